From an optimization exercise on the open Yosys and OpenROAD flow, aimed at small area; shortcuts taken in it are not production practice. At most, simulation tests tie the RTL to the original design; equivalence was not proved. Runs are listed by start time; runs that overlapped did not see each other's results, and the first one shown may already differ from the original design. Some runs may be left out. An edit can pass the tests and still lose a function that they never use. No functional check of the RTL was part of runs 1 to 5.

## flow/run.sh

```bash
#!/bin/bash
# synth_recipe.tcl (not shown) runs the flow's synth.tcl, then flattens the netlist and writes it again
# the make line also repeats each setting of config.mk as NAME=value (left out here)
make -C /OpenROAD-flow-scripts/flow DESIGN_CONFIG=/design/flow/config.mk WORK_HOME=/design/flow/orfs CLKGATE_MAP_FILE= SYNTH_SCRIPT=/design/flow/synth_recipe.tcl finish
```

## flow/config.mk

```make
export PLATFORM = sky130hd
export DESIGN_NAME = mini16sc_cpu
export DESIGN_NICKNAME = mini16sc_cpu
export VERILOG_FILES = /design/flow/design.v
export SDC_FILE = /design/flow/constraint.sdc
export NUM_CORES = 4
export LEC_CHECK = 0
export CAP_MARGIN = 20
export CORE_MARGIN = 2
export CORE_UTILIZATION = 40
export SLEW_MARGIN = 20
```

## flow/constraint.sdc

```tcl
create_clock -name core_clock -period 7.0 [get_ports {clk}]
set_input_delay 1.4000 -clock core_clock [delete_from_list [all_inputs] [get_ports {clk}]]
set_output_delay 1.4000 -clock core_clock [all_outputs]
set_load 0.01 [all_outputs]
```

## flow/design.v

```verilog
module mini16sc_cpu
  #(
    parameter WIDTH_I = 16,
    parameter WIDTH_D = 16,
    parameter DEPTH_I = 10,
    parameter DEPTH_D = 10,
    parameter DEPTH_REG = 5
    )
  (
   input                    clk,
   input                    reset,
   input                    soft_reset,
   output reg [DEPTH_I-1:0] mem_i_r_addr,
   input [WIDTH_I-1:0]      mem_i_r_data,
   output reg [DEPTH_D-1:0] mem_d_r_addr,
   input [WIDTH_D-1:0]      mem_d_r_data,
   output reg [DEPTH_D-1:0] mem_d_w_addr,
   output reg [WIDTH_D-1:0] mem_d_w_data,
   output reg               mem_d_we
   );
  localparam TRUE = 1'b1;
  localparam FALSE = 1'b0;
  localparam ONE = 1'd1;
  localparam ZERO = 1'd0;
  localparam FFFF = {WIDTH_D{1'b1}};
  localparam SHIFT_BITS = $clog2(WIDTH_D);
  localparam DEPTH_OPERAND = 5;
  localparam MUL_DELAY = 3;
  localparam BL_OFFSET = 1'd1;
  localparam I_NOP  = 5'h00;
  localparam I_ST   = 5'h01;
  localparam I_MVC  = 5'h02;
  localparam I_BA   = 5'h03;
  localparam I_BC   = 5'h04;
  localparam I_MUL  = 5'h05;
  localparam I_SR   = 5'h06;
  localparam I_SL   = 5'h07;
  localparam I_SRA  = 5'h08;
  localparam I_ADD  = 5'h10;
  localparam I_SUB  = 5'h11;
  localparam I_AND  = 5'h12;
  localparam I_OR   = 5'h13;
  localparam I_XOR  = 5'h14;
  localparam I_MV   = 5'h15;
  localparam I_MVIL = 5'h16;
  localparam I_MVS  = 5'h17;
  localparam I_BL   = 5'h18;
  localparam I_LD   = 5'h19;
  localparam I_CNZ  = 5'h1a;
  localparam I_CNM  = 5'h1b;
  localparam SP_REG_MVC = 0;
  localparam SP_REG_MVIL = 1;
  reg [WIDTH_I-1:0]        inst;
  wire [DEPTH_OPERAND-1:0] ol_d;
  wire [DEPTH_OPERAND-1:0] ol_a;
  wire [10:0]              im_l;
  wire                     is_im;
  wire [4:0]               op;
  reg                      do_jump;
  reg [DEPTH_I-1:0]        jump_addr;
  reg [WIDTH_D-1:0]        reg_data_w;
  reg [WIDTH_D-1:0]        reg_data_r_d;
  reg [WIDTH_D-1:0]        reg_data_r_a;
  wire [WIDTH_D-1:0]       reg_addr_a;
  reg [DEPTH_REG-1:0]      reg_addr_w;
  reg                      reg_we;
  reg [WIDTH_D-1:0]        alu_din_d,  alu_din_a;
  reg [WIDTH_D-1:0]        result_sl,  sl_pd,  sl_pa,  sl_b;
  reg [WIDTH_D-1:0]        result_sr,  sr_pd,  sr_pa,  sr_b;
  reg [WIDTH_D-1:0]        result_sra, sra_pd, sra_pa, sra_b;
  reg [WIDTH_D-1:0]        result_mul, mul_pd, mul_pa;
  reg [WIDTH_D-1:0]        mul_b [0:MUL_DELAY];
  reg [WIDTH_D-1:0]        regfile [0:(1<<DEPTH_REG)-1];
  reg [WIDTH_D-1:0]        reg_sp [0:3];
  reg                      reg_a_nz;
  reg                      reg_a_nm;
  integer                  i;
  assign ol_d = inst[15:11];
  assign ol_a = inst[10:6];
  assign is_im = inst[5];
  assign op = inst[4:0];
  assign im_l = inst[15:5];
  always @*
  begin
    reg_data_r_d = regfile[ol_d];
    reg_data_r_a = regfile[ol_a];
    reg_a_nz = (reg_data_r_a != ZERO);
    reg_a_nm = (reg_data_r_a[WIDTH_D-1] == 1'b0);
    case (op)
      I_MVC:   reg_addr_w = SP_REG_MVC;
      I_MVIL:  reg_addr_w = SP_REG_MVIL;
      default: reg_addr_w = ol_d;
    endcase
    if ((op[4] == TRUE) || ((op == I_MVC) && (reg_a_nz == TRUE)))
      reg_we = TRUE;
    else
      reg_we = FALSE;
    if ((op == I_BA) || ((op == I_BC) && (reg_data_r_d != ZERO)) || (op == I_BL))
    begin
      do_jump = TRUE;
      jump_addr = reg_data_r_a;
    end
    else
    begin
      do_jump = FALSE;
      jump_addr = ZERO;
    end
    alu_din_d = reg_data_r_d;
    if (is_im == TRUE)
      alu_din_a = $signed(ol_a);
    else
      alu_din_a = reg_data_r_a;
    case (op)
      I_ADD: reg_data_w = alu_din_d + alu_din_a;
      I_SUB: reg_data_w = alu_din_d - alu_din_a;
      I_AND: reg_data_w = alu_din_d & alu_din_a;
      I_OR:  reg_data_w = alu_din_d | alu_din_a;
      I_XOR: reg_data_w = alu_din_d ^ alu_din_a;
      I_MV:  reg_data_w = alu_din_a;
      I_MVC: reg_data_w = alu_din_d;
      I_MVS: reg_data_w = reg_sp[alu_din_a[1:0]];
      I_BL:  reg_data_w = mem_i_r_addr + BL_OFFSET;
      I_LD:  reg_data_w = mem_d_r_data;
      I_MVIL: reg_data_w = im_l;
      I_CNZ:
        begin
          if (reg_a_nz == TRUE)
            reg_data_w = {WIDTH_D{TRUE}};
          else
            reg_data_w = {WIDTH_D{FALSE}};
        end
      I_CNM:
        begin
          if (reg_a_nm == TRUE)
            reg_data_w = {WIDTH_D{TRUE}};
          else
            reg_data_w = {WIDTH_D{FALSE}};
        end
      default: reg_data_w = ZERO;
    endcase
  end
  always @(posedge clk)
  begin
    if (reg_we == 1'b1)
    begin
      regfile[reg_addr_w] <= reg_data_w;
    end
    if (reset == TRUE)
    begin
      mem_i_r_addr <= ZERO;
    end
    else
    begin
      if (soft_reset == TRUE)
      begin
        mem_i_r_addr <= ZERO;
      end
      else
      begin
        if (do_jump == TRUE)
        begin
          mem_i_r_addr <= jump_addr;
        end
        else
        begin
          mem_i_r_addr <= mem_i_r_addr + ONE;
        end
      end
    end
    if (reset == TRUE)
      inst <= ZERO;
    else
      inst <= mem_i_r_data;
    if (op == I_LD)
      mem_d_r_addr <= reg_data_r_a;
    if (op == I_ST)
      mem_d_w_addr <= reg_data_r_d;
    if (op == I_ST)
      mem_d_w_data <= alu_din_a;
    if (op == I_ST)
      mem_d_we <= TRUE;
    else
      mem_d_we <= FALSE;
    if (op == I_MUL)
    begin
      mul_pd <= alu_din_d;
      mul_pa <= alu_din_a;
    end
    mul_b[0] <= mul_pd * mul_pa;
    for (i = 0; i < MUL_DELAY; i = i + 1)
    begin: gen_mul_b
      mul_b[i + 1] <= mul_b[i];
    end
    reg_sp[3] <= mul_b[MUL_DELAY];
    if (op == I_SL)
    begin
      sl_pd <= alu_din_d;
      sl_pa <= alu_din_a;
    end
    sl_b <= sl_pd << sl_pa;
    reg_sp[0] <= sl_b;
    if (op == I_SR)
    begin
      sr_pd <= alu_din_d;
      sr_pa <= alu_din_a;
    end
    sr_b <= sr_pd >> sr_pa;
    reg_sp[1] <= sr_b;
    if (op == I_SRA)
    begin
      sra_pd <= alu_din_d;
      sra_pa <= alu_din_a;
    end
    sra_b <= $signed(sra_pd) >>> sra_pa;
    reg_sp[2] <= sra_b;
  end
endmodule
```

==> results of run 1 <==
-- worst min-delay path by stage --
stage	startpoint	end	slack (ns)	cells after the start
finish	sra_b[4]	reg_sp[2][4]	0.32	0
floorplan	mul_b[0][0]	mul_b[1][0]	0.31	0
detailed placement	sl_b[10]	reg_sp[0][10]	0.31	0
CTS	sra_b[4]	reg_sp[2][4]	0.32	0
global placement	sr_b[13]	reg_sp[1][13]	0.31	0
global route	sr_b[11]	reg_sp[1][11]	0.33	0
-- per-stage QoR --
stage          cell area (um^2)  utilization [%]  hold WS [ns]  worst slack [ns]  instances
2_1_floorplan             42700                -         0.310              1.60       2909
3_3_place_gp              45700             43.3         0.311             0.748       4340
3_5_place_dp              45700             43.3         0.312             0.649       4340
4_1_cts                   48700             46.2         0.325             0.586       4510
5_1_grt                   48700             46.2         0.328             0.232       4510
6_report                  48700             46.2         0.321             0.729       4510
-- Yosys cell counts (6+ instances only) --
library cell / instances / area [um^2]
o21bai_1: 6 / 45.0
nor3_1: 26 / 130
o2111ai_1: 7 / 61.3
o211ai_1: 28 / 210
a211oi_1: 9 / 67.6
a22oi_1: 57 / 428
o21ai_0: 58 / 290
inv_1: 158 / 593
a31oi_1: 16 / 100
nor2b_1: 42 / 263
mux4_2: 264 / 5950
nor3b_1: 9 / 67.6
nand2b_1: 16 / 100
dfxtp_1: 203 / 4060
buf_2: 30 / 150
a21o_1: 9 / 67.6
nand2_1: 197 / 739
xnor2_1: 57 / 499
buf_1: 19 / 71.3
buf_6: 8 / 90.1
xor2_1: 17 / 149
nand3_1: 34 / 170
edfxtp_1: 676 / 20300
ha_1: 102 / 1280
and2_1: 78 / 488
a222oi_1: 22 / 220
clkbuf_1: 100 / 375
nor2_1: 162 / 608
nor4_1: 14 / 87.6
nand4_1: 11 / 68.8
a221oi_1: 23 / 201
fa_1: 81 / 1620
and3_1: 8 / 50.1
a2111oi_0: 6 / 52.6
buf_4: 9 / 67.6
mux2_2: 26 / 293
mux2i_1: 151 / 1510
a21oi_1: 79 / 395
-- layer usage --
| metal | GRT usage (%) | up-vias | part of all wire, % |
|---|---|---|---|
| li1 | - | 11398 | - |
| met1 | 34.5 | 14096 | 41 |
| met2 | 39.1 | 1453 | 46 |
| met3 | 4.86 | 292 | 8.5 |
| met4 | 10.0 | 0 | 4.0 |
| met5 | 0 | - | 0 |
-- logic make-up after synthesis --
family / after synthesis / synth area share (%)
compound gates: 373 / 6.09
xor+xnor: 74 / 1.52
fa+ha+maj: 183 / 6.78
buf+inv: 331 / 3.29
flops: 879 / 57.0
mux: 441 / 18.1
simple gates: 628 / 7.13
-- worst reg2reg max path: cells and delay by family (launching register included) --
kind | cells | cell delay (ns)
compound gates | 4 | 1.30
buf+inv | 3 | 1.17
simple gates | 3 | 0.53
mux | 4 | 1.54
fa+ha+maj | 1 | 0.47
flops | 1 | 0.96
-- sequential cells by signal (all words and copies together), names as in the netlist --
signal        cells
regfile         512
mul_b            64
reg_sp           64
inst             16
mem_d_w_data     16
mul_pa           16
mul_pd           16
sl_b             16
sl_pa            16
sl_pd            16
sr_b             16
sr_pa            16
sr_pd            16
sra_b            16
sra_pa           16
sra_pd           16
mem_d_r_addr     10
mem_d_w_addr     10
mem_i_r_addr     10
mem_d_we          1
-- cell type report --
type | instances | area (um^2) | area share (%)
repair buffers | 208 | 1830 | 3.75
well taps | 1391 | 1740 | 3.57
flip-flops and latches | 879 | 24400 | 50.0
clock buffers | 117 | 2540 | 5.21
clock inverters | 53 | 522 | 1.07
inverters | 163 | 612 | 1.26
multi-input cells | 1699 | 17100 | 35.1
==> impl_metrics.tcl, run 1 <==
set metrics [dict create \
    routed_wl_um 137000 \
    start_util_pct 40.5 \
    crit_arrival_ns 6.65 \
    crit_family "multiplexers" \
    tritoncts "done" \
    critical_path_class "reg2reg" \
    yosysWarningCount 3 \
    io_pins 82 \
    max_stage_delay_ns 0.96 \
    synth-seq-cells 879 \
    crit_buf_inv 3 \
    area_growth_pct 14.1 \
    post-route-min-period_ns 6.27 \
    layout-drive-gt1-share_pct 20.4 \
    fin_skew_ns 0.0602 \
    seq_area_frac_synth_pct 57.0 \
    fin_tns_setup_ns 0 \
    cts_setup_buffers 0 \
    root_buffer "clkbuf_16" \
    hold_viol 0 \
    clk_pin_slew_ns 0.06 \
    maxSlewHeadroom_pct 24.4 \
    crit_required_ns 7.38 \
    grt_pass1_wl_um 195000 \
    cts_hold_buf 0 \
    synth_edf_count 676 \
    worstSetupStartpoint "inst[11]" \
    r2r_start "inst[11]" \
    cp-end-kind "flip-flop" \
    ant_nets 0 \
    grt_max_degree 64 \
    clock_path_buffers 3 \
    critPathMaxFanout 63 \
    setup_viol 0 \
    period_share_pct 89.6 \
    outcome "no timing/DRC/antenna violations" \
    grt_antenna_before_repair 1 \
    num_rows 119 \
    via_per_inst 6.04 \
    rr_worst_depth 15 \
    crit_cells 15 \
    port_buffers 81 \
    cpMaxStageDelayCell "dfxtp_4" \
    final_cell_mix "676 x edfxtp_1, 264 x mux4_2, 197 x nand2_1" \
    layout_commonest_cell "edfxtp_1" \
    cts_buffers 91 \
    drtIter0Drc 3576 \
    synthCells 2909 \
    cp-endpoint "regfile[4][15]" \
    ys.flop_type "edfxtp_1" \
    die_height_um 331 \
    fmax_mhz 159 \
    ys_async_sr_fraction_pct 0 \
    grt_usage_pct 25.0 \
    synthDistinctLibCells 80 \
    cts_sinks 879 \
    clkLatencyLatePin_ns 0.70 \
    grt_pass1_vias 27230 \
    hp-class "reg2reg" \
    num-fill-cells 9043 \
    tightest_slew_ns 1.13 \
    grt_setup_unrepaired "no" \
    wl_per_cell_um 30.3 \
    grt-ovfl-total 0 \
    drv_cap 0 \
    finalMaxSlewViolations 0 \
    core_area_um2 106000 \
    avgSynthCellArea_um2 14.7 \
    nets 3260 \
    regToRegEndpoint "regfile[4][15]" \
    antenna_cells 0 \
    drc 0 \
    start_kind "flip-flop" \
    hpwl_um 94900 \
    dr_total_vias 27239 \
    die-area_um2 109000 \
    synth_area_um2 42700 \
    cts_resized 0 \
    gp_congestion 0.947 \
    htree_levels 3 \
    dr.pass1.iters 7 \
    crit_chain "buf_12 -> mux4_2 -> mux4_2 -> mux2i_1 -> inv_1 -> ha_1 -> a21oi_1 -> a21oi_1 -> o31ai_1 -> o21ai_0 -> nand4_1 -> mux2i_1 -> nor4b_2 -> nand2_1 -> buf_4" \
    chipWidth_um 331 \
    ff2ff_setup_slack_ns 0.73 \
]
Power of run 1 is not shown: the default activity estimate is doubtful for this run.
==> run 2, diff against run 1 <==
==> flow/design.v (replaced) <==
module mini16sc_cpu
  #(
    parameter WIDTH_I = 16,
    parameter WIDTH_D = 16,
    parameter DEPTH_I = 10,
    parameter DEPTH_D = 10,
    parameter DEPTH_REG = 5
    )
  (
   input                    clk,
   input                    reset,
   input                    soft_reset,
   output reg [DEPTH_I-1:0] mem_i_r_addr,
   input [WIDTH_I-1:0]      mem_i_r_data,
   output reg [DEPTH_D-1:0] mem_d_r_addr,
   input [WIDTH_D-1:0]      mem_d_r_data,
   output reg [DEPTH_D-1:0] mem_d_w_addr,
   output reg [WIDTH_D-1:0] mem_d_w_data,
   output reg               mem_d_we
   );
  localparam I_ST   = 5'h01;
  localparam I_MVC  = 5'h02;
  localparam I_BA   = 5'h03;
  localparam I_BC   = 5'h04;
  localparam I_MUL  = 5'h05;
  localparam I_SR   = 5'h06;
  localparam I_SL   = 5'h07;
  localparam I_SRA  = 5'h08;
  localparam I_ADD  = 5'h10;
  localparam I_SUB  = 5'h11;
  localparam I_AND  = 5'h12;
  localparam I_OR   = 5'h13;
  localparam I_XOR  = 5'h14;
  localparam I_MV   = 5'h15;
  localparam I_MVIL = 5'h16;
  localparam I_MVS  = 5'h17;
  localparam I_BL   = 5'h18;
  localparam I_LD   = 5'h19;
  localparam I_CNZ  = 5'h1a;
  localparam I_CNM  = 5'h1b;
  reg [15:0]  inst;
  wire [4:0]  ol_d = inst[15:11];
  wire [4:0]  ol_a = inst[10:6];
  wire        is_im = inst[5];
  wire [4:0]  op = inst[4:0];
  reg [15:0]  regfile [0:31];
  wire [15:0] rd = regfile[ol_d];
  wire [15:0] ra = regfile[ol_a];
  wire [15:0] b = is_im ? {{11{ol_a[4]}}, ol_a} : ra;
  wire        ra_nz = |ra;
  wire        u_go = (op == I_MUL) | (op == I_SR) | (op == I_SL) | (op == I_SRA);
  wire [1:0]  u_sel = {(op == I_SRA) | (op == I_MUL), (op == I_SR) | (op == I_MUL)};
  reg         s1_v, s2_v;
  reg [1:0]   s1_k, s2_k;
  reg [15:0]  s1_d, s1_b, s2_d;
  reg [15:0]  m3, m4, m5;
  reg [15:0]  sp0, sp1, sp2, sp3;
  wire        sh_big = |s1_b[15:4];
  wire        sh_left = (s1_k == 2'd0);
  wire        sh_fill = (s1_k == 2'd2) & s1_d[15];
  wire [15:0] sh_in;
  wire [15:0] sh_out;
  wire [15:0] sh_res;
  genvar g;
  generate
    for (g = 0; g < 16; g = g + 1) begin : g_rev
      assign sh_in[g] = sh_left ? s1_d[15-g] : s1_d[g];
      assign sh_res[g] = sh_left ? sh_out[15-g] : sh_out[g];
    end
  endgenerate
  wire [31:0] sh_ext = {{16{sh_fill}}, sh_in} >> s1_b[3:0];
  assign sh_out = sh_big ? {16{sh_fill}} : sh_ext[15:0];
  wire [15:0] mul_res = s1_d * s1_b;
  always @(posedge clk) begin
    s1_v <= u_go;
    s1_k <= u_sel;
    s1_d <= rd;
    s1_b <= b;
    s2_v <= s1_v;
    s2_k <= s1_k;
    s2_d <= (s1_k == 2'd3) ? mul_res : sh_res;
    if (s2_v && s2_k == 2'd0) sp0 <= s2_d;
    if (s2_v && s2_k == 2'd1) sp1 <= s2_d;
    if (s2_v && s2_k == 2'd2) sp2 <= s2_d;
    if (s2_v && s2_k == 2'd3) m3 <= s2_d;
    m4 <= m3;
    m5 <= m4;
    sp3 <= m5;
  end
  reg [15:0] sp_r;
  always @* begin
    case (b[1:0])
      2'd0: sp_r = sp0;
      2'd1: sp_r = sp1;
      2'd2: sp_r = sp2;
      default: sp_r = sp3;
    endcase
  end
  wire [10:0] pc_inc = {1'b0, mem_i_r_addr} + 11'd1;
  reg [15:0] wdata;
  always @* begin
    case (op)
      I_ADD:  wdata = rd + b;
      I_SUB:  wdata = rd - b;
      I_AND:  wdata = rd & b;
      I_OR:   wdata = rd | b;
      I_XOR:  wdata = rd ^ b;
      I_MV:   wdata = b;
      I_MVC:  wdata = rd;
      I_MVS:  wdata = sp_r;
      I_BL:   wdata = {5'd0, pc_inc};
      I_LD:   wdata = mem_d_r_data;
      I_MVIL: wdata = {5'd0, inst[15:5]};
      I_CNZ:  wdata = {16{ra_nz}};
      I_CNM:  wdata = {16{~ra[15]}};
      default: wdata = 16'd0;
    endcase
  end
  wire       we = op[4] | ((op == I_MVC) & ra_nz);
  wire [4:0] waddr = (op == I_MVC) ? 5'd0 : (op == I_MVIL) ? 5'd1 : ol_d;
  wire do_jump = (op == I_BA) | (op == I_BL) | ((op == I_BC) & (|rd));
  always @(posedge clk) begin
    if (we)
      regfile[waddr] <= wdata;
    if (reset | soft_reset)
      mem_i_r_addr <= 10'd0;
    else if (do_jump)
      mem_i_r_addr <= ra[9:0];
    else
      mem_i_r_addr <= pc_inc[9:0];
    if (reset)
      inst <= 16'd0;
    else
      inst <= mem_i_r_data;
    if (op == I_LD)
      mem_d_r_addr <= ra[9:0];
    mem_d_w_addr <= rd[9:0];
    mem_d_w_data <= b;
    mem_d_we <= (op == I_ST);
  end
endmodule
==> run 2 against run 1 <==
  * Still clean
  * Wire length shrank 9.9%
  * Area after synthesis is 11% lower
  * Die area down 11%
  * Utilization down 0.33 points
  * Via count fell by 7.9%
  * Cell count down 8.7%
  * Cell area is 11% lower
==> impl_metrics.tcl, run 2 <==
set metrics [dict create \
    gp_congestion 0.975 \
    crit_arrival_ns 6.92 \
    routed_wl_um 123000 \
    area_growth_pct 13.8 \
    hold_viol 0 \
    synth_top_family_by_area "multiplexers" \
    final_cell_mix "586 x edfxtp_1, 239 x mux4_2, 203 x mux2i_1" \
    synth_mux_area_share_pct 20.3 \
    cts_sinks 715 \
    io_pins 82 \
    maxSlewHeadroom_pct 15.5 \
    chipWidth_um 313 \
    hpwl_um 83700 \
    grt_max_degree 80 \
    synth_top_area_share_pct 46.1 \
    start_util_pct 40.3 \
    fmax_mhz 152 \
    nets 3005 \
    setup_viol 0 \
    htree_levels 3 \
    die-area_um2 97900 \
    root_buffer "clkbuf_16" \
    synth-seq-cells 715 \
    drtIter0Drc 3058 \
    num_rows 113 \
    cts_resized 0 \
    synth_compound_area_share_pct 6.82 \
    worst_slack_ns 0.421 \
    synth_edf_count 586 \
    ant_nets 0 \
    cts_buffers 74 \
    synth_xor_xnor_area_share_pct 1.65 \
    grt_antenna_before_repair 2 \
    post-route-min-period_ns 6.58 \
    drc 0 \
    crit_required_ns 7.34 \
    largest_register_ff_count 512 \
    finalMaxSlewViolations 0 \
    seq_area_frac_synth_pct 52.9 \
    port_buffers 81 \
    drv_cap 0 \
    tightest_slew_ns 1.26 \
    synth_top_cell_by_area "edfxtp_1" \
    ys.flop_type "edfxtp_1" \
    critical_path_class "reg2reg" \
    synth_most_common_cell "edfxtp_1" \
    synth_area_um2 38200 \
    yosys.area_share.simple_pct 6.83 \
    grt_pass1_wl_um 178000 \
    grt_usage_pct 25.0 \
    clk_pin_slew_ns 0.06 \
    period_share_pct 94.0 \
    tritoncts "done" \
    critPathMaxFanout 79 \
    yosysWarningCount 1 \
    ys_async_sr_fraction_pct 0 \
    start_kind "flip-flop" \
    clkLatencyLatePin_ns 0.64 \
    avgSynthCellArea_um2 14.1 \
    core_area_um2 94700 \
    fin_tns_setup_ns 0 \
    die_height_um 313 \
    layout-drive-gt1-share_pct 19.3 \
    top_register "regfile" \
    synthAdderAreaFrac_pct 7.56 \
    place_ws_ns 0.590 \
    synth_commonest_cells "586 x edfxtp_1, 239 x mux4_2, 203 x mux2i_1" \
    fin_skew_ns 0.0266 \
    clock_path_buffers 3 \
    via_per_inst 6.10 \
    cts_hold_buf 0 \
    synthDistinctLibCells 74 \
    layout_commonest_cell "edfxtp_1" \
    hp-class "reg2reg" \
    ys_top_cells_by_area "edfxtp_1 46%, mux4_2 14%, dfxtp_1 6.8%" \
    grt-ovfl-total 0 \
    cp-end-kind "flip-flop" \
    grt_setup_unrepaired "no" \
    synthCells 2710 \
    dr_total_vias 25100 \
    outcome "no timing/DRC/antenna violations" \
    dr.pass1.iters 6 \
    grt_pass1_vias 25263 \
    cts_setup_buffers 0 \
    wl_per_cell_um 29.9 \
]
run 2: cell count changes after synthesis, sizes merged, moves of 14 or more:
cell	before	now
nor2	162	139
dfxtp	203	129
nand2	197	144
inv	161	175
a21oi	80	103
a211oi	9	26
mux4	264	239
edfxtp	676	586
o211ai	29	7
mux2i	151	203
run 2: metal layers:
metal	global-route usage (%)	routed length, um
met2	39.5	57500
met3	4.14	10100
met5	0	0
met4	11.1	5860
met1	34.0	49700
run 2: layout make-up:
cell class / count / area, um^2
Antenna cell: 3 / 7.51
Clock buffer: 97 / 2010
Clock inverter: 41 / 552
Fill cell: 8317 / 51300
Inverter: 176 / 661
Multi-Input combinational cell: 1635 / 16800
Sequential cell: 715 / 20200
Tap cell: 1265 / 1580
Timing Repair Buffer: 186 / 1640
run 2: final timing paths:
check / startpoint / endpoint / slack (ns) / cells past startpoint
max: inst[6] / regfile[21][15] / 0.42 / 23
min: m4[15] / m5[15] / 0.33 / 0
max reg2reg: inst[6] / regfile[21][15] / 0.42 / 23
min reg2reg: m4[15] / m5[15] / 0.33 / 0
run 2: critical path, stage by stage, from the launching register on:
cell	delay (ns)
dfxtp_4	0.65
buf_12	0.31
buf_12	0.44
mux4_2	0.61
nand2_1	0.09
a21o_1	0.11
nand4_1	0.53
a21o_1	0.39
nand2_1	0.07
nand2_1	0.09
nor2_1	0.23
a21oi_1	0.12
xnor2_1	0.17
ha_1	0.35
or2_2	0.30
a21oi_1	0.17
inv_1	0.09
a31oi_1	0.23
o21ai_0	0.16
xnor2_1	0.20
a21oi_1	0.06
a41oi_1	0.21
nand3_1	0.20
buf_4	0.35
run 2: stage by stage:
step	cell area (um^2)	instances	hold WS (ns)	util, %
2_1_floorplan	38200	2710	0.310	-
3_3_place_gp	40800	3977	0.310	43.1
3_5_place_dp	40800	3977	0.313	43.1
4_1_cts	43400	4115	0.328	45.8
5_1_grt	43400	4116	0.331	45.8
6_report	43400	4118	0.328	45.8
run 2: kinds of logic after synthesis:
group,count (synthesis)
adders and majority gates,182
DFF,715
muxes,470
AOI/OAI and AO/OA,377
xor gates and xnor gates,72
and+or+nand+nor,534
buffers and inverters,360
Power of run 2 is not shown: the default activity estimate is doubtful for this run.
==> run 3, diff against run 2 <==
--- a/flow/design.v
+++ b/flow/design.v
@@ -46,4 +46,12 @@
   reg [15:0]  regfile [0:31];
-  wire [15:0] rd = regfile[ol_d];
-  wire [15:0] ra = regfile[ol_a];
+  wire [511:0] rf_all;
+  genvar      gr;
+  generate
+    for (gr = 0; gr < 32; gr = gr + 1) begin : g_rf
+      assign rf_all[16*gr+15:16*gr] = regfile[gr];
+    end
+  endgenerate
+  wire [15:0] rd, ra;
+  mini16sc_rf_read u_rd (.sel(ol_d), .rf(rf_all), .q(rd));
+  mini16sc_rf_read u_ra (.sel(ol_a), .rf(rf_all), .q(ra));
   wire [15:0] b = is_im ? {{11{ol_a[4]}}, ol_a} : ra;
@@ -141 +149,26 @@
 endmodule
+module mini16sc_aoi222(input [2:0] a, input [2:0] s, output y);
+  assign y = ~|(a & s);
+endmodule
+module mini16sc_rf_read(input [4:0] sel, input [511:0] rf, output [15:0] q);
+  wire [32:0] dec;
+  genvar i, j;
+  generate
+    for (i = 0; i < 32; i = i + 1) begin : g_dec
+      assign dec[i] = (sel == i);
+    end
+    assign dec[32] = 1'b0;
+    for (j = 0; j < 16; j = j + 1) begin : g_bit
+      wire [32:0] col;
+      wire [10:0] y;
+      for (i = 0; i < 32; i = i + 1) begin : g_col
+        assign col[i] = rf[16*i+j];
+      end
+      assign col[32] = 1'b0;
+      for (i = 0; i < 11; i = i + 1) begin : g_aoi
+        mini16sc_aoi222 u (.a(col[3*i+2:3*i]), .s(dec[3*i+2:3*i]), .y(y[i]));
+      end
+      assign q[j] = ~&y;
+    end
+  endgenerate
+endmodule
--- a/flow/config.mk
+++ b/flow/config.mk
@@ -11 +11,2 @@
 export SLEW_MARGIN = 20
+export SYNTH_HIERARCHICAL = 1
==> run 3 against run 2 <==
  * Sequential cell count is the same
  * Non-clock buffer count up 32
  * Cell area decreased by 8.1%
  * Sequential share of layout area rose by 4.1 points
  * Global-route usage is 2.2 points higher
  * Via count grew 3.4%
  * Clock skew grew 0.011 ns
  * Clock-buffer cell count fell by 7
  * Highest routed layer is now met5
  * Synthesized cell count fell by 5.9%
==> impl_metrics.tcl, run 3 <==
set metrics [dict create \
    clock_path_buffers 3 \
    setup_viol 0 \
    num_rows 107 \
    num-fill-cells 7572 \
    routed_wl_um 121000 \
    cts_setup_buffers 0 \
    clk_pin_slew_ns 0.07 \
    grt-ovfl-total 0 \
    area_growth_pct 16.8 \
    hp-class "reg2reg" \
    fin_skew_ns 0.0375 \
    crit_arrival_ns 6.96 \
    fin_tns_setup_ns 0 \
    top_register "regfile" \
    hold_viol 0 \
    outcome "no timing/DRC/antenna violations" \
    final_cell_mix "586 x edfxtp_1, 375 x a222oi_1, 162 x nor2_1" \
    chipWidth_um 296 \
    cpMaxStageDelayCell "a222oi_1" \
    synthCells 2550 \
    dr_total_vias 25958 \
    tightest_slew_ns 1.14 \
    yosysWarningCount 7 \
    wl_per_cell_um 30.0 \
    crit_chain "nand2b_1 -> nor2_1 -> a222oi_1 -> nand4_1 -> or3_1 -> mux2_2 -> inv_1 -> ha_1 -> o21ai_0 -> ha_1 -> nor2b_1 -> o31a_1 -> o21a_1 -> a21oi_1 -> o21ai_1 -> o21ai_0 -> xnor2_1 -> a211o_1 -> buf_4" \
    cp-end-kind "flip-flop" \
    cts_sinks 715 \
    critPathMaxFanout 32 \
    gp_congestion 0.980 \
    synth_commonest_cells "586 x edfxtp_1, 375 x a222oi_1, 173 x nor2_1" \
    finalMaxSlewViolations 0 \
    cp-endpoint "regfile[23][11]" \
    post-route-min-period_ns 6.65 \
    io_pins 82 \
    cts_resized 0 \
    max_stage_delay_ns 0.59 \
    ant_nets 0 \
    grt_usage_pct 27.2 \
    r2r_start "inst[6]" \
    hpwl_um 86000 \
    worstSetupStartpoint "inst[6]" \
    drv_cap 0 \
    clkLatencyLatePin_ns 0.65 \
    synthDistinctLibCells 75 \
    grt_pass1_vias 24842 \
    avgSynthCellArea_um2 13.4 \
    period_share_pct 95.0 \
    ys_top_cells_by_area "edfxtp_1 52%, a222oi_1 11%, dfxtp_1 7.6%" \
    start_util_pct 40.2 \
    via_per_inst 6.45 \
    nets 3035 \
    port_buffers 81 \
    fmax_mhz 150 \
    layout_commonest_cell "edfxtp_1" \
    regToRegEndpoint "regfile[23][11]" \
    die-area_um2 87700 \
    root_buffer "clkbuf_16" \
    cts_buffers 75 \
    synth_most_common_cell "edfxtp_1" \
    layout-drive-gt1-share_pct 11.6 \
    rr_worst_depth 19 \
    drc 0 \
    synth_edf_count 586 \
    cts_hold_buf 0 \
    grt_pass1_wl_um 172000 \
    drtIter0Drc 4973 \
    synth_top_area_share_pct 51.5 \
    ys_async_sr_fraction_pct 0 \
    start_kind "flip-flop" \
    synth-seq-cells 715 \
    crit_required_ns 7.31 \
    grt_max_degree 38 \
    grt_antenna_before_repair 3 \
    largest_register_ff_count 512 \
    core_area_um2 84900 \
    critical_path_class "reg2reg" \
    tritoncts "done" \
    die_height_um 296 \
    htree_levels 3 \
    seq_area_frac_synth_pct 59.1 \
    synth_top_cell_by_area "edfxtp_1" \
    synth_area_um2 34100 \
    dr.pass1.iters 15 \
    maxSlewHeadroom_pct 23.8 \
    ys.flop_type "edfxtp_1" \
    grt_setup_unrepaired "no" \
    ff2ff_setup_slack_ns 0.35 \
]
## run 3: cell types whose count changed after synthesis, moves of 37 or more
cell | previous run | this run
a222oi_1 | 16 | 375
mux4_2 | 239 | 18
mux2i_1 | 203 | 17
nand4_1 | 9 | 70
a21oi_1 | 103 | 52
a22oi_1 | 52 | 15
## run 3: through the flow
stage	setup slack, ns	instance area [um^2]	util, %	cells	hold slack (ns)
floorplan	0.592	34400	-	2612	0.310
CTS	0.545	39900	47.0	4021	0.326
global placement	0.587	37300	44.0	3882	0.311
finish	0.351	39900	47.0	4025	0.326
global route	0.00433	39900	47.0	4023	0.332
detailed placement	0.600	37300	44.0	3883	0.312
## run 3: area by class of cell
type                       instances  area [um^2]  area share (%)
sequential                       715        20200            50.6
multi-input combinational       1652        13300            33.4
clock buffer                      90         2030            5.08
timing repair buffer             218         1840            4.60
tap                             1144         1430            3.59
inverter                         155          582            1.46
clock inverter                    48          492            1.23
antenna                            3         7.51          0.0188
## run 3: kinds of logic after synthesis
kind of cell / count (synthesis) / share of synthesized area [%]
multiplexers: 39 / 1.86
buffers and inverters: 245 / 2.87
AO/OA/AOI/OAI: 622 / 15.8
other: 2 / 0.0220
AND/OR/NAND/NOR: 671 / 9.94
adder cells (fa/ha/maj): 183 / 8.49
XOR/XNOR: 73 / 1.91
flip-flops: 715 / 59.1
## run 3: worst min path at each step
stage,start,to,slack [ns],cells after the start
floorplan,m4[0],m5[0],0.31,0
global placement,m4[8],m5[8],0.31,0
detailed placement,m4[10],m5[10],0.31,0
CTS,m4[10],m5[10],0.33,0
global route,m5[7],sp3[7],0.33,0
finish,m4[10],m5[10],0.33,0
## run 3: worst max-delay path, delay by kind of cell, from the launching register on
kind            cells  cell delay [ns]
mux                 1             0.37
compound gates      8             2.46
flops               1             0.48
fa+ha+maj           2             0.56
simple gates        5             1.85
buf+inv             2             0.44
xor+xnor            1             0.12
## run 3: modules after synthesis, one instance, submodules excluded
module	times used	flip-flops and latches
mini16sc_cpu	1	715
mini16sc_rf_read	2	0
mini16sc_aoi222	352	0
## run 3: metal layers
metal	wire length [um]	GRT usage (%)
met5	7	0
met2	55100	42.4
met1	47400	36.6
met4	5440	11.5
met3	13000	6.01
Power of run 3 is not shown: the default activity estimate is doubtful for this run.
==> run 4, diff against run 3 <==
--- a/flow/design.v
+++ b/flow/design.v
@@ -107,2 +107,5 @@
   wire [10:0] pc_inc = {1'b0, mem_i_r_addr} + 11'd1;
+  wire        is_sub = op[0];
+  wire [16:0] addsub_x = {rd, 1'b1} + {b ^ {16{is_sub}}, is_sub};
+  wire [15:0] addsub = addsub_x[16:1];
   reg [15:0] wdata;
@@ -110,4 +113,4 @@
     case (op)
-      I_ADD:  wdata = rd + b;
-      I_SUB:  wdata = rd - b;
+      I_ADD,
+      I_SUB:  wdata = addsub;
       I_AND:  wdata = rd & b;
@@ -138,6 +141,7 @@
       mem_i_r_addr <= pc_inc[9:0];
+    inst[15:5] <= mem_i_r_data[15:5];
     if (reset)
-      inst <= 16'd0;
+      inst[4:0] <= 5'd0;
     else
-      inst <= mem_i_r_data;
+      inst[4:0] <= mem_i_r_data[4:0];
     if (op == I_LD)
--- a/flow/config.mk
+++ b/flow/config.mk
@@ -7,6 +7,8 @@
 export LEC_CHECK = 0
-export CAP_MARGIN = 20
+export CAP_MARGIN = 0
 export CORE_MARGIN = 2
 export CORE_UTILIZATION = 40
-export SLEW_MARGIN = 20
+export CTS_BUF_LIST = sky130_fd_sc_hd__clkbuf_4 sky130_fd_sc_hd__clkbuf_8
+export CTS_CLUSTER_SIZE = 25
+export SLEW_MARGIN = 0
 export SYNTH_HIERARCHICAL = 1
==> run 4 against run 3 <==
  * Critical endpoint is now regfile[29][14]
  * First-iteration DRC count grew 4.3%
  * Non-clock buffer count shrank 6
  * Register-to-register slack lost 0.02 ns
  * Sequential cell count is the same
  * Fmax shrank 0.28%
  * Clock skew grew 0.023 ns
  * Wire length grew 0.18%
  * Worst setup slack lost 0.019 ns
  * Synthesized cell count shrank 2.9%
  * Utilization grew 0.12 points
  * Sequential share of layout area grew 0.51 points
  * Highest routed layer unchanged
==> impl_metrics.tcl, run 4 <==
set metrics [dict create \
    via_per_inst 6.48 \
    outcome "no timing/DRC/antenna violations" \
    critical_path_class "reg2reg" \
    top_register "regfile" \
    synth-seq-cells 715 \
    largest_register_ff_count 512 \
    die-area_um2 87100 \
    grt_antenna_before_repair 14 \
    synth_most_common_cell "edfxtp_1" \
    critPathMaxFanout 18 \
    fin_skew_ns 0.0610 \
    hp-class "reg2reg" \
    cts_resized 0 \
    cts_sinks 715 \
    hold_viol 0 \
    finalMaxSlewViolations 0 \
    crit_arrival_ns 7.23 \
    routed_wl_um 121000 \
    avgSynthCellArea_um2 13.7 \
    ys.flop_type "edfxtp_1" \
    cp-end-kind "flip-flop" \
    wl_per_cell_um 30.2 \
    clkLatencyLatePin_ns 0.78 \
    post-route-min-period_ns 6.67 \
    synth_top_area_share_pct 51.9 \
    grt_setup_unrepaired "no" \
    crit_required_ns 7.56 \
    htree_levels 3 \
    synth_edf_count 586 \
    drv_cap 0 \
    setup_viol 0 \
    gp_congestion 1.00 \
    final_cell_mix "586 x edfxtp_1, 356 x a222oi_1, 158 x inv_1" \
    clock_path_buffers 3 \
    synth_commonest_cells "586 x edfxtp_1, 356 x a222oi_1, 158 x inv_1" \
    dr.pass1.iters 15 \
    root_buffer "clkbuf_8" \
    io_pins 82 \
    ff2ff_setup_slack_ns 0.33 \
    grt-ovfl-total 0 \
    start_util_pct 40.4 \
    grt_pass1_vias 25189 \
    tightest_slew_ns 1.36 \
    dr_total_vias 26003 \
    nets 2993 \
    port_buffers 81 \
    clk_pin_slew_ns 0.07 \
    fin_tns_setup_ns 0 \
    ys_async_sr_fraction_pct 0 \
    grt_usage_pct 27.5 \
    hpwl_um 86500 \
    layout_commonest_cell "edfxtp_1" \
    period_share_pct 95.3 \
    start_kind "flip-flop" \
    drc 0 \
    yosysWarningCount 7 \
    ant_nets 0 \
    die_height_um 295 \
    area_growth_pct 16.5 \
    chipWidth_um 295 \
    num_rows 106 \
    core_area_um2 83800 \
    maxSlewHeadroom_pct 8.86 \
    grt_max_degree 33 \
    synthDistinctLibCells 68 \
    cts_setup_buffers 0 \
    ys_top_cells_by_area "edfxtp_1 52%, a222oi_1 11%, dfxtp_1 7.6%" \
    synthCells 2475 \
    layout-drive-gt1-share_pct 14.3 \
    synth_top_cell_by_area "edfxtp_1" \
    cts_hold_buf 0 \
    grt_pass1_wl_um 174000 \
    num-fill-cells 7362 \
    drtIter0Drc 5186 \
    tritoncts "done" \
    fmax_mhz 150 \
    seq_area_frac_synth_pct 59.5 \
    cts_buffers 113 \
    synth_area_um2 33900 \
]
-- run 4: logic make-up after synthesis --
family / synth area share (%)
flip-flops: 59.5
XOR/XNOR: 1.86
buffers and inverters: 2.81
other: 0.0222
AO/OA/AOI/OAI: 14.8
adder cells (fa/ha/maj): 8.30
multiplexers: 3.23
AND/OR/NAND/NOR: 9.42
-- run 4: path summary, 6_finish.rpt --
path	start	endpoint	depth (start not counted)
worst min register to register	m5[2]	sp3[2]	0
worst max register to register	inst[7]	regfile[29][14]	17
worst max-delay path	inst[7]	regfile[29][14]	17
worst min-delay path	m5[2]	sp3[2]	0
-- run 4: worst max-delay path: stages (launching register included) --
cell       delay (ns)
dfxtp_1          0.49
nand2b_1         0.49
nor2_1           0.36
a222oi_1         0.66
nand4_1          0.47
or3_1            0.64
a21oi_1          0.35
xnor2_1          0.11
ha_1             0.33
a41oi_1          0.15
o21ai_0          0.14
a21oi_1          0.24
o21bai_1         0.12
a21oi_1          0.32
o21ai_0          0.16
mux2i_1          0.16
o2111ai_2        0.89
buf_4            0.37
-- run 4: per-module statistics from Yosys (local to each module, per instance) --
module / cells inside / flip-flops and latches / times used
mini16sc_cpu: 1899 / 715 / 1
mini16sc_rf_read: 112 / 0 / 2
mini16sc_aoi222: 1 / 0 / 352
-- run 4: per-stage QoR --
step	cell area [um^2]	util [%]	std cells	setup WS, ns	hold slack [ns]
finish	39500	47.1	4015	0.332	0.321
global route	39500	47.1	4011	0.247	0.333
CTS	39500	47.1	4008	0.588	0.326
detailed placement	37100	44.3	3800	0.651	0.312
global placement	37100	44.3	3800	0.745	0.311
floorplan	34100	-	2537	0.500	0.310
-- run 4: area by class of cell --
cell class	count	area [um^2]	area share, %
clock inverter	55	450	1.14
sequential	715	20200	51.1
multi-input combinational	1581	13100	33.3
tap	1134	1420	3.59
antenna	7	17.5	0.0444
clock buffer	153	1890	4.78
inverter	158	593	1.50
timing repair buffer	212	1790	4.54
-- run 4: per-layer routing --
metal  up-vias  global-route usage [%]  part of all wire, %
met3       314                    5.95                   11
met1     13092                    36.2                   38
met2      1772                    43.2                   46
met5         -                       0                0.090
met4        16                    13.4                  5.4
li1      10809                       -                    -
Power of run 4 is not shown: the default activity estimate is doubtful for this run.
==> run 5, diff against run 4 <==
--- a/flow/config.mk
+++ b/flow/config.mk
@@ -9,5 +9,6 @@
 export CORE_MARGIN = 2
-export CORE_UTILIZATION = 40
+export CORE_UTILIZATION = 55
 export CTS_BUF_LIST = sky130_fd_sc_hd__clkbuf_4 sky130_fd_sc_hd__clkbuf_8
 export CTS_CLUSTER_SIZE = 25
+export GPL_TIMING_DRIVEN = 0
 export SLEW_MARGIN = 0
==> run 5 against run 4 <==
  * The layout now fails its checks (capacitance limit, slew limit)
  * Via count grew 0.12%
  * Cell count shrank 8.7%
  * Global-route usage rose by 9.6 points
  * Worst setup slack worse by 0.12 ns
==> impl_metrics.tcl, run 5 <==
set metrics [dict create \
    outcome "finished with violations" \
    so_faults "capacitance limit, slew limit" \
    worst_slack_ns 0.215 \
    cts_buffers 112 \
    die_height_um 252 \
    grt_setup_unrepaired "no" \
    root_buffer "clkbuf_8" \
    final_cell_mix "586 x edfxtp_1, 356 x a222oi_1, 158 x inv_1" \
    clk_pin_slew_ns 0.07 \
    hpwl_um 85200 \
    layout_commonest_cell "edfxtp_1" \
    critPathMaxFanout 16 \
    grt_pass1_wl_um 170000 \
    grt_antenna_before_repair 4 \
    grt_usage_pct 37.1 \
    die-area_um2 63600 \
    clkLatencyLatePin_ns 0.77 \
    synth_top_cell_by_area "edfxtp_1" \
    layout-drive-gt1-share_pct 13.8 \
    maxSlewHeadroom_pct -2.70 \
    drv_cap 4 \
    synth_most_common_cell "edfxtp_1" \
    top_register "regfile" \
    ant_nets 0 \
    yosysWarningCount 7 \
    fin_tns_setup_ns 0 \
    fin_skew_ns 0.0658 \
    avgSynthCellArea_um2 13.7 \
    finalMaxSlewViolations 35 \
    io_pins 82 \
    dpl.cell_count 3462 \
    place_ws_ns -0.683 \
    ys.flop_type "edfxtp_1" \
    ys_top_cells_by_area "edfxtp_1 52%, a222oi_1 11%, dfxtp_1 7.6%" \
    core_area_um2 61400 \
    synthCells 2475 \
    cp-end-kind "flip-flop" \
    nets 2999 \
    synthDistinctLibCells 68 \
    rr_worst_depth 18 \
    num_rows 91 \
    setup_viol 0 \
    dr_total_vias 26034 \
    chipWidth_um 252 \
    synth_area_um2 33900 \
    synth_top_area_share_pct 51.9 \
    ys_async_sr_fraction_pct 0 \
    drc 0 \
    routed_wl_um 119000 \
    htree_levels 3 \
    clock_path_buffers 3 \
    synth_commonest_cells "586 x edfxtp_1, 356 x a222oi_1, 158 x inv_1" \
    period_share_pct 96.9 \
    tritoncts "done" \
    area_growth_pct 15.8 \
    seq_area_frac_synth_pct 59.5 \
    crit_required_ns 7.61 \
    via_per_inst 7.10 \
    start_kind "flip-flop" \
    whs_path_depth 0 \
    wl_per_cell_um 32.6 \
    grt_pass1_vias 25119 \
    num-fill-cells 4632 \
    fmax_mhz 147 \
    crit_arrival_ns 7.39 \
    grt_max_degree 33 \
    largest_register_ff_count 512 \
    cts_hold_buf 0 \
    hold_viol 0 \
    final-instance-count-excl-fill 3666 \
    post-route-min-period_ns 6.78 \
    critical_path_class "reg2reg" \
    synth_edf_count 586 \
    port_buffers 81 \
    gp_congestion 0.964 \
    synth-seq-cells 715 \
    cts_sinks 715 \
    hp-class "reg2reg" \
    dr.pass1.iters 14 \
    tightest_slew_ns 1.53 \
    grt-ovfl-total 0 \
    start_util_pct 55.2 \
    drtIter0Drc 4544 \
]
## run 5: final cells by class
class | instances | area, um^2 | share of cell area (%)
clock buffers | 149 | 1880 | 4.79
well taps | 790 | 988 | 2.52
plain buffers | 79 | 359 | 0.914
flip-flops and latches | 715 | 20200 | 51.4
diodes | 2 | 5.00 | 0.0127
multi-input cells | 1581 | 13300 | 33.9
repair buffers | 140 | 1590 | 4.06
inverters | 158 | 593 | 1.51
clock inverters | 52 | 367 | 0.934
## run 5: kinds of logic (layout without fill, tap and decap cells)
| logic type | after synthesis | in the layout | synth area share (%) |
|---|---|---|---|
| mux | 65 | 65 | 3.23 |
| other cells | 2 | 66 | 0.0222 |
| compound gates | 575 | 575 | 14.8 |
| buf+inv | 241 | 578 | 2.81 |
| fa+ha+maj | 177 | 177 | 8.30 |
| simple gates | 628 | 628 | 9.42 |
| flops | 715 | 715 | 59.5 |
| xor+xnor | 72 | 72 | 1.86 |
## run 5: modules after synthesis, one instance, submodules excluded
module,cells,area [um^2],flip-flops and latches
mini16sc_cpu,1899,29200,715
mini16sc_rf_read,112,606,0
mini16sc_aoi222,1,10.0,0
## run 5: worst max-delay path, stage by stage, from the launching register on
cell	delay, ns
dfxtp_1	0.62
nand2b_1	0.17
clkbuf_1	0.53
nor2_1	0.48
a222oi_1	0.70
nand4_1	0.41
or3_1	0.71
ha_1	0.51
nand2_1	0.10
nor3_1	0.20
a21boi_0	0.35
a2111oi_2	0.12
nor2_1	0.42
o21ai_0	0.16
mux2_2	0.29
o211ai_1	0.28
buf_6	0.21
buf_4	0.20
buf_4	0.20
## run 5: repair_timing
action                                  CTS  global route
gates resized for setup                  18            18
setup buffers                             1             2
hold endpoints to repair                  0             0
pin swaps                                 3             3
endpoints found under the setup margin  248           155
## run 5: through the flow
step / area, um^2 / util (%) / hold WS (ns)
CTS: 39200 / 63.8 / 0.290
global route: 39300 / 64.0 / 0.284
detailed placement: 36900 / 60.1 / 0.312
finish: 39300 / 64.0 / 0.297
global placement: 35900 / 58.5 / 0.310
floorplan: 34100 / - / 0.310
## run 5: path summary, 6_finish.rpt
kind,end,startpoint,slack [ns]
hold / removal,s2_v,s1_v,0.30
setup reg to reg,regfile[16][11],inst[11],0.22
setup / recovery,regfile[16][11],inst[11],0.22
hold reg to reg,s2_v,s1_v,0.30
## run 5: layer usage
layer | track usage [%] | part of all wire (%)
met2 | 57.4 | 45
met1 | 49.3 | 37
met3 | 7.74 | 12
met4 | 20.7 | 6.4
met5 | 0 | 0.011
Power of run 5 is not shown: the default activity estimate is doubtful for this run.
==> run 6, diff against run 5 <==
--- a/flow/design.v
+++ b/flow/design.v
@@ -163,3 +163,3 @@
     end
-    assign dec[32] = 1'b0;
+    assign dec[32] = dec[31];
     for (j = 0; j < 16; j = j + 1) begin : g_bit
@@ -170,3 +170,3 @@
       end
-      assign col[32] = 1'b0;
+      assign col[32] = col[31];
       for (i = 0; i < 11; i = i + 1) begin : g_aoi
==> flow/config.mk (replaced) <==
export PLATFORM = sky130hd
export DESIGN_NAME = mini16sc_cpu
export DESIGN_NICKNAME = mini16sc_cpu
export VERILOG_FILES = /design/flow/design.v
export SDC_FILE = /design/flow/constraint.sdc
export NUM_CORES = 4
export LEC_CHECK = 0
export CAP_MARGIN = 20
export CORE_MARGIN = 2
export CORE_UTILIZATION = 40
export SLEW_MARGIN = 20
export SYNTH_HIERARCHICAL = 1
==> run 6 against run 5 <==
  * Now clean on timing, DRC and antenna
  * Critical path type unchanged
  * Non-clock buffer count fell by 2
  * Critical path depth is the same
  * Area after synthesis is essentially flat
==> impl_metrics.tcl, run 6 <==
set metrics [dict create \
    htree_levels 3 \
    num-fill-cells 7482 \
    gp_congestion 1.06 \
    seq_area_frac_synth_pct 59.5 \
    synth_commonest_cells "586 x edfxtp_1, 356 x a222oi_1, 158 x inv_1" \
    ys_top_cells_by_area "edfxtp_1 52%, a222oi_1 11%, dfxtp_1 7.6%" \
    maxSlewHeadroom_pct 17.8 \
    routed_wl_um 121000 \
    hpwl_um 84600 \
    via_per_inst 6.58 \
    min_from "m5[14]" \
    clk_pin_slew_ns 0.07 \
    drtIter0Drc 4982 \
    cts_buffers 75 \
    io_pins 82 \
    setup_viol 0 \
    fin_skew_ns 0.0498 \
    grt_setup_unrepaired "no" \
    cts_setup_buffers 0 \
    cp-end-kind "flip-flop" \
    synth-seq-cells 715 \
    place_ws_ns 0.799 \
    ff2ff_setup_slack_ns 0.51 \
    crit_family "compound AO/OA/AOI/OAI gates" \
    synthDistinctLibCells 67 \
    grt_max_degree 34 \
    rr_worst_depth 18 \
    die_height_um 295 \
    worst_slack_ns 0.509 \
    regToRegEndpoint "regfile[29][14]" \
    synthCells 2473 \
    final_cell_mix "586 x edfxtp_1, 356 x a222oi_1, 158 x inv_1" \
    chipWidth_um 295 \
    hold_viol 0 \
    multi_input_area_um2 13000 \
    period_share_pct 92.7 \
    grt_pass1_vias 24529 \
    fin_tns_setup_ns 0 \
    clock_path_buffers 3 \
    synth_mux_area_share_pct 3.23 \
    cpMaxStageDelayCell "o2111ai_2" \
    drc 0 \
    hp-class "reg2reg" \
    cts_resized 0 \
    die-area_um2 87100 \
    critPathMaxFanout 17 \
    final-instance-count-excl-fill 3882 \
    yosysWarningCount 7 \
    start_kind "flip-flop" \
    tightest_slew_ns 1.23 \
    synth_edf_count 586 \
    crit_buf_inv 2 \
    grt_usage_pct 27.2 \
    synth_area_um2 33900 \
    tritoncts "done" \
    grt_use_met1_pct 35.8 \
    synthAdderAreaFrac_pct 8.31 \
    grt_use_met3_pct 6.75 \
    synth_most_common_cell "edfxtp_1" \
    area_growth_pct 16.3 \
    synth_top_cell_by_area "edfxtp_1" \
    wl_per_cell_um 31.1 \
    layout-drive-gt1-share_pct 12.5 \
    avgSynthCellArea_um2 13.7 \
    dr_total_vias 25525 \
    whs_path_depth 0 \
    post-route-min-period_ns 6.49 \
    use_met2_pct 42.2 \
    top_register "regfile" \
    dpl.cell_count 3740 \
    ys.flop_type "edfxtp_1" \
    crit_required_ns 7.47 \
    ys_async_sr_fraction_pct 0 \
    synth_compound_area_share_pct 14.8 \
    nets 2896 \
    grt_pass1_wl_um 171000 \
    outcome "no timing/DRC/antenna violations" \
    grt_antenna_before_repair 11 \
    cts_sinks 715 \
    fin_area_um2 39400 \
    grt-ovfl-total 0 \
    placed_area_um2 37000 \
    num_rows 106 \
    cts_hold_buf 0 \
    drv_cap 0 \
    crit_chain "or3_1 -> nor2_1 -> buf_4 -> a222oi_1 -> nand4_1 -> or3_1 -> mux2i_1 -> xnor2_1 -> ha_1 -> nand3_1 -> o2111ai_1 -> a21oi_1 -> o21bai_1 -> a21oi_1 -> o21ai_0 -> mux2i_1 -> o2111ai_2 -> buf_4" \
    port_buffers 81 \
    ant_nets 0 \
    crit_arrival_ns 6.96 \
    seqCellArea_um2 20200 \
    layout_commonest_cell "edfxtp_1" \
    clkLatencyLatePin_ns 0.65 \
    synth_xor_xnor_area_share_pct 1.86 \
    dr.pass1.iters 15 \
    core_area_um2 83800 \
    critical_path_class "reg2reg" \
    root_buffer "clkbuf_16" \
    synth_top_family_by_area "compound AO/OA/AOI/OAI gates" \
    r2r_start "inst[9]" \
    start_util_pct 40.4 \
    yosys.area_share.simple_pct 9.42 \
    max_stage_delay_ns 0.76 \
    fmax_mhz 154 \
    hold_end "sp3[14]" \
    busiest_layer "met2" \
    finalMaxSlewViolations 0 \
    synth_top_area_share_pct 51.9 \
    largest_register_ff_count 512 \
]
-- run 6: cell types whose count changed in the layout (fill, tap and decap cells not counted), sizes merged --
cell / delta
clkbuf: -104
buf: +53
conb: -64
bufinv: +1
clkinvlp: -1
inv: +4
clkinv: -16
clkdlybuf4s15: -1
-- run 6: cell type report --
cell class	instances	share of cell area [%]
inverter	158	1.50
tap	1134	3.60
antenna	2	0.0127
sequential	715	51.2
multi-input combinational	1517	32.9
timing repair buffer	217	4.67
clock inverter	40	0.895
clock buffer	99	5.28
-- run 6: cell families (layout without fill, tap and decap cells) --
| kind of cell | count (synthesis) | count (layout) |
|---|---|---|
| other | 0 | 2 |
| DFF | 715 | 715 |
| and+or+nand+nor | 628 | 628 |
| buffers and inverters | 241 | 514 |
| AOI/OAI and AO/OA | 575 | 575 |
| muxes | 65 | 65 |
| xor gates and xnor gates | 72 | 72 |
| adders and majority gates | 177 | 177 |
-- run 6: worst max-delay path by stage --
| stage | cells past startpoint | end | slack (ns) | from |
|---|---|---|---|---|
| floorplan | 13 | regfile[0][9] | 0.37 | inst[9] |
| global placement | 17 | regfile[25][14] | 0.68 | inst[9] |
| detailed placement | 18 | regfile[26][14] | 0.80 | inst[7] |
| CTS | 18 | regfile[25][14] | 0.78 | inst[7] |
| global route | 18 | regfile[29][14] | 0.32 | inst[8] |
| finish | 18 | regfile[29][14] | 0.51 | inst[9] |
-- run 6: stage by stage --
| step | hold slack (ns) | util (%) |
|---|---|---|
| floorplan | 0.310 | - |
| global placement | 0.310 | 44.1 |
| detailed placement | 0.312 | 44.1 |
| CTS | 0.311 | 47.0 |
| global route | 0.314 | 47.0 |
| finish | 0.313 | 47.0 |
-- run 6: layer usage --
layer | up-vias | part of all wire (%)
li1 | 10639 | -
met1 | 12792 | 38
met2 | 1767 | 45
met3 | 317 | 12
met4 | 10 | 5.5
met5 | - | 0.054
-- run 6: Yosys stat by module, one instance, submodules excluded --
module / flops+latches / cells / cell area (um^2)
mini16sc_cpu: 715 / 1899 / 29200
mini16sc_aoi222: 0 / 1 / 10.0
mini16sc_rf_read: 0 / 111 / 602
Power of run 6 is not shown: the default activity estimate is doubtful for this run.
==> run 7, diff against run 6 <==
==> flow/flow/run.sh (new file) <==
#!/bin/bash
# The standard layout, with clock tree synthesis told not to add dummy
# loads (the standard flow's arguments otherwise)
set -euo pipefail
export CTS_ARGS="-sink_clustering_enable -repair_clock_nets -dont_use_dummy_load"
bash standard.sh > standard_flow.log 2>&1
==> flow/standard.sh (new file) <==
#!/bin/bash
# synth_recipe.tcl (not shown) runs the flow's synth.tcl, then flattens the netlist and writes it again
# the make line also repeats each setting of config.mk as NAME=value (left out here)
make -C /OpenROAD-flow-scripts/flow DESIGN_CONFIG=/design/flow/config.mk WORK_HOME=/design/flow/orfs CLKGATE_MAP_FILE= SYNTH_SCRIPT=/design/flow/synth_recipe.tcl "${@:-finish}"
--- a/flow/config.mk
+++ b/flow/config.mk
@@ -9,3 +9,4 @@
 export CORE_MARGIN = 2
-export CORE_UTILIZATION = 40
+export CORE_UTILIZATION = 50
+export GPL_TIMING_DRIVEN = 0
 export SLEW_MARGIN = 20
removed: flow/run.sh
==> run 7 against run 6 <==
  * Utilization increased by 11 points
  * Critical path type unchanged
  * Fmax decreased by 8.1%
  * Via count decreased by 0.50%
  * Hold slack got worse by 0.035 ns
  * Non-clock buffer count increased by 36
  * Critical path depth unchanged
  * The layout now fails its checks (setup timing)
  * Register-to-register slack got worse by 0.58 ns
  * Global-route usage increased by 6.4 points
  * Sequential cell count unchanged
==> impl_metrics.tcl, run 7 <==
set metrics [dict create \
    grt-ovfl-total 0 \
    nets 2933 \
    cp-endpoint "regfile[4][11]" \
    grt_max_degree 33 \
    ys.flop_type "edfxtp_1" \
    cts_hold_buf 0 \
    r2r_start "inst[11]" \
    grt_pass1_wl_um 170000 \
    synth_most_common_cell "edfxtp_1" \
    post-route-min-period_ns 7.07 \
    synth-seq-cells 715 \
    grt_usage_pct 33.6 \
    chipWidth_um 264 \
    clock_path_buffers 3 \
    grt_antenna_before_repair 5 \
    maxSlewHeadroom_pct 20.7 \
    layout-drive-gt1-share_pct 13.7 \
    hold_viol 0 \
    wl_per_cell_um 33.1 \
    drc 0 \
    gp_congestion 0.986 \
    hp-class "reg2reg" \
    critical_path_class "reg2reg" \
    synth_top_cell_by_area "edfxtp_1" \
    num-fill-cells 5343 \
    fin_skew_ns 0.0794 \
    synthDistinctLibCells 67 \
    htree_levels 3 \
    via_per_inst 7.07 \
    core_area_um2 67200 \
    hold_slack_ns 0.277 \
    synth_top_family_by_area "compound AO/OA/AOI/OAI gates" \
    clkLatencyLatePin_ns 0.63 \
    top_layer "met5" \
    synth_area_um2 33900 \
    tritoncts "done" \
    synthAdderAreaFrac_pct 8.31 \
    grt_pass1_vias 24816 \
    ys_async_sr_fraction_pct 0 \
    synth_commonest_cells "586 x edfxtp_1, 356 x a222oi_1, 158 x inv_1" \
    hpwl_um 86600 \
    area_growth_pct 16.0 \
    cts_sinks 715 \
    critPathMaxFanout 16 \
    top_register "regfile" \
    crit_required_ns 7.41 \
    finalMaxSlewViolations 0 \
    die-area_um2 69900 \
    synth_top_area_share_pct 51.9 \
    regToRegEndpoint "regfile[4][11]" \
    die_height_um 264 \
    drv_cap 0 \
    grt_setup_unrepaired "no" \
    synthCells 2473 \
    io_pins 82 \
    start_kind "flip-flop" \
    largest_register_ff_count 512 \
    seq_area_frac_synth_pct 59.5 \
    synth_mux_area_share_pct 3.23 \
    cts_buffers 76 \
    routed_wl_um 119000 \
    place_ws_ns -1.57 \
    wl_met3_um 14300 \
    final_cell_mix "586 x edfxtp_1, 356 x a222oi_1, 158 x inv_1" \
    fmax_mhz 142 \
    cp-end-kind "flip-flop" \
    root_buffer "clkbuf_16" \
    layout_commonest_cell "edfxtp_1" \
    worst_slack_ns -0.0666 \
    ff2ff_setup_slack_ns -0.07 \
    so_faults "setup timing" \
    drtIter0Drc 4498 \
    ys_top_cells_by_area "edfxtp_1 52%, a222oi_1 11%, dfxtp_1 7.6%" \
    worstSetupStartpoint "inst[11]" \
    synth_edf_count 586 \
    tightest_slew_ns 1.18 \
    start_util_pct 50.5 \
    yosysWarningCount 7 \
    dr_total_vias 25397 \
    wl_met1_um 43400 \
    period_share_pct 101 \
    outcome "finished with violations" \
    crit_arrival_ns 7.47 \
    ant_nets 0 \
    yosys.area_share.simple_pct 9.42 \
    synth_compound_area_share_pct 14.8 \
    synth_xor_xnor_area_share_pct 1.86 \
    avgSynthCellArea_um2 13.7 \
    clk_pin_slew_ns 0.06 \
    num_rows 95 \
    rr_worst_depth 18 \
    setup_viol 3 \
    port_buffers 81 \
    dr.pass1.iters 13 \
    routed-wl-met2_um 54500 \
]
run 7: final cells by class:
type / count / area (um^2) / area share (%)
Tap cell: 873 / 1090 / 2.78
Multi-Input combinational cell: 1517 / 13200 / 33.6
Inverter: 158 / 593 / 1.51
Timing Repair Buffer: 176 / 1990 / 5.07
Buffer: 77 / 353 / 0.897
Antenna cell: 2 / 5.00 / 0.0127
Sequential cell: 715 / 20200 / 51.3
Clock buffer: 76 / 1900 / 4.84
run 7: Yosys stat by module, one instance, submodules excluded:
module,cells inside,area (um^2),copies in the design,flops+latches
mini16sc_cpu,1899,29200,1,715
mini16sc_rf_read,111,602,2,0
mini16sc_aoi222,1,10.0,352,0
run 7: worst max-delay path: stages, from the launching register on:
cell and delay, ns:
dfxtp_1 0.67, nand2b_1 0.58, nor2_2 0.32, a222oi_1 0.99, nand4_1 0.39, or3_1 0.73
ha_1 0.51, nand2_1 0.10, nor3_1 0.26, a21boi_0 0.40, a2111oi_2 0.13, nor2_1 0.37
o21ai_0 0.15, mux2_2 0.29, o211ai_1 0.17, buf_4 0.18, buf_4 0.20, buf_4 0.19
buf_4 0.19
run 7: stage by stage:
step,instances,utilization (%),setup TNS (ns),cell area (um^2)
5_1_grt,3592,58.5,0,39300
2_1_floorplan,2473,-,0,33900
3_5_place_dp,3521,55.6,-209.94,37300
3_3_place_gp,3427,53.3,-1044.00,35800
6_report,3594,58.5,-0.200,39300
4_1_cts,3594,58.4,0,39300
run 7: cells by family (layout without fill, tap and decap cells):
group	count (synthesis)	in the layout
xor+xnor	72	72
other cells	0	2
buf+inv	241	487
mux	65	65
compound gates	575	575
fa+ha+maj	177	177
simple gates	628	628
flops	715	715
run 7: repair_timing:
action | 4_1_cts | 5_1_grt
setup endpoints to repair | 377 | 94
gates cloned | 0 | 0
setup buffers | 0 | 1
pin swaps | 3 | 11
resized for setup | 18 | 18
run 7: how the worst min path moves through the flow:
| stage | start | to | slack [ns] | cells past startpoint |
|---|---|---|---|---|
| floorplan | m4[0] | m5[0] | 0.31 | 0 |
| global placement | m4[15] | m5[15] | 0.31 | 0 |
| detailed placement | m5[0] | sp3[0] | 0.31 | 0 |
| CTS | m5[5] | sp3[5] | 0.28 | 0 |
| global route | m5[5] | sp3[5] | 0.29 | 0 |
| finish | m5[5] | sp3[5] | 0.28 | 0 |
run 7: metal layers:
layer	vias to the layer above	global-route usage (%)
met5	-	0
met4	6	17.4
met3	303	8.46
met2	1717	52.6
met1	12708	43.5
li1	10663	-
Power of run 7 is not shown: the default activity estimate is doubtful for this run.
==> run 8, diff against run 7 <==
--- a/flow/config.mk
+++ b/flow/config.mk
@@ -9,4 +9,3 @@
 export CORE_MARGIN = 2
-export CORE_UTILIZATION = 50
-export GPL_TIMING_DRIVEN = 0
+export CORE_UTILIZATION = 40
 export SLEW_MARGIN = 20
==> run 8 against run 7 <==
  * Now clean on timing, DRC and antenna
  * Die area rose by 25%
  * Critical path depth is the same
  * Wire length grew 0.97%
==> impl_metrics.tcl, run 8 <==
set metrics [dict create \
    drv_cap 0 \
    crit_buf_inv 2 \
    grt-ovfl-total 0 \
    yosysWarningCount 7 \
    ys_top_cells_by_area "edfxtp_1 52%, a222oi_1 11%, dfxtp_1 7.6%" \
    cp-end-kind "flip-flop" \
    hp-class "reg2reg" \
    cts_resized 0 \
    max_stage_delay_ns 0.78 \
    synth_top_area_share_pct 51.9 \
    crit_family "compound AO/OA/AOI/OAI gates" \
    final_cell_mix "586 x edfxtp_1, 356 x a222oi_1, 158 x inv_1" \
    layout_commonest_cell "edfxtp_1" \
    synth_xor_xnor_area_share_pct 1.86 \
    hpwl_um 84600 \
    cpMaxStageDelayCell "o2111ai_2" \
    cts_hold_buf 0 \
    worstSetupStartpoint "inst[9]" \
    grt_antenna_before_repair 13 \
    via_per_inst 6.66 \
    ff2ff_setup_slack_ns 0.49 \
    die_height_um 295 \
    wl_met1_um 45700 \
    synthCells 2473 \
    period_share_pct 92.9 \
    ys.flop_type "edfxtp_1" \
    seq_area_frac_synth_pct 59.5 \
    synthAdderAreaFrac_pct 8.31 \
    synth_area_um2 33900 \
    maxSlewHeadroom_pct 18.5 \
    cts_buffers 75 \
    root_buffer "clkbuf_16" \
    port_buffers 81 \
    clk_pin_slew_ns 0.07 \
    layout-drive-gt1-share_pct 11.6 \
    core_area_um2 83800 \
    grt_max_degree 34 \
    synth_compound_area_share_pct 14.8 \
    drc 0 \
    fmax_mhz 154 \
    htree_levels 3 \
    avgSynthCellArea_um2 13.7 \
    top_register "regfile" \
    fin_tns_setup_ns 0 \
    fin_skew_ns 0.0993 \
    regToRegEndpoint "regfile[19][14]" \
    outcome "no timing/DRC/antenna violations" \
    post-route-util_pct 46.4 \
    yosys.area_share.simple_pct 9.42 \
    dr_total_vias 25437 \
    nets 2896 \
    clkLatencyLatePin_ns 0.65 \
    synth_top_cell_by_area "edfxtp_1" \
    top_layer "met5" \
    start_kind "flip-flop" \
    drtIter0Drc 4993 \
    grt_usage_pct 27.1 \
    crit_arrival_ns 6.96 \
    critPathMaxFanout 17 \
    chipWidth_um 295 \
    die-area_um2 87100 \
    clock_path_buffers 3 \
    grt_pass1_wl_um 171000 \
    cts_setup_buffers 0 \
    setup_viol 0 \
    tightest_slew_ns 1.22 \
    rr_worst_depth 18 \
    synth_top_family_by_area "compound AO/OA/AOI/OAI gates" \
    post-route-min-period_ns 6.51 \
    synth_most_common_cell "edfxtp_1" \
    cts_sinks 715 \
    crit_cells 18 \
    dr.pass1.iters 22 \
    grt_pass1_vias 24413 \
    crit_chain "or3_1 -> nor2_1 -> buf_4 -> a222oi_1 -> nand4_1 -> or3_1 -> mux2i_1 -> xnor2_1 -> ha_1 -> nand3_1 -> o2111ai_1 -> a21oi_1 -> o21bai_1 -> a21oi_1 -> o21ai_0 -> mux2i_1 -> o2111ai_2 -> buf_4" \
    wl_met3_um 14000 \
    largest_register_ff_count 512 \
    start_util_pct 40.4 \
    hold_viol 0 \
    crit_required_ns 7.45 \
    ys_async_sr_fraction_pct 0 \
    tritoncts "done" \
    ant_nets 0 \
    synth-seq-cells 715 \
    synth_edf_count 586 \
    synth_mux_area_share_pct 3.23 \
    grt_setup_unrepaired "no" \
    r2r_start "inst[9]" \
    routed_wl_um 120000 \
    cp-endpoint "regfile[19][14]" \
    synth_commonest_cells "586 x edfxtp_1, 356 x a222oi_1, 158 x inv_1" \
    gp_congestion 1.06 \
    synthDistinctLibCells 67 \
    routed-wl-met2_um 54000 \
    wl_per_cell_um 31.5 \
    area_growth_pct 14.7 \
    critical_path_class "reg2reg" \
    io_pins 82 \
    num_rows 106 \
    finalMaxSlewViolations 0 \
]
run 8: cell types whose count changed in the layout (fill, tap and decap cells not counted), moves of 5 or more:
cell      change
buf_1         -7
buf_16        -5
buf_2         -5
buf_4        +92
buf_6        -25
buf_8        -30
clkbuf_1     -47
nor2_1       +66
nor2_2       -68
run 8: metal layers:
| metal | GRT usage (%) | vias up |
|---|---|---|
| met5 | 0 | - |
| met3 | 6.65 | 299 |
| met2 | 42.3 | 1743 |
| met1 | 35.7 | 12795 |
| li1 | - | 10588 |
| met4 | 12.5 | 12 |
run 8: layout make-up:
cell class,count,area [um^2]
inverters,158,593
diodes,3,7.51
clock buffers,75,1880
multi-input cells,1517,13000
repair buffers,217,1840
well taps,1134,1420
flip-flops and latches,715,20200
fillers,7503,44900
run 8: cell families after synthesis:
kind of cell / Yosys count
DFF: 715
muxes: 65
buffers and inverters: 241
AOI/OAI and AO/OA: 575
and+or+nand+nor: 628
xor gates and xnor gates: 72
adders and majority gates: 177
run 8: worst register-to-register path: stages (launching register included):
cell and delay [ns]:
dfxtp_1 0.63, or3_1 0.31, nor2_1 0.10, buf_4 0.21, a222oi_1 0.60, nand4_1 0.48, or3_1 0.62, mux2i_1 0.38
xnor2_1 0.17, ha_1 0.31, nand3_1 0.11, o2111ai_1 0.23, a21oi_1 0.32, o21bai_1 0.10, a21oi_1 0.35, o21ai_0 0.18
mux2i_1 0.15, o2111ai_2 0.78, buf_4 0.36
run 8: how the worst min path moves through the flow:
stage	from	endpoint	slack (ns)	cells after the start
2_1_floorplan	m4[0]	m5[0]	0.31	0
3_3_place_gp	m4[9]	m5[9]	0.31	0
3_5_place_dp	m4[10]	m5[10]	0.31	0
4_1_cts	m5[14]	sp3[14]	0.27	0
5_1_grt	m5[14]	sp3[14]	0.28	0
6_report	m5[14]	sp3[14]	0.28	0
run 8: per-module statistics from Yosys, one instance, submodules excluded:
| module | cells | cell area, um^2 | flops+latches |
|---|---|---|---|
| mini16sc_aoi222 | 1 | 10.0 | 0 |
| mini16sc_cpu | 1899 | 29200 | 715 |
| mini16sc_rf_read | 111 | 602 | 0 |
run 8: through the flow:
stage	setup slack, ns	hold WS [ns]	std cells	cell area, um^2
after floorplan	0.373	0.310	2473	33900
after global placement	0.679	0.310	3739	36900
after detailed placement	0.799	0.312	3740	37000
after CTS	0.790	0.274	3815	38800
after global routing	0.319	0.276	3817	38900
final	0.495	0.277	3819	38900
Power of run 8 is not shown: the default activity estimate is doubtful for this run.
==> run 9, diff against run 8 <==
==> flow/flow/run.sh (replaced) <==
#!/bin/bash
# The standard layout, with clock tree synthesis told not to add dummy
# loads and to drive larger clusters of flip-flops from each leaf buffer
set -euo pipefail
export CTS_ARGS="-sink_clustering_enable -repair_clock_nets -dont_use_dummy_load -sink_clustering_size 20 -sink_clustering_max_diameter 120"
bash standard.sh > standard_flow.log 2>&1
==> run 9 against run 8 <==
  * Register-to-register slack better by 0.04 ns
  * Cell area is 2.2% lower
  * Wire length is 0.78% lower
  * Critical path type unchanged
  * Cell count down 0.92%
  * Area after synthesis unchanged
  * Clock skew decreased by 0.022 ns
  * Hold slack better by 0.052 ns
  * Sequential share of layout area increased by 1.2 points
  * Via count shrank 0.89%
  * Critical path depth stayed put
  * Largest cell class unchanged
  * Synthesized cell count unchanged
  * Non-clock buffer count increased by 1
==> impl_metrics.tcl, run 9 <==
set metrics [dict create \
    final-instance-count-excl-fill 3784 \
    ff2ff_setup_slack_ns 0.53 \
    synth_top_cell_by_area "edfxtp_1" \
    crit_required_ns 7.44 \
    cts_sinks 715 \
    clock_path_buffers 3 \
    clk_pin_slew_ns 0.09 \
    rr_worst_depth 18 \
    nets 2863 \
    cts_hold_buf 0 \
    drv_cap 0 \
    min_from "m4[4]" \
    port_buffers 81 \
    dr_total_vias 25211 \
    die_height_um 295 \
    ys_async_sr_fraction_pct 0 \
    top_register "regfile" \
    layout_commonest_cell "edfxtp_1" \
    critPathMaxFanout 17 \
    cp-end-kind "flip-flop" \
    tightest_slew_ns 1.20 \
    die-area_um2 87100 \
    chipWidth_um 295 \
    crit_arrival_ns 6.91 \
    regToRegEndpoint "regfile[29][14]" \
    hp-class "reg2reg" \
    finalMaxSlewViolations 0 \
    start_util_pct 40.4 \
    cts_resized 0 \
    final_cell_mix "586 x edfxtp_1, 356 x a222oi_1, 158 x inv_1" \
    start_kind "flip-flop" \
    seq_area_frac_synth_pct 59.5 \
    synthDistinctLibCells 67 \
    synth_commonest_cells "586 x edfxtp_1, 356 x a222oi_1, 158 x inv_1" \
    hold_viol 0 \
    tritoncts "done" \
    fmax_mhz 155 \
    grt_pass1_wl_um 170000 \
    via_per_inst 6.66 \
    multi_input_area_um2 13000 \
    dpl.cell_count 3740 \
    drc 0 \
    cts_buffers 41 \
    whs_path_depth 0 \
    grt_max_degree 34 \
    post-route-min-period_ns 6.47 \
    synth-seq-cells 715 \
    synth_area_um2 33900 \
    cts_setup_buffers 0 \
    largest_register_ff_count 512 \
    root_buffer "clkbuf_16" \
    ys_top_cells_by_area "edfxtp_1 52%, a222oi_1 11%, dfxtp_1 7.6%" \
    seqCellArea_um2 20200 \
    grt_pass1_vias 24269 \
    grt_setup_unrepaired "no" \
    critical_path_class "reg2reg" \
    layout-drive-gt1-share_pct 10.5 \
    htree_levels 2 \
    num-fill-cells 7575 \
    core_area_um2 83800 \
    outcome "no timing/DRC/antenna violations" \
    maxSlewHeadroom_pct 19.6 \
    fin_tns_setup_ns 0 \
    hold_end "m5[4]" \
    num_rows 106 \
    synth_top_area_share_pct 51.9 \
    grt-ovfl-total 0 \
    synthCells 2473 \
    area_growth_pct 12.2 \
    ys.flop_type "edfxtp_1" \
    r2r_start "inst[10]" \
    grt_usage_pct 26.8 \
    hpwl_um 84600 \
    clkLatencyLatePin_ns 0.62 \
    synth_edf_count 586 \
    grt_antenna_before_repair 10 \
    fin_skew_ns 0.0772 \
    gp_congestion 1.06 \
    drtIter0Drc 5118 \
    routed_wl_um 119000 \
    yosysWarningCount 7 \
    wl_per_cell_um 31.5 \
    period_share_pct 92.4 \
    synth_most_common_cell "edfxtp_1" \
    ant_nets 0 \
    avgSynthCellArea_um2 13.7 \
    dr.pass1.iters 19 \
    setup_viol 0 \
    io_pins 82 \
]
-- run 9: cell counts after synthesis --
No cell type changed its count.
-- run 9: how the worst max path moves through the flow --
stage	startpoint	end	slack, ns	cells after the start
floorplan	inst[9]	regfile[0][9]	0.37	13
detailed placement	inst[7]	regfile[26][14]	0.80	18
CTS	inst[7]	regfile[29][14]	0.78	18
global route	inst[10]	regfile[29][14]	0.33	18
global placement	inst[9]	regfile[25][14]	0.68	17
finish	inst[10]	regfile[29][14]	0.53	18
-- run 9: through the flow --
stage / setup slack, ns / hold slack, ns / area [um^2] / utilization [%]
6_report: 0.530 / 0.329 / 38000 / 45.4
2_1_floorplan: 0.373 / 0.310 / 33900 / -
4_1_cts: 0.781 / 0.329 / 38000 / 45.3
3_5_place_dp: 0.799 / 0.312 / 37000 / 44.1
3_3_place_gp: 0.679 / 0.310 / 36900 / 44.1
5_1_grt: 0.329 / 0.338 / 38000 / 45.4
-- run 9: cell families after synthesis --
| group | after synthesis | share of synthesized area [%] |
|---|---|---|
| buffers and inverters | 241 | 2.81 |
| multiplexers | 65 | 3.23 |
| adder cells (fa/ha/maj) | 177 | 8.31 |
| flip-flops | 715 | 59.5 |
| AND/OR/NAND/NOR | 628 | 9.42 |
| XOR/XNOR | 72 | 1.86 |
| AO/OA/AOI/OAI | 575 | 14.8 |
-- run 9: final cells by class --
| class | instances | area share, % |
|---|---|---|
| clock buffer | 41 | 2.70 |
| tap | 1134 | 3.73 |
| timing repair buffer | 218 | 4.88 |
| sequential | 715 | 53.1 |
| antenna | 1 | 0.00658 |
| multi-input combinational | 1517 | 34.1 |
| inverter | 158 | 1.56 |
-- run 9: layer usage --
metal  track usage, %  up-vias  part of all wire, %
met5                0        -                0.045
met3             5.92      318                   12
met4             12.3        8                  5.4
met2             42.0     1769                   45
met1             35.7    12600                   38
li1                 -    10516                    -
-- run 9: per-module statistics from Yosys, one instance, submodules excluded --
module            cells  times used
mini16sc_aoi222       1         352
mini16sc_cpu       1899           1
mini16sc_rf_read    111           2
-- run 9: critical path, cell delays in order (launching register included) --
cell	delay (ns)
dfxtp_1	0.58
or3_1	0.31
nor2_1	0.10
buf_4	0.21
a222oi_1	0.57
nand4_1	0.44
or3_1	0.65
mux2i_2	0.26
xnor2_1	0.15
ha_1	0.28
a21oi_1	0.23
o2111ai_1	0.26
a21oi_1	0.31
o21bai_1	0.10
a21oi_1	0.36
o21ai_0	0.18
mux2i_1	0.15
o2111ai_2	0.79
buf_4	0.35
Power of run 9 is not shown: the default activity estimate is doubtful for this run.
==> run 10, diff against run 9 <==
==> flow/flow/run.sh (replaced) <==
#!/bin/bash
# The standard layout, with clock tree synthesis told not to add dummy
# loads and to drive larger clusters of flip-flops from each leaf buffer
set -euo pipefail
export CTS_ARGS="-sink_clustering_enable -repair_clock_nets -dont_use_dummy_load -sink_clustering_size 24 -sink_clustering_max_diameter 130"
bash standard.sh > standard_flow.log 2>&1
--- a/flow/config.mk
+++ b/flow/config.mk
@@ -7,6 +7,6 @@
 export LEC_CHECK = 0
-export CAP_MARGIN = 20
+export CAP_MARGIN = 10
 export CORE_MARGIN = 2
 export CORE_UTILIZATION = 40
-export SLEW_MARGIN = 20
+export SLEW_MARGIN = 10
 export SYNTH_HIERARCHICAL = 1
==> run 10 against run 9 <==
  * Via count down 0.29%
  * Highest routed layer unchanged
  * Worst setup slack got worse by 0.062 ns
  * Clock skew up 0.012 ns
==> impl_metrics.tcl, run 10 <==
set metrics [dict create \
    avgSynthCellArea_um2 13.7 \
    fin_skew_ns 0.0889 \
    synthAdderAreaFrac_pct 8.31 \
    crit_buf_inv 2 \
    maxSlewHeadroom_pct 18.6 \
    hold_viol 0 \
    fmax_mhz 153 \
    yosysWarningCount 7 \
    synth_mux_area_share_pct 3.23 \
    ant_nets 0 \
    gp_congestion 1.06 \
    clock_path_buffers 3 \
    ys_top_cells_by_area "edfxtp_1 52%, a222oi_1 11%, dfxtp_1 7.6%" \
    crit_chain "or3_1 -> nor2_1 -> buf_4 -> a222oi_1 -> nand4_1 -> or3_1 -> mux2i_1 -> xnor2_1 -> ha_1 -> nand3_1 -> o2111ai_1 -> a21oi_1 -> o21bai_1 -> a21oi_1 -> o21ai_0 -> mux2i_1 -> o2111ai_2 -> buf_4" \
    num_rows 106 \
    area_growth_pct 11.7 \
    root_buffer "clkbuf_16" \
    cts_setup_buffers 0 \
    nets 2856 \
    critical_path_class "reg2reg" \
    synth_top_area_share_pct 51.9 \
    worst_slack_ns 0.468 \
    drv_cap 0 \
    cts_sinks 715 \
    rr_worst_depth 18 \
    grt_max_degree 34 \
    grt_setup_unrepaired "no" \
    synth_edf_count 586 \
    top_register "regfile" \
    grt_usage_pct 26.9 \
    num-fill-cells 7541 \
    clk_pin_slew_ns 0.11 \
    layout_commonest_cell "edfxtp_1" \
    die-area_um2 87100 \
    wl_met3_um 14000 \
    hp-class "reg2reg" \
    grt_pass1_vias 24319 \
    synth_top_family_by_area "compound AO/OA/AOI/OAI gates" \
    top_layer "met5" \
    largest_register_ff_count 512 \
    ys_async_sr_fraction_pct 0 \
    grt_pass1_wl_um 170000 \
    post-route-util_pct 45.2 \
    grt-ovfl-total 0 \
    chipWidth_um 295 \
    tightest_slew_ns 1.22 \
    tritoncts "done" \
    synthCells 2473 \
    start_util_pct 40.4 \
    setup_viol 0 \
    synth_xor_xnor_area_share_pct 1.86 \
    hpwl_um 84700 \
    crit_required_ns 7.42 \
    synth_area_um2 33900 \
    final_cell_mix "586 x edfxtp_1, 356 x a222oi_1, 158 x inv_1" \
    crit_family "compound AO/OA/AOI/OAI gates" \
    wl_per_cell_um 31.5 \
    cp-end-kind "flip-flop" \
    port_buffers 81 \
    dr.pass1.iters 15 \
    crit_cells 18 \
    seq_area_frac_synth_pct 59.5 \
    synth-seq-cells 715 \
    routed_wl_um 119000 \
    yosys.area_share.simple_pct 9.42 \
    synthDistinctLibCells 67 \
    die_height_um 295 \
    clkLatencyLatePin_ns 0.60 \
    fin_tns_setup_ns 0 \
    ys.flop_type "edfxtp_1" \
    drc 0 \
    place_ws_ns 0.599 \
    period_share_pct 93.3 \
    io_pins 82 \
    hold_slack_ns 0.327 \
    dr_total_vias 25139 \
    wl_met1_um 44900 \
    drtIter0Drc 5296 \
    post-route-min-period_ns 6.53 \
    layout-drive-gt1-share_pct 10.2 \
    cpMaxStageDelayCell "o2111ai_2" \
    ff2ff_setup_slack_ns 0.47 \
    via_per_inst 6.65 \
    cts_buffers 36 \
    synth_most_common_cell "edfxtp_1" \
    regToRegEndpoint "regfile[18][14]" \
    finalMaxSlewViolations 0 \
    outcome "no timing/DRC/antenna violations" \
    synth_top_cell_by_area "edfxtp_1" \
    r2r_start "inst[8]" \
    synth_commonest_cells "586 x edfxtp_1, 356 x a222oi_1, 158 x inv_1" \
    htree_levels 2 \
    worstSetupStartpoint "inst[8]" \
    cp-endpoint "regfile[18][14]" \
    critPathMaxFanout 17 \
    core_area_um2 83800 \
    cts_hold_buf 0 \
    grt_antenna_before_repair 9 \
    max_stage_delay_ns 0.79 \
    routed-wl-met2_um 54200 \
    crit_arrival_ns 6.95 \
    start_kind "flip-flop" \
    synth_compound_area_share_pct 14.8 \
    cts_resized 0 \
]
## run 10: cell counts after synthesis
No cell type changed its count.
## run 10: modules after synthesis, one instance, submodules excluded
module,cell area (um^2),times used,cells inside
mini16sc_rf_read,602,2,111
mini16sc_aoi222,10.0,352,1
mini16sc_cpu,29200,1,1899
## run 10: worst min path at each step
stage / startpoint / endpoint / slack (ns) / cells past startpoint
2_1_floorplan: m4[0] / m5[0] / 0.31 / 0
3_3_place_gp: m4[9] / m5[9] / 0.31 / 0
3_5_place_dp: m4[10] / m5[10] / 0.31 / 0
4_1_cts: m4[10] / m5[10] / 0.33 / 0
5_1_grt: m5[8] / sp3[8] / 0.34 / 0
6_report: m4[14] / m5[14] / 0.33 / 0
## run 10: cell families (layout without fill, tap and decap cells)
logic type	after synthesis	in the layout
mux	65	65
xor+xnor	72	72
buf+inv	241	410
simple gates	628	628
compound gates	575	575
fa+ha+maj	177	177
other cells	0	2
flops	715	715
## run 10: per-stage QoR
stage / area [um^2] / std cells
final: 37900 / 3778
after CTS: 37800 / 3776
after global placement: 36900 / 3739
after floorplan: 33900 / 2473
after detailed placement: 36900 / 3740
after global routing: 37800 / 3776
## run 10: layer usage
| layer | vias up | GRT usage [%] |
|---|---|---|
| li1 | 10494 | - |
| met1 | 12591 | 35.5 |
| met2 | 1763 | 42.7 |
| met3 | 287 | 6.25 |
| met4 | 4 | 11.2 |
| met5 | - | 0 |
## run 10: layout make-up
cell class / instances / area, um^2 / share of cell area [%]
Antenna cell: 2 / 5.00 / 0.0132
Clock buffer: 36 / 901 / 2.38
Inverter: 158 / 593 / 1.57
Multi-Input combinational cell: 1517 / 12900 / 34.1
Sequential cell: 715 / 20200 / 53.3
Tap cell: 1134 / 1420 / 3.75
Timing Repair Buffer: 216 / 1830 / 4.83
## run 10: worst reg2reg max path, cell delays in order (launching register included)
cell       delay, ns
dfxtp_1         0.63
or3_1           0.30
nor2_1          0.10
buf_4           0.21
a222oi_1        0.61
nand4_1         0.47
or3_1           0.61
mux2i_1         0.39
xnor2_1         0.17
ha_1            0.30
nand3_1         0.11
o2111ai_1       0.22
a21oi_1         0.32
o21bai_1        0.10
a21oi_1         0.35
o21ai_0         0.17
mux2i_1         0.15
o2111ai_2       0.79
buf_4           0.37
Power of run 10 is not shown: the default activity estimate is doubtful for this run.
==> run 11, diff against run 10 <==
--- a/flow/config.mk
+++ b/flow/config.mk
@@ -7,6 +7,6 @@
 export LEC_CHECK = 0
-export CAP_MARGIN = 10
+export CAP_MARGIN = 0
 export CORE_MARGIN = 2
 export CORE_UTILIZATION = 40
-export SLEW_MARGIN = 10
+export SLEW_MARGIN = 0
 export SYNTH_HIERARCHICAL = 1
==> run 11 against run 10 <==
  * First-iteration DRC count increased by 0.21%
  * Sequential share of layout area about the same
  * Hold slack improved by 0.0048 ns
==> impl_metrics.tcl, run 11 <==
set metrics [dict create \
    root_buffer "clkbuf_16" \
    post-route-min-period_ns 6.73 \
    top_register "regfile" \
    clk_pin_slew_ns 0.10 \
    htree_levels 2 \
    finalMaxSlewViolations 0 \
    grt_antenna_before_repair 6 \
    tritoncts "done" \
    hpwl_um 84500 \
    dr_total_vias 25158 \
    drtIter0Drc 5307 \
    die_height_um 295 \
    ys.flop_type "edfxtp_1" \
    synth_area_um2 33900 \
    place_ws_ns 0.590 \
    synthDistinctLibCells 67 \
    setup_viol 0 \
    hold_viol 0 \
    maxSlewHeadroom_pct 9.30 \
    area_growth_pct 11.7 \
    cts_sinks 715 \
    chipWidth_um 295 \
    outcome "no timing/DRC/antenna violations" \
    start_util_pct 40.4 \
    cp-end-kind "flip-flop" \
    cts_hold_buf 0 \
    layout_commonest_cell "edfxtp_1" \
    largest_register_ff_count 512 \
    seqCellArea_um2 20200 \
    ant_nets 0 \
    seq_area_frac_synth_pct 59.5 \
    layout-drive-gt1-share_pct 10.1 \
    wl_per_cell_um 31.5 \
    synth-seq-cells 715 \
    nets 2856 \
    die-area_um2 87100 \
    synth_top_area_share_pct 51.9 \
    grt_pass1_vias 24186 \
    synthCells 2473 \
    clock_path_buffers 3 \
    crit_arrival_ns 7.16 \
    port_buffers 81 \
    cts_resized 0 \
    grt_usage_pct 26.9 \
    period_share_pct 96.1 \
    fin_tns_setup_ns 0 \
    crit_required_ns 7.43 \
    critPathMaxFanout 17 \
    final_cell_mix "586 x edfxtp_1, 356 x a222oi_1, 158 x inv_1" \
    drv_cap 0 \
    cts_setup_buffers 0 \
    avgSynthCellArea_um2 13.7 \
    synth_commonest_cells "586 x edfxtp_1, 356 x a222oi_1, 158 x inv_1" \
    synth_edf_count 586 \
    synth_top_cell_by_area "edfxtp_1" \
    fin_skew_ns 0.103 \
    via_per_inst 6.66 \
    routed_wl_um 119000 \
    grt_pass1_wl_um 170000 \
    cts_buffers 36 \
    clkLatencyLatePin_ns 0.61 \
    ys_top_cells_by_area "edfxtp_1 52%, a222oi_1 11%, dfxtp_1 7.6%" \
    gp_congestion 1.06 \
    drc 0 \
    fmax_mhz 149 \
    core_area_um2 83800 \
    ys_async_sr_fraction_pct 0 \
    io_pins 82 \
    num-fill-cells 7519 \
    grt_setup_unrepaired "no" \
    grt_max_degree 34 \
    tightest_slew_ns 1.36 \
    start_kind "flip-flop" \
    grt-ovfl-total 0 \
    critical_path_class "reg2reg" \
    synth_most_common_cell "edfxtp_1" \
    dr.pass1.iters 17 \
    yosysWarningCount 7 \
    multi_input_area_um2 12900 \
    num_rows 106 \
    hp-class "reg2reg" \
    worst_slack_ns 0.271 \
]
run 11: cell counts after synthesis:
No cell type changed its count.
run 11: final cells by class:
cell class	instances	area share, %
antenna	4	0.0265
sequential	715	53.3
timing repair buffer	216	4.82
tap	1134	3.75
clock buffer	36	2.38
inverter	158	1.57
multi-input combinational	1517	34.1
run 11: critical path, cell delays in order, from the launching register on:
cell       delay (ns)
dfxtp_1          0.63
or3b_4           0.47
nor2_1           0.98
a222oi_1         0.34
nand4_1          0.39
or3_1            0.37
mux2i_2          0.15
xnor2_1          0.15
ha_1             0.32
a21oi_1          0.25
o2111ai_1        0.25
a21oi_1          0.30
o21bai_1         0.11
a21oi_1          0.35
o21ai_0          0.18
mux2i_1          0.15
o2111ai_2        0.80
buf_4            0.35
run 11: logic make-up after synthesis:
group / Yosys count / synth area share (%)
DFF: 715 / 59.5
and+or+nand+nor: 628 / 9.42
AOI/OAI and AO/OA: 575 / 14.8
buffers and inverters: 241 / 2.81
adders and majority gates: 177 / 8.31
xor gates and xnor gates: 72 / 1.86
muxes: 65 / 3.23
run 11: path summary, 6_finish.rpt:
kind           start         endpoint  slack (ns)  depth (start not counted)
min reg2reg   m4[10]           m5[10]        0.33                          0
min           m4[10]           m5[10]        0.33                          0
max          inst[9]  regfile[26][14]        0.27                         17
max reg2reg  inst[9]  regfile[26][14]        0.27                         17
run 11: layer usage:
metal / part of all wire [%] / wire [um] / up-vias / GRT usage, %
met5: 0.030 / 36 / - / 0
met4: 4.9 / 5780 / 6 / 11.7
met3: 12 / 14200 / 263 / 6.11
met2: 46 / 54400 / 1737 / 42.6
met1: 37 / 44600 / 12652 / 35.6
li1: - / - / 10500 / -
run 11: per-stage QoR:
step / instance area, um^2 / hold WS [ns] / cells / util, %
6_report: 37800 / 0.331 / 3780 / 45.1
4_1_cts: 37800 / 0.332 / 3775 / 45.1
3_3_place_gp: 36900 / 0.310 / 3739 / 44.1
3_5_place_dp: 36900 / 0.312 / 3739 / 44.1
5_1_grt: 37800 / 0.342 / 3776 / 45.1
2_1_floorplan: 33900 / 0.310 / 2473 / -
run 11: modules after synthesis (local to each module, per instance):
| module | cells | area [um^2] |
|---|---|---|
| mini16sc_cpu | 1899 | 29200 |
| mini16sc_rf_read | 111 | 602 |
| mini16sc_aoi222 | 1 | 10.0 |
Power of run 11 is not shown: the default activity estimate is doubtful for this run.

[static timing again, ports no longer ideal]
The results above use ideal ports. As a check the final layouts listed here were re-extracted and re-timed, cells and wires unchanged. Step 1, drivers: a clkbuf_16 drives clk and a buf_2 each remaining input, both assumed. Step 2, shift: input delay + t, output delay - t, t = (earliest + latest rising clock arrival at the registers) / 2. This alone moves slack from input paths to output paths. a / b / c = no drivers / after step 1 / after step 2; a / b = the first two.
run	t (ns)	slack for setup (ns)	hold WS [ns]	worst register clock-pin slew, ns	pins driven straight from the clock port
run 1	0.735	0.729 / 0.729 / 0.729	0.321 / 0.321 / 0.321	0.08 / 0.08	1
run 2	0.694	0.421 / 0.421 / 0.421	0.328 / 0.328 / 0.328	0.07 / 0.07	1
run 3	0.690	0.351 / 0.351 / 0.351	0.326 / 0.326 / 0.326	0.07 / 0.07	1
run 4	0.814	0.332 / 0.332 / 0.332	0.321 / 0.321 / 0.321	0.07 / 0.07	1
run 5	0.796	0.215 / 0.215 / 0.215	0.297 / 0.297 / 0.297	0.08 / 0.08	1
run 6	0.695	0.509 / 0.509 / 0.509	0.313 / 0.313 / 0.313	0.07 / 0.07	1
run 7	0.660	-0.067 / -0.067 / -0.067	0.277 / 0.277 / 0.277	0.06 / 0.06	1
run 8	0.670	0.495 / 0.495 / 0.495	0.277 / 0.277 / 0.277	0.07 / 0.07	1
run 9	0.646	0.530 / 0.530 / 0.530	0.329 / 0.329 / 0.329	0.09 / 0.09	1
run 10	0.629	0.468 / 0.468 / 0.468	0.327 / 0.327 / 0.327	0.11 / 0.11	1
run 11	0.632	0.271 / 0.271 / 0.271	0.331 / 0.331 / 0.331	0.10 / 0.10	1
